This design comes from an exercise in tuning for small area on the open sky130 flow, not from production work.
Where RTL was checked, it was by simulation tests only, not by an equivalence proof against the original.
Runs are listed by start time; runs that overlapped did not see each other's results, and the first one shown may already differ from the original design.
The series may have gaps, and a smaller design here may also do less where the tests do not look.
For runs 1, 2 and 7, only the layout was checked, not whether the RTL still works.
Power figures rest on the tool's default switching activity, not on a simulated workload.

===== flow/config.mk =====
export PLATFORM = sky130hd
export DESIGN_NAME = proc
export DESIGN_NICKNAME = proc
export VERILOG_FILES = /design/flow/design.v
export SDC_FILE = /design/flow/constraint.sdc
export NUM_CORES = 4
export LEC_CHECK = 0
export CAP_MARGIN = 20
export CORE_MARGIN = 2
export CORE_UTILIZATION = 40
export SLEW_MARGIN = 20

===== flow/constraint.sdc =====
create_clock -name core_clock -period 10.0 [get_ports {clk}]
set_input_delay 2.0000 -clock core_clock [delete_from_list [all_inputs] [get_ports {clk}]]
set_output_delay 2.0000 -clock core_clock [all_outputs]
set_load 0.01 [all_outputs]

===== flow/design.v =====
module flip_flop(clk, d, enable, reset, q);
input clk, d, enable, reset;
output reg q;
always @(posedge clk)
begin
    if (reset == 0) begin
      q <= 0;  
    end
  else if (enable == 1) begin
      q <= d;
  end 
end
endmodule
module register#(parameter WIDTH = 16)
(
  input clk,
  input [WIDTH-1:0] d,
  input enable,
  input reset,
  output [WIDTH-1:0] q
  );
  genvar i;
  generate
    for (i=0; i< WIDTH; i=i+1)
      begin: gen_register
        flip_flop my_flip_flop(.clk(clk), .d(d[i]), .enable(enable), 
          .reset(reset), .q(q[i]));
      end
  endgenerate
endmodule
module mux2 #(parameter WIDTH=16)(
  input [WIDTH-1:0] a,
  input [WIDTH-1:0] b,
  input sel,
  output reg   [WIDTH-1:0] out);
  always @(*)
  begin
    case(sel)
      1'b0 : out=a;
      1'b1 : out=b;
      default : out= {WIDTH{1'b0}};
    endcase
  end
endmodule
module mux4(
  input [15:0] a,
  input [15:0] b,
  input [15:0] c,
  input [15:0] d,
  input [1:0] sel, 
  output reg   [15:0] out);
  always @(*)
  begin
    case(sel)
      2'b00 : out=a;
      2'b01 : out=b;
      2'b10 : out=c;
      2'b11 : out=d;
      default : out= 16'h0;
    endcase
  end
endmodule
module mux4_#(parameter WIDTH=16)(
  input [WIDTH-1:0] a,
  input [WIDTH-1:0] b,
  input [WIDTH-1:0] c,
  input [WIDTH-1:0] d,
  input [1:0] sel, 
  output reg   [WIDTH-1:0] out);
  always @(*)
  begin
    case(sel)
      2'b00 : out<=a;
      2'b01 : out<=b;
      2'b10 : out<=c;
      2'b11 : out<=d;
      default : out<= {WIDTH{1'b0}};
    endcase
  end
endmodule
module mux8(
  input [15:0] a,
  input [15:0] b,
  input [15:0] c,
  input [15:0] d,
  input [15:0] e,
  input [15:0] f,
  input [15:0] g,
  input [15:0] h,
  input [2:0] sel, 
  output reg   [15:0] out);
  always @(*)
  begin
    case(sel)
      3'b000 : out=a;
      3'b001 : out=b;
      3'b010 : out=c;
      3'b011 : out=d;
      3'b100 : out=e;
      3'b101 : out=f;
      3'b110 : out=g;
      3'b111 : out=h;
      default : out= 16'h0;
    endcase
  end
endmodule
module decode3
( 
input writeEnable,
input [2:0] d,
output reg [7:0] q
);
always @(*)
begin
  if (writeEnable == 0)
    begin
      q = 8'h00;
    end
  else
    begin
      case(d)
        3'b000: q <= 8'b00000001;
        3'b001: q <= 8'b00000010;
        3'b010: q <= 8'b00000100;
        3'b011: q <= 8'b00001000;
        3'b100: q <= 8'b00010000;
        3'b101: q <= 8'b00100000;
        3'b110: q <= 8'b01000000;
        3'b111: q <= 8'b10000000;
        default: q <= 8'b00000000;
      endcase
    end
end
endmodule
module port_selector #(parameter ADDR_WIDTH=3, parameter LOG_PORT_NUM=2)(
	input[ADDR_WIDTH-1:0] addr_a,
	input[ADDR_WIDTH-1:0] addr_b,
	input[ADDR_WIDTH-1:0] addr_c,
	input we_a,
	input we_b,
	input we_c,
	input[ADDR_WIDTH-1:0] fixed_addr,  
	output reg we_output,
	output reg[LOG_PORT_NUM-1:0]sel  
);
	always @(*)begin
		if(we_a==1 & addr_a==fixed_addr) begin
			we_output<=1'b1;
			sel<=2'b00;  
		end
		else if(we_b==1 & addr_b==fixed_addr) begin
			we_output<=1'b1;
			sel<=2'b01; 
		     end
		else if(we_c==1 & addr_c==fixed_addr) begin
			we_output<=1'b1;
			sel<=2'b10;
		     end
		else begin
			we_output<=1'b0;
			sel<=2'b00;	
		end
	end
endmodule
module register_file#(parameter NUM_REGISTERS = 8, parameter LOG_NUM_REGISTERS=3, parameter WIDTH = 16)
( 
  input clk,
  input [LOG_NUM_REGISTERS-1:0]rb,  
  input [LOG_NUM_REGISTERS-1:0]ra,
  output reg [WIDTH-1:0] a,
  output reg [WIDTH-1:0] b,
  input [WIDTH-1:0] d,
  input [LOG_NUM_REGISTERS-1:0] writeAddr,
  input writeEnable,  
  input reset
  );
  wire [7:0] writeEnableInternal1;
  wire [WIDTH*NUM_REGISTERS - 1:0]concatenated_outputs;  
  always @(*)
    begin
      case(ra)
        3'b000: a <= concatenated_outputs[15:0];
        3'b001: a <= concatenated_outputs[31:16];
        3'b010: a <= concatenated_outputs[47:32];
        3'b011: a <= concatenated_outputs[63:48];
        3'b100: a <= concatenated_outputs[79:64];
        3'b101: a <= concatenated_outputs[95:80];
        3'b110: a <= concatenated_outputs[111:96];
        default: a <= concatenated_outputs[127:112];
      endcase
    end
  always @(*)
    begin
      case(rb)
        3'b000: b <= concatenated_outputs[15:0];
        3'b001: b <= concatenated_outputs[31:16];
        3'b010: b <= concatenated_outputs[47:32];
        3'b011: b <= concatenated_outputs[63:48];
        3'b100: b <= concatenated_outputs[79:64];
        3'b101: b <= concatenated_outputs[95:80];
        3'b110: b <= concatenated_outputs[111:96];
        default: b <= concatenated_outputs[127:112];
      endcase
    end
  decode3 we_dec
  ( 
    .writeEnable(writeEnable),
    .d(writeAddr),
    .q(writeEnableInternal1)
  );
  genvar i;
  generate
    for (i=0; i<NUM_REGISTERS; i=i+1)
      begin: gen_regfile
        register my_register(.clk(clk), .d(d), .enable(writeEnableInternal1[i]), 
          .reset(reset), 
          .q(concatenated_outputs[(i + 1)*WIDTH - 1:i*WIDTH]));
      end  
  endgenerate
endmodule
module rob_bypasses_reg_file#(parameter NUM_REGISTERS = 8, parameter LOG_NUM_REGISTERS=3, parameter WIDTH = 3)
( 
  input clk,
  input [LOG_NUM_REGISTERS-1:0]rb,  
  input [LOG_NUM_REGISTERS-1:0]ra,
  output reg [WIDTH-1:0] a,
  output reg [WIDTH-1:0] b,
  input [WIDTH-1:0] d,
  input [LOG_NUM_REGISTERS-1:0] writeAddr,
  input writeEnable,  
  input reset
  );
  wire [7:0] writeEnableInternal1;
  wire [WIDTH*NUM_REGISTERS - 1:0]concatenated_outputs;  
  always @(*)
    begin
      case(ra)
        3'b000: a <= concatenated_outputs[WIDTH-1:0];
        3'b001: a <= concatenated_outputs[2*WIDTH-1:WIDTH];
        3'b010: a <= concatenated_outputs[3*WIDTH-1:2*WIDTH];
        3'b011: a <= concatenated_outputs[4*WIDTH-1:3*WIDTH];
        3'b100: a <= concatenated_outputs[5*WIDTH-1:4*WIDTH];
        3'b101: a <= concatenated_outputs[6*WIDTH-1:5*WIDTH];
        3'b110: a <= concatenated_outputs[7*WIDTH-1:6*WIDTH];
        3'b111: a <= concatenated_outputs[8*WIDTH-1:7*WIDTH];
      endcase
      case(rb)
        3'b000: b <= concatenated_outputs[WIDTH-1:0];
        3'b001: b <= concatenated_outputs[2*WIDTH-1:WIDTH];
        3'b010: b <= concatenated_outputs[3*WIDTH-1:2*WIDTH];
        3'b011: b <= concatenated_outputs[4*WIDTH-1:3*WIDTH];
        3'b100: b <= concatenated_outputs[5*WIDTH-1:4*WIDTH];
        3'b101: b <= concatenated_outputs[6*WIDTH-1:5*WIDTH];
        3'b110: b <= concatenated_outputs[7*WIDTH-1:6*WIDTH];
        3'b111: b <= concatenated_outputs[8*WIDTH-1:7*WIDTH];
      endcase
    end
  decode3 we_dec
  ( 
    .writeEnable(writeEnable),
    .d(writeAddr),
    .q(writeEnableInternal1)
  );
  genvar i;
  generate
    for (i=0; i<NUM_REGISTERS; i=i+1)
      begin: gen_regfile
        register#(WIDTH) my_register(.clk(clk), .d(d), .enable(writeEnableInternal1[i]), 
          .reset(reset), 
          .q(concatenated_outputs[(i + 1)*WIDTH - 1:i*WIDTH]));
      end  
  endgenerate
endmodule
module rob_register_file#(parameter NUM_REGISTERS = 8, parameter LOG_NUM_REGISTERS=3, parameter WIDTH = 41)
( 
  input clk,
  input [LOG_NUM_REGISTERS-1:0]ra,
  output reg [WIDTH-1:0] a,
  input [LOG_NUM_REGISTERS-1:0]rb,
  output reg [WIDTH-1:0] b,
  input [LOG_NUM_REGISTERS-1:0]rc,
  output reg [WIDTH-1:0] c,
  input [WIDTH-1:0] d_a,
  input [LOG_NUM_REGISTERS-1:0] writeAddr_a,
  input writeEnable_a, 
  input [WIDTH-1:0] d_b,
  input [LOG_NUM_REGISTERS-1:0] writeAddr_b,
  input writeEnable_b, 
  input [WIDTH-1:0] d_c,
  input [LOG_NUM_REGISTERS-1:0] writeAddr_c,
  input writeEnable_c, 
  input reset
  );
  wire [NUM_REGISTERS-1:0]write_enable_reg;
  wire [2*NUM_REGISTERS-1:0] port_sel__mux;
  wire [WIDTH*NUM_REGISTERS - 1:0] mux_out__reg_in;
  wire [WIDTH*NUM_REGISTERS - 1:0]concatenated_outputs;  
  always @(*)
    begin
      case(ra)
        3'b000: a <= concatenated_outputs[WIDTH-1:0];
        3'b001: a <= concatenated_outputs[2*WIDTH-1:WIDTH];
        3'b010: a <= concatenated_outputs[3*WIDTH-1:2*WIDTH];
        3'b011: a <= concatenated_outputs[4*WIDTH-1:3*WIDTH];
        3'b100: a <= concatenated_outputs[5*WIDTH-1:4*WIDTH];
        3'b101: a <= concatenated_outputs[6*WIDTH-1:5*WIDTH];
        3'b110: a <= concatenated_outputs[7*WIDTH-1:6*WIDTH];
        3'b111: a <= concatenated_outputs[8*WIDTH-1:7*WIDTH];
        default: a <= {WIDTH{1'b0}};
      endcase
      case(rb)
        3'b000: b <= concatenated_outputs[WIDTH-1:0];
        3'b001: b <= concatenated_outputs[2*WIDTH-1:WIDTH];
        3'b010: b <= concatenated_outputs[3*WIDTH-1:2*WIDTH];
        3'b011: b <= concatenated_outputs[4*WIDTH-1:3*WIDTH];
        3'b100: b <= concatenated_outputs[5*WIDTH-1:4*WIDTH];
        3'b101: b <= concatenated_outputs[6*WIDTH-1:5*WIDTH];
        3'b110: b <= concatenated_outputs[7*WIDTH-1:6*WIDTH];
        3'b111: b <= concatenated_outputs[8*WIDTH-1:7*WIDTH];
        default: b <= {WIDTH{1'b0}};
      endcase
      case(rc)
        3'b000: c <= concatenated_outputs[WIDTH-1:0];
        3'b001: c <= concatenated_outputs[2*WIDTH-1:WIDTH];
        3'b010: c <= concatenated_outputs[3*WIDTH-1:2*WIDTH];
        3'b011: c <= concatenated_outputs[4*WIDTH-1:3*WIDTH];
        3'b100: c <= concatenated_outputs[5*WIDTH-1:4*WIDTH];
        3'b101: c <= concatenated_outputs[6*WIDTH-1:5*WIDTH];
        3'b110: c <= concatenated_outputs[7*WIDTH-1:6*WIDTH];
        3'b111: c <= concatenated_outputs[8*WIDTH-1:7*WIDTH];
        default: c <= {WIDTH{1'b0}};
      endcase
    end
  genvar i;
  generate
    for (i=0; i<NUM_REGISTERS; i=i+1)
      begin: gen_regfile
        register #(WIDTH) my_register(.clk(clk), .d(mux_out__reg_in[(i + 1)*WIDTH - 1:i*WIDTH]),
          .enable(write_enable_reg[i]), 
          .reset(reset), 
          .q(concatenated_outputs[(i + 1)*WIDTH - 1:i*WIDTH]));
      end  
  endgenerate
  generate
    for (i=0; i<NUM_REGISTERS; i=i+1)
      begin: control_multi_writting
      port_selector #(3, 2) my_port_selector(.addr_a(writeAddr_a), .addr_b(writeAddr_b), 
       .addr_c(writeAddr_c), .we_a(writeEnable_a), .we_b(writeEnable_b), .we_c(writeEnable_c),
       .fixed_addr(i[2:0]), .we_output(write_enable_reg[i]), 
       .sel(port_sel__mux[i*2+1:i*2]));
      mux4_ #(WIDTH) my_mux(.a(d_a), .b(d_b), .c(d_c), .d({WIDTH{1'b0}}), 
            .sel(port_sel__mux[i*2+1:i*2]),
            .out(mux_out__reg_in[(i + 1)*WIDTH - 1:i*WIDTH]));
      end 
  endgenerate
endmodule
module rob#(parameter ROB_REGISTER_SIZE=41, 
           parameter ROB_NUM_REGS=8,
           parameter LOG_ROB_NUM_REGS=3)(
  input clk,
  input reset,
  input [2:0]   slot_id_input_sp,
  input [1:0]   valid_exception_input_sp,
  input [2:0]   addr_result_input_sp,
  input [15:0]  result_input_sp,
  input [15:0]  pc_input_sp,
  input         write_enable_input_sp, 
  input [1:0]   ex_vector_input_sp,
  input         ticketWE_input_sp, 
  input         ldBYTE,
  input [2:0]   slot_id_input_lp,
  input [1:0]   valid_exception_input_lp,
  input [2:0]   addr_result_input_lp,
  input [15:0]  result_input_lp,
  input [15:0]  pc_input_lp,
  input         write_enable_input_lp,
  input [1:0]   ex_vector_input_lp, 
  input ticketWE_input_lp, 
  input tail_increment_enable,
  input [2:0]rb,  
  input [2:0]rc,  
  output [15:0] result_head,
  output [2:0] addr_result_head,
  output        write_enable_RB,
  output [15:0] pc_output,
  output [1:0]  ex_vector_head,
  output ldBYTE_output,
  output reg[2:0]tail,
  output[ROB_REGISTER_SIZE-1:0] b,
  output[ROB_REGISTER_SIZE-1:0] c,
  output reg  empty
  );
  wire [2:0]increment_tail;
  wire [2:0]increment_head;
  reg [2:0]     head;
  wire[1:0]     valid_exception_head;
  reg enable_increment_head;
   rob_register_file #(ROB_NUM_REGS, LOG_ROB_NUM_REGS, ROB_REGISTER_SIZE) reorder_buffer(
  .clk(clk), 
  .reset(reset),
  .ra(head), 
  .a({addr_result_head, result_head,
      valid_exception_head, pc_output, ex_vector_head, ldBYTE_output, write_enable_RB}),
  .rb(rb),
  .b(b),
  .rc(rc),
  .c(c),
  .writeAddr_b(slot_id_input_sp),
  .d_b({addr_result_input_sp, result_input_sp, valid_exception_input_sp,
    pc_input_sp, ex_vector_input_sp, ldBYTE, write_enable_input_sp}),
  .writeEnable_b(ticketWE_input_sp),
  .d_a(41'h0000000000),
  .writeAddr_a(tail),
  .writeEnable_a(1'b1),
  .writeAddr_c(slot_id_input_lp),
  .d_c({addr_result_input_lp, result_input_lp, valid_exception_input_lp,
    pc_input_lp, ex_vector_input_lp, 1'b0, write_enable_input_lp}),
  .writeEnable_c(ticketWE_input_lp)
  );
  register #(LOG_ROB_NUM_REGS) tail_aux(
  .clk(clk),
  .reset(reset),
  .enable(tail_increment_enable),
  .d((increment_tail +1'b1)),
  .q(increment_tail)
  );
  register #(LOG_ROB_NUM_REGS) head_aux(
  .clk(clk),
  .reset(reset),
  .enable(enable_increment_head),
  .d((increment_head +1'b1)),
  .q(increment_head)
  );
  always @ (*)
  begin
      if(valid_exception_head==2'b10) begin 
        enable_increment_head<=1'b1;
      end
      else begin
        enable_increment_head<=1'b0;
      end
  end
  always @ (*)
  begin
    if((tail-head)==0 | (tail-head==1))begin
      empty<=1'b1;
    end
    else begin
      empty<=1'b0;
    end
    tail <=increment_tail;
    head <=increment_head;
  end
endmodule
module fetch(
  input [15:0]initial_inst_addr,   
  input [1:0]sel_pc,               
  input [15:0]branch_pc,           
  input clk,
  input enable_pc,
  input reset,
  output[15:0]imem_addr,
  input [15:0]imem_data,
  output[15:0]inst_code,
  output[15:0]pc_output,
  output [1:0] ex_vector_output
);
  wire [15:0]mux_out__pc_in;
  wire [15:0]pc_out__mem_in;
  assign pc_output=pc_out__mem_in;
assign ex_vector_output=2'b00;
mux4 my_mux(
  .a(initial_inst_addr), 
  .b(pc_out__mem_in+2'b01),
  .c(branch_pc),
  .d(16'h000),
  .sel(sel_pc),
  .out(mux_out__pc_in)
);
register my_pc(
  .clk(clk),
  .enable(enable_pc),
  .reset(1'b1),
  .d(mux_out__pc_in),
  .q(pc_out__mem_in)
);
assign imem_addr=pc_out__mem_in;
assign inst_code=imem_data;
endmodule
module decode #(parameter ROB_REG_SIZE=41)(
  input clk,    
  input reset,  
  output reg [1:0]  sel_pc,    
  output [15:0]     branch_pc, 
  output        enable_pc,
  output [15:0] pc_output,
  output ticketWE_output,
  output [15:0]     regA,
  output [15:0]     regB,
  output [15:0]     dataReg,
  output reg [1:0] ldSt_enable,
  output reg [3:0]      cop,
  output [2:0]      destReg_addr,
  output reg        writeEnableALU,
  output reg[2:0]   bypass_rob_addr,
  output reg[2:0]   bypass_rob_data,
  output reg        bypass_rob_we,
  output reg[2:0]   bypass_rob_read_porta,
  output reg[2:0]   bypass_rob_read_portb,
  output reg[2:0]   opa_addr_fstages,
  output reg[2:0]   opb_addr_fstages,
  output reg        enableALU,
  output reg        enableFSTAGES,
  output reg[8:0]      inmed,
  output reg [1:0]  bp_output,
  output        clean_alu,  
  output tail_rob_increment_enable,
  input[15:0]pc_input,
  input[2:0]destReg_addrALU,
  input[15:0]alu_result,
  input[1:0] bp_ALU,
  input[2:0] ticketALU, 
  input[2:0]destReg_addrTLB,
  input[15:0]tlblookup_result,
  input[1:0] bp_TLB,
  input[2:0] ticketTLB, 
  input[2:0]destReg_addrCACHE,
  input[15:0]cache_result,
  input[1:0] bp_CACHE,
  input[2:0] ticketCACHE, 
  input[2:0]destReg_addrWB,
  input[15:0]wb_result,
  input[1:0] bp_WB,
  input[2:0] ticketWB, 
  input [2:0] tail_rob_input,
  input       rob_empty,
  input [15:0] dROB,
  input [2:0] writeAddrROB,
  input writeEnableROB,
  input [ROB_REG_SIZE-1:0] bypass_rob_opa,
  input [ROB_REG_SIZE-1:0] bypass_rob_opb,
  input [15:0] ex_pc,
  input [15:0] ex_dTLB,
  input [1:0]  ex_vectorROB,
  input [2:0] updated_ticket_opa,
  input [2:0] updated_ticket_opb,
  input [1:0] bypass_here_ready_a,
  input [1:0] bypass_here_ready_b,
  input [15:0] bypass_data_fstages,
  input[15:0]instruction_code_a,
  input[1:0]  ex_vector_input_a,
  output[1:0] ex_vector_output
);
  reg [1:0] sel_pc_aux;
  wire [15:0] instruction_code;
  wire [1:0]  ex_vector_input;
  reg Ex_sel;
  mux2 #(16) my_Exmux(
  .a(instruction_code_a),
  .b(16'h0000),
  .sel(Ex_sel),
  .out(instruction_code)
  );
  mux2 #(2) my_Exmux_2(
  .a(ex_vector_input_a),
  .b(2'b10),
  .sel(Ex_sel),
  .out(ex_vector_input)
  );
  always @(*)
  begin
    if(instruction_code_a[15:12]==4'b1111)begin
        Ex_sel<=1'b1;
    end
    else begin
        Ex_sel<=1'b0;
    end
  end
  reg        inst_needs_ticket;
  reg        inst_needs_ticket_2;
  reg        enable_pc_a;
  reg        enable_pc_b;
  reg        enable_pc_reset;
  reg        clean_alu_a;
  reg        clean_alu_b;  
  reg        clean_alu_reset;  
  reg[2:0]    operating_a;
  reg[2:0]    operating_b;
  wire [15:0]   q_instruction_code;
  wire [15:0]   regAWire;
  wire [15:0]   regBWire;
  reg[2:0]      sel_bypass_a;
  reg[2:0]      sel_bypass_b;
  reg           enable_decode_a;
  reg           enable_decode_b;
  reg           enable_decode_reset;
  reg           clean_instruction_code;
  assign destReg_addr = q_instruction_code[11:9];
  assign branch_pc =regB; 
  assign dataReg =regB; 
  assign enable_pc= (enable_pc_a & enable_pc_b & enable_pc_reset);
  assign clean_alu= clean_alu_a | clean_alu_b | clean_alu_reset;
  assign tail_rob_increment_enable= enable_decode_a & enable_decode_b &inst_needs_ticket_2;
  assign ticketWE_output=inst_needs_ticket_2;
  register #(34) decode_register(
    .clk(clk),
    .enable(enable_decode_a & enable_decode_b),  
    .reset(reset & ~clean_instruction_code),
    .d({instruction_code, pc_input, ex_vector_input}),
    .q({q_instruction_code, pc_output, ex_vector_output})
  );
 register_file my_register_file(
  .clk(clk),  
  .reset(reset),
  .ra(operating_a),
  .rb(operating_b),
  .a(regAWire),
  .b(regBWire),
  .d(dROB),
  .writeAddr(writeAddrROB),
  .writeEnable(writeEnableROB)
);
  mux8 mux_bypass_a(
  .a(regAWire),            
  .b(alu_result),
  .c(tlblookup_result),
  .d(cache_result),
  .e(wb_result),
  .f(bypass_data_fstages),  
  .g(bypass_rob_opa[ROB_REG_SIZE-4:ROB_REG_SIZE-19]),       
  .h(16'h0000),
  .sel(sel_bypass_a),
  .out(regA)
  );
  mux8 mux_bypass_b(
  .a(regBWire),
  .b(alu_result),
  .c(tlblookup_result),
  .d(cache_result),
  .e(wb_result),
  .f(bypass_data_fstages),  
  .g(bypass_rob_opb[ROB_REG_SIZE-4:ROB_REG_SIZE-19]),
  .h(16'h0000),
  .sel(sel_bypass_b),
  .out(regB)
  );  
  always @(*)
  begin
    clean_alu_reset<=0;
    enable_decode_reset<=1;
    enable_pc_reset<= 1;
    if (reset == 0)begin
      sel_pc <= 2'b00;  
    end
    else begin
      sel_pc <= sel_pc_aux;
    end
  end
  always @(*)
  begin
      sel_bypass_a<= 3'b000;
      clean_alu_a<=0;
      enable_decode_a<=1;
      enable_pc_a<= 1;
      case(cop)
        4'b0001, 4'b0010, 4'b0100, 4'b0101, 4'b0110:
          if(operating_a==destReg_addrALU & ticketALU==updated_ticket_opa & bp_ALU!=2'b00)begin
            if(bp_ALU==2'b01)begin  
              sel_bypass_a<= 3'b001;
              clean_alu_a<=0;
              enable_decode_a<=1;
              enable_pc_a<= 1;
            end
            else if(bp_ALU==2'b10)begin  
              clean_alu_a<=1;
              enable_decode_a<=0;
              enable_pc_a<=0;
            end
          end
        else 
          if(operating_a == destReg_addrTLB & ticketTLB==updated_ticket_opa & bp_TLB!=2'b00)begin
            if(bp_TLB==2'b01)begin  
              sel_bypass_a<= 3'b010;
              clean_alu_a<=0;
              enable_decode_a<=1;
              enable_pc_a<= 1;
            end
            else if(bp_TLB==2'b10)begin  
              clean_alu_a<=1;
              enable_decode_a<=0;
              enable_pc_a<=0;
            end
          end
        else 
          if(operating_a == destReg_addrCACHE & ticketCACHE==updated_ticket_opa & bp_CACHE!=2'b00)begin
              sel_bypass_a<= 3'b011;
              clean_alu_a<=0;
              enable_decode_a<=1;
              enable_pc_a<= 1;
          end
        else
          if(operating_a == destReg_addrWB & ticketWB==updated_ticket_opa & bp_WB!=2'b00)begin
              sel_bypass_a<= 3'b100;
              clean_alu_a<=0;
              enable_decode_a<=1;
              enable_pc_a<= 1;
          end
        else
          if(bypass_here_ready_a==2'b11)begin
              sel_bypass_a<= 3'b101;
              clean_alu_a<=0;
              enable_decode_a<=1;
              enable_pc_a<= 1;
            end
            else if(bypass_here_ready_a==2'b10)begin  
              clean_alu_a<=1;
              enable_decode_a<=0;
              enable_pc_a<=0;
            end
        else 
          if(operating_a==bypass_rob_opa[ROB_REG_SIZE-1:ROB_REG_SIZE-3] & bypass_rob_opa[ROB_REG_SIZE-20]==1'b1)begin
              sel_bypass_a<= 3'b110;
              clean_alu_a<=0;
              enable_decode_a<=1;
              enable_pc_a<= 1;
          end
        else begin
          sel_bypass_a<= 3'b000;
          clean_alu_a<=0;
          enable_decode_a<=1;
          enable_pc_a<= 1;
        end
        default : begin
                  sel_bypass_a<= 3'b000;
                  clean_alu_a<=0;
                  enable_decode_a<=1;
                  enable_pc_a<= 1;
                  end
      endcase
  end
  always @(*)
  begin
      sel_bypass_b<= 3'b000;
      clean_alu_b<=0;
      enable_decode_b<=1;
      enable_pc_b<= 1;
      case(cop)
        4'b0001, 4'b0010, 4'b0100, 4'b0101:
          if(operating_b==destReg_addrALU & ticketALU==updated_ticket_opb & bp_ALU!=2'b00)begin
            if(bp_ALU==2'b01)begin  
              sel_bypass_b<= 3'b001;
              clean_alu_b<=0;
              enable_decode_b<=1;
              enable_pc_b<= 1;
            end
            else if(bp_ALU==2'b10)begin  
              clean_alu_b<=1;
              enable_decode_b<=0;
              enable_pc_b<=0;
            end
          end
        else 
          if(operating_b == destReg_addrTLB & ticketTLB==updated_ticket_opb & bp_TLB!=2'b00)begin
            if(bp_TLB==2'b01)begin  
              sel_bypass_b<= 3'b010;
              clean_alu_b<=0;
              enable_decode_b<=1;
              enable_pc_b<= 1;
            end
            else if(bp_TLB==2'b10)begin  
              clean_alu_b<=1;
              enable_decode_b<=0;
              enable_pc_b<=0;
            end
          end
        else 
          if(operating_b == destReg_addrCACHE & ticketCACHE==updated_ticket_opb & bp_CACHE!=2'b00)begin
              sel_bypass_b<= 3'b011;
              clean_alu_b<=0;
              enable_decode_b<=1;
              enable_pc_b<= 1;
          end
        else
          if(operating_b == destReg_addrWB & ticketWB==updated_ticket_opb & bp_WB!=2'b00)begin
              sel_bypass_b<= 3'b100;
              clean_alu_b<=0;
              enable_decode_b<=1;
              enable_pc_b<= 1;
          end
        else
          if(bypass_here_ready_b==2'b11)begin
              sel_bypass_b<= 3'b101;
              clean_alu_b<=0;
              enable_decode_b<=1;
              enable_pc_b<= 1;
            end
            else if(bypass_here_ready_b==2'b10)begin  
              clean_alu_b<=1;
              enable_decode_b<=0;
              enable_pc_b<=0;
            end
        else 
          if(operating_b==bypass_rob_opb[ROB_REG_SIZE-1:ROB_REG_SIZE-3]& bypass_rob_opb[ROB_REG_SIZE-20]==1'b1)begin
              sel_bypass_b<= 3'b110;
              clean_alu_b<=0;
              enable_decode_b<=1;
              enable_pc_b<= 1;
          end
        else begin
          sel_bypass_b<= 3'b000;
          clean_alu_b<=0;
          enable_decode_b<=1;
          enable_pc_b<= 1;
        end
        4'b0111:  
          if(rob_empty==1)begin
            sel_bypass_b<= 3'b000;
            clean_alu_b<=0;
            enable_decode_b<=1;
            enable_pc_b<= 1;
          end
          else begin
              clean_alu_b<=1;
              enable_decode_b<=0;
              enable_pc_b<=0;
          end
        default : begin
                  sel_bypass_b<= 3'b000;
                  clean_alu_b<=0;
                  enable_decode_b<=1;
                  enable_pc_b<= 1;
                  end
      endcase
  end
  always @(*)
  begin
    bypass_rob_read_porta<=operating_a;
    bypass_rob_read_portb<=operating_b;
    opa_addr_fstages<=operating_a;
    opb_addr_fstages<=operating_b;
  end
  always @(*)begin
    if(writeEnableALU==1 & enable_decode_a & enable_decode_b)begin
      bypass_rob_addr<=destReg_addr;
      bypass_rob_data<=tail_rob_input;
      bypass_rob_we<=1'b1;
    end
    else begin
      bypass_rob_addr<=3'b000;
      bypass_rob_data<=3'b000;
      bypass_rob_we<=1'b0;
    end
  end
  always @(*)
  begin
    cop<=q_instruction_code[15:12];
    if(cop==4'b0110 | cop == 4'b0111)
      inmed <= {3'b000, q_instruction_code[5:0]};
    else
      inmed <= q_instruction_code[8:0];
    operating_a<=q_instruction_code[8:6];
    case(cop) 
      4'b0101 : begin  
                  operating_b<=q_instruction_code[2:0];
                  ldSt_enable<=2'b00;
                  if(regA==16'b0000000000000000)begin
                    sel_pc_aux<=2'b01;
                    clean_instruction_code<=0;      
                  end
                  else begin
                    sel_pc_aux<=2'b10;
                    clean_instruction_code<=1;
                  end
                end
      4'b0111 : begin  
                  operating_b<=q_instruction_code[11:9];
                  ldSt_enable<=2'b01;
                  clean_instruction_code<=0;
                  sel_pc_aux<=1;
                end
      4'b0110 : begin  
                  operating_b<=q_instruction_code[2:0];
                  ldSt_enable<=2'b10;
                  clean_instruction_code<=0;
                  sel_pc_aux<=1;
                end
      default : begin 
                  operating_b<=q_instruction_code[2:0];
                  ldSt_enable<=2'b00;
                  clean_instruction_code<=0;
                  sel_pc_aux<=1;
                end
    endcase
  end
  always @(*)
  begin
    case(q_instruction_code[15:12]) 
      4'b0000 : bp_output <= 0;
      4'b0101 : bp_output <= 0;
      4'b0111 : bp_output <= 0;
      4'b0110 : bp_output <= 2;
      default : bp_output <= 1;
    endcase
  end
  always @(*)
  begin
    case(q_instruction_code[15:12])
      4'b0000 : writeEnableALU <= 0;
      4'b0001 : writeEnableALU <= 1;
      4'b0010 : writeEnableALU <= 1;
      4'b0011 : writeEnableALU <= 1;
      4'b0100 : writeEnableALU <= 1; 
      4'b0101 : writeEnableALU <= 0; 
      4'b0110 : writeEnableALU <= 1;       
      4'b0111 : writeEnableALU <= 0;
      4'b1000 : writeEnableALU <= 1;
      default : writeEnableALU <= 0; 
    endcase
  end
  always @(*)
  begin
    case(q_instruction_code[15:12])
      4'b0000 : if(ex_vector_output!=2'b00)begin
                  inst_needs_ticket_2 <= 1;
                end
                else begin
                  inst_needs_ticket_2 <= 0;
                end
      4'b0001 : inst_needs_ticket_2 <= 1;
      4'b0010 : inst_needs_ticket_2 <= 1;
      4'b0011 : inst_needs_ticket_2 <= 1;
      4'b0100 : inst_needs_ticket_2 <= 1; 
      4'b0101 : inst_needs_ticket_2 <= 0; 
      4'b0110 : inst_needs_ticket_2 <= 1;       
      4'b0111 : inst_needs_ticket_2 <= 1;
      4'b1000 : inst_needs_ticket_2 <= 1;
      default : inst_needs_ticket_2 <= 0; 
    endcase
  end
  always @(*)
  begin
    if(q_instruction_code[15:12]== 4'b1000)begin
      enableFSTAGES<=1;
      enableALU<=0;
    end
  else begin
      enableFSTAGES<=0;
      enableALU<=1;
    end
  end
endmodule
module alu #(parameter INPUT_WIDTH=16)(
  input unsigned [INPUT_WIDTH-1:0]reg_A,
  input unsigned [INPUT_WIDTH-1:0]reg_B,
  input [3:0] cop,
  output [INPUT_WIDTH-1:0]result,
  output OVF
);
wire unsigned [INPUT_WIDTH:0] aux_reg_A=reg_A;
wire unsigned [INPUT_WIDTH:0] aux_reg_B=reg_B;
reg unsigned [INPUT_WIDTH:0] result_aux;
assign result= result_aux[INPUT_WIDTH-1:0];
assign OVF= result_aux[INPUT_WIDTH];
always @(*)
  begin
    case(cop)
      4'b0000 : result_aux=0;
      4'b0001 : result_aux=aux_reg_A + aux_reg_B;
      4'b0010 : result_aux=aux_reg_A - aux_reg_B;
      4'b0011 : result_aux=aux_reg_B;
      4'b0100 : if(aux_reg_A == aux_reg_B)begin
                  result_aux=1;
                end else begin
                  result_aux=0;
                end
      4'b0101 : result_aux=0;
      4'b0110 : result_aux= aux_reg_A + aux_reg_B; 
      4'b0111 : result_aux= aux_reg_A + aux_reg_B; 
      default : result_aux= 0;
    endcase
  end
endmodule
module alu_stage(
  input       clk,
  input       enable_alu,
  input       reset,
  input [15:0]regA,
  input [15:0]regB,
  input [3:0] cop,
  input [8:0] inmediate,
  input [15:0]dataReg,
  input [1:0] ldSt_enable,
  input [2:0] destReg_addr,
  input [1:0] ex_vector_input,
  input ticketWE_input,
  input       we,
  input [1:0] bp_input,
  input [2:0] tail_rob_input,
  input [15:0]pc_input,
  output[15:0]  alu_result,
  output        OVF,
  output[2:0]   destReg_addr_output,
  output        we_output,
  output [1:0]  bp_output,
  output [15:0] dataReg_output,
  output [1:0]  ldSt_enable_output,
  output [2:0]  tail_rob_output,
  output [15:0] pc_output,
  output [1:0] ex_vector_output,
  output ticketWE_output
  );
  wire [15:0]q_regA__alu_in;
  wire [15:0]q_regB__mux_a;
  wire [15:0]mux_out__alu_in;
  wire [3:0] q_cop__alu_in;
  wire [8:0] q_inmediate__mux_b; 
  reg regB_sel;
  register #(91) alu_register(
    .clk(clk),
    .enable(enable_alu),
    .reset(reset & enable_alu),
    .d({regA, regB, cop, destReg_addr, we, inmediate, bp_input, dataReg,
       ldSt_enable, tail_rob_input, pc_input, 
       ex_vector_input, ticketWE_input}),
    .q({q_regA__alu_in, q_regB__mux_a, q_cop__alu_in, destReg_addr_output,
       we_output, q_inmediate__mux_b, bp_output, dataReg_output, 
       ldSt_enable_output, tail_rob_output, pc_output, 
       ex_vector_output, ticketWE_output})
  );
  mux2 my_mux(
    .a(q_regB__mux_a),
    .b({ 7'b0000000, q_inmediate__mux_b}),
    .out(mux_out__alu_in),
    .sel(regB_sel)
  );
  alu my_alu(
    .reg_A(q_regA__alu_in),
    .reg_B(mux_out__alu_in),
    .cop(q_cop__alu_in),
    .result(alu_result),
    .OVF(OVF)
  );
  always @(*)
  begin
    case (q_cop__alu_in)
      4'b0011, 4'b0110, 4'b0111: regB_sel<=1;
      default:                   regB_sel<=0;
    endcase
  end
endmodule
module tlblookup_stage(
  input       clk,
  input       enable_tlblookup,
  input       reset,
  input[15:0] alu_result,
  input[15:0] dataReg,
  input[1:0]  ldSt_enable,
  input[2:0]  destReg_addr_input,
  input       we_input,
  input [1:0] bp_input,
  input [2:0] tail_rob_input,
  input [15:0]pc_input,
  input [1:0] ex_vector_input,
  input ticketWE_input,
  output[15:0]  tlblookup_result,
  output[2:0]   destReg_addr_output,
  output        we_output,
  output [1:0]  bp_output,
  output[15:0]  dataReg_output,
  output[1:0]   ldSt_enable_output,
  output [2:0]  tail_rob_output,
  output [15:0] pc_output,  
  output [1:0]  ex_vector_output,
  output ticketWE_output
  );
  register #(62) tlblookup_register(
    .clk(clk),
    .enable(enable_tlblookup),
    .reset(reset),
    .d({alu_result, destReg_addr_input, we_input, bp_input,
     dataReg, ldSt_enable, tail_rob_input, pc_input,
     ex_vector_input, ticketWE_input}),
    .q({tlblookup_result, destReg_addr_output, we_output, bp_output,
     dataReg_output, ldSt_enable_output, tail_rob_output, pc_output,
     ex_vector_output, ticketWE_output})
  );
endmodule
module cache_stage(
  input       clk,
  input       enable_cache,
  input       reset,
  input[15:0] dataReg,
  input[1:0]  ldSt_enable,
  input[15:0]tlb_result,
  input[2:0] destReg_addr_input,
  input      we_input,
  input [1:0] bp_input,
  input [2:0] tail_rob_input,
  input [15:0]pc_input,
  input [1:0] ex_vector_input,
  input ticketWE_input,
  output[15:0]cache_result,
  output[2:0] destReg_addr_output,
  output     we_output,
  output [1:0] bp_output,
  output [2:0] tail_rob_output,
  output [15:0]pc_output,
  output [1:0] ex_vector_output,
  output ticketWE_output
  );
  wire[15:0] dataReg_output;
  wire[1:0]  ldSt_enable_output;
  register #(62) cache_register(
    .clk(clk),
    .enable(enable_cache),
    .reset(reset),
    .d({tlb_result, destReg_addr_input, we_input, bp_input, dataReg,
      ldSt_enable, tail_rob_input, pc_input, 
      ex_vector_input, ticketWE_input}),
    .q({cache_result, destReg_addr_output, we_output, bp_output,
      dataReg_output, ldSt_enable_output, tail_rob_output, pc_output,
      ex_vector_output, ticketWE_output})
  );
endmodule
module wb_stage(
  input       clk,
  input       enable_wb,
  input       reset,
  input[15:0] cache_result,
  input[2:0]  destReg_addr_input,
  input       we_input,
  input [1:0] bp_input,
  input [2:0]  tail_rob_input,
  input [15:0]  pc_input,
  input [1:0] ex_vector_input,
  input ticketWE_input,
  output[15:0]wb_result,
  output[2:0] destReg_addr_output,
  output      we_output,
  output [1:0]bp_output,
  output [2:0]  tail_rob_output,
  output [15:0]  pc_output,
  output [1:0] ex_vector_output,
  output ticketWE_output
  );
  register #(44) tlblookup_register(
    .clk(clk),
    .enable(enable_wb),
    .reset(reset),
    .d({cache_result, destReg_addr_input, we_input, bp_input,
      tail_rob_input, pc_input, ex_vector_input, ticketWE_input}),
    .q({wb_result, destReg_addr_output, we_output, bp_output,
      tail_rob_output, pc_output, ex_vector_output, ticketWE_output})
  );
endmodule
module f_stages#(parameter NUM_STAGES=6, parameter REG_SIZE=39)(
  input         clk,
  input         enable,
  input         reset,
  input [2:0]   opa_addr,
  input [2:0]   opb_addr,
  input [8:0]   inmediate,
  input [2:0]   opa_ticket,
  input [2:0]   opb_ticket,
  input [2:0]   destReg_addr,
  input         we,
  input [2:0]   tail_rob_input,
  input [15:0]  pc_input,
  output[2:0]   destReg_addr_output,
  output        we_output,
  output [2:0]  tail_rob_output,
  output [15:0] pc_output,
  output[15:0]  result_output,
  output reg[1:0] bypass_here_ready_a,
  output reg[1:0] bypass_here_ready_b,
  output reg[15:0] bypass_data
);
wire [(REG_SIZE*(NUM_STAGES-1))-1:0]dq;
wire [15:0] result_input;
assign result_input= {7'b0000000, inmediate};
genvar i;
generate
    for (i=0; i<NUM_STAGES; i=i+1)
      begin: generate_f_stages
       if(i==0)
        register #(REG_SIZE) my_register(.clk(clk), .enable(enable), .reset(reset&enable), 
          .d({destReg_addr, we, tail_rob_input, pc_input, result_input}), 
          .q(dq[REG_SIZE-1:0]) );
       else if(i==NUM_STAGES-1)
        register #(REG_SIZE) my_register(.clk(clk), .enable(1'b1), .reset(reset), 
          .d(dq[(i*REG_SIZE)-1 :(i-1)*REG_SIZE]), 
          .q({destReg_addr_output, we_output, tail_rob_output, pc_output, result_output}));
       else
         register #(REG_SIZE) my_register(.clk(clk), .enable(1'b1), .reset(reset), 
          .d(dq[(i*REG_SIZE)-1 :(i-1)*REG_SIZE]), 
          .q(dq[(i*REG_SIZE)+REG_SIZE-1 : i*REG_SIZE]) );
      end 
  endgenerate
  always @(*)
  begin
    bypass_data<=result_output;
     if(opa_addr==dq[REG_SIZE-1:REG_SIZE-3]          
      & dq[REG_SIZE-4]==1'b1                         
      & opa_ticket==dq[REG_SIZE-5:REG_SIZE-7])begin  
      bypass_here_ready_a<=2'b10;
    end
    else if(opa_addr==dq[REG_SIZE-3+(1*REG_SIZE)+2:REG_SIZE-3+(1*REG_SIZE)]
            & dq[36+(1*REG_SIZE)-1]==1'b1
            & opa_ticket==dq[REG_SIZE-3+(1*REG_SIZE)-2:REG_SIZE-3+(1*REG_SIZE)-4])begin
      bypass_here_ready_a<=2'b10;
    end
    else if(opa_addr==dq[REG_SIZE-3+(2*REG_SIZE)+2:REG_SIZE-3+(2*REG_SIZE)]
            & dq[36+(2*REG_SIZE)-1]==1'b1
            & opa_ticket==dq[REG_SIZE-3+(2*REG_SIZE)-2:REG_SIZE-3+(2*REG_SIZE)-4])begin
      bypass_here_ready_a<=2'b10;
    end
    else if(opa_addr==dq[REG_SIZE-3+(3*REG_SIZE)+2:REG_SIZE-3+(3*REG_SIZE)]
            & dq[36+(3*REG_SIZE)-1]==1'b1
            & opa_ticket==dq[REG_SIZE-3+(3*REG_SIZE)-2:REG_SIZE-3+(3*REG_SIZE)-4])begin
      bypass_here_ready_a<=2'b10;
    end
    else if(opa_addr==dq[REG_SIZE-3+(4*REG_SIZE)+2:REG_SIZE-3+(4*REG_SIZE)]
            & dq[36+(4*REG_SIZE)-1]==1'b1
            & opa_ticket==dq[REG_SIZE-3+(4*REG_SIZE)-2:REG_SIZE-3+(4*REG_SIZE)-4])begin
      bypass_here_ready_a<=2'b10;
    end
    else if(opa_addr==destReg_addr_output 
            & we_output==1'b1
            & opa_ticket==tail_rob_output)begin
      bypass_here_ready_a<=2'b11;
    end
    else begin
      bypass_here_ready_a<=2'b00;
    end
  end
  always @(*)
  begin
    if(opb_addr==dq[REG_SIZE-1:REG_SIZE-3] 
      & dq[REG_SIZE-4]==1'b1
      & opb_ticket==dq[REG_SIZE-5:REG_SIZE-7])begin
      bypass_here_ready_b<=2'b10;
    end
    else if(opb_addr==dq[REG_SIZE-3+(1*REG_SIZE)+2:REG_SIZE-3+(1*REG_SIZE)]
            & dq[36+(1*REG_SIZE)-1]==1'b1
            & opb_ticket==dq[REG_SIZE-3+(1*REG_SIZE)-2:REG_SIZE-3+(1*REG_SIZE)-4])begin
            bypass_here_ready_b<=2'b10;
    end
    else if(opb_addr==dq[REG_SIZE-3+(2*REG_SIZE)+2:REG_SIZE-3+(2*REG_SIZE)]
            & dq[36+(2*REG_SIZE)-1]==1'b1
            & opb_ticket==dq[REG_SIZE-3+(2*REG_SIZE)-2:REG_SIZE-3+(2*REG_SIZE)-4])begin
            bypass_here_ready_b<=2'b10;
    end
    else if(opb_addr==dq[REG_SIZE-3+(3*REG_SIZE)+2:REG_SIZE-3+(3*REG_SIZE)]
            & dq[36+(3*REG_SIZE)-1]==1'b1
            & opb_ticket==dq[REG_SIZE-3+(3*REG_SIZE)-2:REG_SIZE-3+(3*REG_SIZE)-4])begin
            bypass_here_ready_b<=2'b10;
    end
    else if(opb_addr==dq[REG_SIZE-3+(4*REG_SIZE)+2:REG_SIZE-3+(4*REG_SIZE)]
            & dq[36+(4*REG_SIZE)-1]==1'b1
            & opb_ticket==dq[REG_SIZE-3+(4*REG_SIZE)-2:REG_SIZE-3+(4*REG_SIZE)-4])begin
            bypass_here_ready_b<=2'b10;
    end
    else if(opb_addr==destReg_addr_output 
            & we_output==1'b1
            & opb_ticket==tail_rob_output)begin
            bypass_here_ready_b<=2'b11;
    end
    else begin
      bypass_here_ready_b<=2'b00;
    end
  end
endmodule
module proc #(parameter ROB_REGISTER_SIZE=41, 
              parameter ROB_NUM_REGS=8,
              parameter LOG_ROB_NUM_REGS=3)(
  input clk,
  input reset,
  input enable_pc_external,
  output [15:0] imem_addr,
  input  [15:0] imem_data,
  output        rf_we,
  output [2:0]  rf_waddr,
  output [15:0] rf_wdata,
  output        st_valid,
  output [15:0] st_addr,
  output [15:0] st_data
);
assign rf_we    = writeEnable_ROB;
assign rf_waddr = destReg_addr_ROB;
assign rf_wdata = result_ROB;
assign st_valid = (ldSt_enableCACHE == 2'b01);
assign st_addr  = tlb_resultCACHE;
assign st_data  = dataRegCACHE;
wire [15:0] inst_code;
wire [15:0] fetch_pcDECODE;
wire [1:0]  fetch_ex_vector_DECODE;
wire [1:0]  sel_pc;     
wire [15:0] branch_pc_addr;
wire block_pc;
wire tail_rob_increment_enable;
wire [2:0]bypass_rob_addr;
wire [2:0]bypass_rob_data;
wire bypass_rob_we;
wire [2:0]bypass_rob_read_porta;
wire [2:0]bypass_rob_read_portb;
wire [2:0]bypass_rob_read_roba;
wire [2:0]bypass_rob_read_robb;
wire [15:0] regA;
wire [15:0] regB;
wire [3:0]  cop;
wire [15:0] dataRegALU;
wire [1:0]  ldSt_enableALU;
wire [2:0]  destReg_addrALU;
wire        writeEnableALU;
wire [8:0]  inmediate;
wire [1:0]  bp_ALU;
wire        clean_alu;
wire        decode_enableALU;
wire [15:0] pcALU;
wire [1:0]  ex_vectorALU;
wire        ticketWE_ALU;
wire        decode_enableFSTAGES;
wire [2:0]  opa_addr_fstages;
wire [2:0]  opb_addr_fstages;
wire [2:0] tail_robDECODE;
wire [ROB_REGISTER_SIZE-1:0]bypass_rob_opa;
wire [ROB_REGISTER_SIZE-1:0]bypass_rob_opb;
wire rob_empty;
wire [15:0] dataRegTLB;
wire [1:0]  ldSt_enableTLB;
wire[15:0]  alu_resultTLB;
wire [2:0]  destReg_addrTLB;
wire        writeEnableTLB;
wire [1:0]  bp_TLB;
wire [2:0]  tail_robTLB;
wire [15:0] pcTLB;
wire [1:0]  ex_vectorTLB;
wire        ticketWE_TLB;
wire [15:0] dataRegCACHE;
wire [1:0]  ldSt_enableCACHE;
wire[15:0]  tlb_resultCACHE;
wire [2:0]  destReg_addrCACHE;
wire        writeEnableCACHE;
wire [1:0]  bp_CACHE;
wire [2:0]  tail_robCACHE;
wire [15:0] pcCACHE;
wire [1:0]  ex_vectorCACHE;
wire        ticketWE_CACHE;
wire[15:0]  cache_resultWB;
wire [2:0]  destReg_addrWB;
wire        writeEnableWB;
wire [1:0]  bp_WB;
wire [2:0]  tail_robWB;
wire [15:0] pcWB;
wire [1:0]  ex_vectorWB;
wire        ticketWE_WB;
wire[15:0]  wb_resultDECODE;
wire [2:0]  destReg_addrDECODE;
wire [1:0]  bp_DECODE;
wire [2:0]  tail_robROB;
wire[15:0]  wb_resultROB;
wire [2:0]  destReg_addrROB;
wire        writeEnableROB;
wire [15:0] short_ppl_pcROB;
wire [1:0]  ex_vectorROB;
wire        wb_ticketWE_ROB;
wire [15:0] result_ROB;
wire [2:0]  destReg_addr_ROB;
wire        writeEnable_ROB;
wire [15:0] ex_pc_DECODE;
wire [15:0] ex_dTLB_DECODE = 16'h0000;
wire [1:0]  ex_vectorROB_DECODE;
wire [2:0]    long_ppl_destReg_addrROB;
wire          long_ppl_writeEnableROB;
wire [2:0]    long_ppl_tail_robROB;
wire [15:0]   long_ppl_pcROB;
wire [15:0]   long_ppl_wb_resultROB;
wire [1:0]  bypass_here_ready_a;
wire [1:0]  bypass_here_ready_b;
wire [15:0] bypass_data_fstages;
rob_bypasses_reg_file my_rob_bypasses_reg_file(
.clk(clk),
.reset(reset),
.a(bypass_rob_read_roba),
.b(bypass_rob_read_robb),
.ra(bypass_rob_read_porta),
.rb(bypass_rob_read_portb),
.d(bypass_rob_data),
.writeAddr(bypass_rob_addr),
.writeEnable(bypass_rob_we)
);
f_stages my_f_stages(
.clk(clk),
.reset(reset),
.enable(decode_enableFSTAGES),
.destReg_addr(destReg_addrALU),
.we(writeEnableALU),  
.tail_rob_input(tail_robDECODE),
.pc_input(pcALU),
.inmediate(inmediate),
.opa_addr(opa_addr_fstages),
.opb_addr(opb_addr_fstages),
.opa_ticket(bypass_rob_read_roba),
.opb_ticket(bypass_rob_read_robb),
.destReg_addr_output(long_ppl_destReg_addrROB),
.we_output(long_ppl_writeEnableROB),
.tail_rob_output(long_ppl_tail_robROB),
.pc_output(long_ppl_pcROB),
.result_output(long_ppl_wb_resultROB),
.bypass_here_ready_a(bypass_here_ready_a),
.bypass_here_ready_b(bypass_here_ready_b),
.bypass_data(bypass_data_fstages)
);
rob my_rob(
.clk(clk),
.reset(reset),
.tail_increment_enable(tail_rob_increment_enable),
.rb(bypass_rob_read_roba),
.rc(bypass_rob_read_robb),
.slot_id_input_sp(tail_robROB),
.valid_exception_input_sp(2'b10),
.addr_result_input_sp(destReg_addrROB),
.result_input_sp(wb_resultROB),
.pc_input_sp(short_ppl_pcROB),
.ex_vector_input_sp(ex_vectorROB),
.write_enable_input_sp(writeEnableROB),
.ticketWE_input_sp(wb_ticketWE_ROB),
.ldBYTE(1'b1),
.slot_id_input_lp(long_ppl_tail_robROB),
.valid_exception_input_lp(2'b10),
.addr_result_input_lp(long_ppl_destReg_addrROB),
.result_input_lp(long_ppl_wb_resultROB),
.pc_input_lp(long_ppl_pcROB),
.ex_vector_input_lp(2'b00), 
.write_enable_input_lp(long_ppl_writeEnableROB),
.ticketWE_input_lp(long_ppl_writeEnableROB),
.result_head(result_ROB),
.addr_result_head(destReg_addr_ROB),
.write_enable_RB(writeEnable_ROB),
.b(bypass_rob_opa),
.c(bypass_rob_opb),
.tail(tail_robDECODE),
.empty(rob_empty),
.ex_vector_head(ex_vectorROB_DECODE),
.pc_output(ex_pc_DECODE)
);
fetch my_fetch(
.clk(clk),                      
.enable_pc(block_pc & enable_pc_external),
.reset(reset),                 
.imem_addr(imem_addr),
.imem_data(imem_data),
.initial_inst_addr(16'h000c),   
.sel_pc(sel_pc),                
.branch_pc(branch_pc_addr),     
.inst_code(inst_code),
.pc_output(fetch_pcDECODE),
.ex_vector_output(fetch_ex_vector_DECODE)
);
decode my_decode(
.clk(clk),    
.reset(reset),  
.instruction_code_a(inst_code),
.pc_input(fetch_pcDECODE),
.ex_vector_input_a(fetch_ex_vector_DECODE),
.tail_rob_input(tail_robDECODE),
.bypass_rob_opa(bypass_rob_opa),
.bypass_rob_opb(bypass_rob_opb),
.dROB(result_ROB),
.writeAddrROB(destReg_addr_ROB),
.writeEnableROB(writeEnable_ROB),
.rob_empty(rob_empty),
.ex_pc(ex_pc_DECODE),
.ex_dTLB(ex_dTLB_DECODE),
.ex_vectorROB(ex_vectorROB_DECODE),
.bypass_here_ready_a(bypass_here_ready_a),
.bypass_here_ready_b(bypass_here_ready_b),
.bypass_data_fstages(bypass_data_fstages),
.sel_pc(sel_pc),               
.branch_pc(branch_pc_addr),         
.enable_pc(block_pc),
.tail_rob_increment_enable(tail_rob_increment_enable),
.bypass_rob_addr(bypass_rob_addr),
.bypass_rob_data(bypass_rob_data),
.bypass_rob_we(bypass_rob_we),
.bypass_rob_read_porta(bypass_rob_read_porta),
.bypass_rob_read_portb(bypass_rob_read_portb),
.regA(regA),
.regB(regB),
.cop(cop),
.destReg_addr(destReg_addrALU),
.writeEnableALU(writeEnableALU),
.inmed(inmediate),
.bp_output(bp_ALU),
.clean_alu(clean_alu),
.dataReg(dataRegALU),
.ldSt_enable(ldSt_enableALU),
.enableALU(decode_enableALU),
.pc_output(pcALU),
.ex_vector_output(ex_vectorALU),
.ticketWE_output(ticketWE_ALU),
.enableFSTAGES(decode_enableFSTAGES),
.opa_addr_fstages(opa_addr_fstages),
.opb_addr_fstages(opb_addr_fstages),
.alu_result(alu_resultTLB),
.destReg_addrALU(destReg_addrTLB),
.bp_ALU(bp_TLB),
.ticketALU(tail_robTLB),
.tlblookup_result(tlb_resultCACHE),
.destReg_addrTLB(destReg_addrCACHE),
.bp_TLB(bp_CACHE),
.ticketTLB(tail_robCACHE),
.cache_result(cache_resultWB),
.destReg_addrCACHE(destReg_addrWB),
.bp_CACHE(bp_WB),
.ticketCACHE(tail_robWB),
.wb_result(wb_resultROB),
.destReg_addrWB(destReg_addrROB),
.bp_WB(bp_DECODE),
.ticketWB(tail_robROB),
.updated_ticket_opa(bypass_rob_read_roba),
.updated_ticket_opb(bypass_rob_read_robb)
);
alu_stage my_alu(
.clk(clk),
.reset(reset & ~clean_alu),
.enable_alu(decode_enableALU),
.regA(regA),
.regB(regB),
.cop(cop),
.destReg_addr(destReg_addrALU),
.we(writeEnableALU),
.inmediate(inmediate),
.bp_input(bp_ALU),
.dataReg(dataRegALU),
.ldSt_enable(ldSt_enableALU),
.tail_rob_input(tail_robDECODE),
.pc_input(pcALU),
.ex_vector_input(ex_vectorALU),
.ticketWE_input(ticketWE_ALU),
.OVF(),                        
.alu_result(alu_resultTLB),
.destReg_addr_output(destReg_addrTLB),
.we_output(writeEnableTLB),
.bp_output(bp_TLB),
.dataReg_output(dataRegTLB),
.ldSt_enable_output(ldSt_enableTLB),
.tail_rob_output(tail_robTLB),
.pc_output(pcTLB),
.ex_vector_output(ex_vectorTLB),
.ticketWE_output(ticketWE_TLB)
);
tlblookup_stage my_tlb(
.clk(clk),
.enable_tlblookup(1'b1),
.reset(reset),
.alu_result(alu_resultTLB),
.destReg_addr_input(destReg_addrTLB),
.we_input(writeEnableTLB),
.bp_input(bp_TLB),
.dataReg(dataRegTLB),
.ldSt_enable(ldSt_enableTLB),
.tail_rob_input(tail_robTLB),
.pc_input(pcTLB),
.ex_vector_input(ex_vectorTLB),
.ticketWE_input(ticketWE_TLB),
.tlblookup_result(tlb_resultCACHE),
.destReg_addr_output(destReg_addrCACHE),
.we_output(writeEnableCACHE),
.bp_output(bp_CACHE),
.dataReg_output(dataRegCACHE),
.ldSt_enable_output(ldSt_enableCACHE),
.tail_rob_output(tail_robCACHE),
.pc_output(pcCACHE),
.ex_vector_output(ex_vectorCACHE),
.ticketWE_output(ticketWE_CACHE)
);
cache_stage my_cache(
.clk(clk),
.enable_cache(1'b1),
.reset(reset),
.tlb_result(tlb_resultCACHE),
.destReg_addr_input(destReg_addrCACHE),
.we_input(writeEnableCACHE),
.bp_input(bp_CACHE),
.dataReg(dataRegCACHE),
.ldSt_enable(ldSt_enableCACHE),
.tail_rob_input(tail_robCACHE),
.pc_input(pcCACHE),
.ex_vector_input(ex_vectorCACHE),
.ticketWE_input(ticketWE_CACHE),
.cache_result(cache_resultWB),
.destReg_addr_output(destReg_addrWB),
.we_output(writeEnableWB),
.bp_output(bp_WB),
.tail_rob_output(tail_robWB),
.pc_output(pcWB),
.ex_vector_output(ex_vectorWB),
.ticketWE_output(ticketWE_WB)
);
wb_stage my_wb(
.clk(clk),
.enable_wb(1'b1),
.reset(reset),
.cache_result(cache_resultWB),
.destReg_addr_input(destReg_addrWB),
.we_input(writeEnableWB),
.bp_input(bp_WB),
.tail_rob_input(tail_robWB),
.pc_input(pcWB),
.ex_vector_input(ex_vectorWB),
.ticketWE_input(ticketWE_WB),
.wb_result(wb_resultROB),
.destReg_addr_output(destReg_addrROB),
.we_output(writeEnableROB),
.tail_rob_output(tail_robROB),
.pc_output(short_ppl_pcROB),
.ex_vector_output(ex_vectorROB),
.ticketWE_output(wb_ticketWE_ROB),
.bp_output(bp_DECODE)
);
endmodule

===== flow/run.sh =====
#!/bin/bash
# synth_recipe.tcl (not shown) runs the flow's synth.tcl, then flattens the netlist and writes it again
# the make line also repeats each setting of config.mk as NAME=value (left out here)
make -C /OpenROAD-flow-scripts/flow DESIGN_CONFIG=/design/flow/config.mk WORK_HOME=/design/flow/orfs CLKGATE_MAP_FILE= SYNTH_SCRIPT=/design/flow/synth_recipe.tcl finish

==> reports/results.txt, run 1 <==
Outcome - timing/DRC/antenna clean
Post-synthesis adder-cell area fraction - 0.0192
GRT met3 Usage - 0.0863
Worst-Margin Slew - 1.29 ns
Most common cell after layout, fill and taps aside - nor2_1
Top FF cell, synth - dfxtp_1
Setup bufs post-CTS - 0
R2r setup slk - 2.01 ns
Most frequent cells in the layout - 696 x nor2_1, 590 x dfxtp_1, 379 x nand2_1
Top post-synthesis cells by area - dfxtp_1 34%, nor2_1 7.6%, mux2i_1 7.0%
Post-Syn Area - 34,400 sq um
GPL Wtd Cong - 1.04
P per Cell Area - 186 nW/um^2
Complex-gate fraction of the synthesized area - 0.206
IO Count - 88
GRT busiest layer - met2
Clk latency of the worst-skew pair - 0.65 ns
FF-to-FF path depth - 16
Combinational family with the most area after synthesis - simple AND/OR/NAND/NOR gates
Pint - 4560 uW
Die H - 297 um
Fin crit period - 7.99 ns
Gr ovfl total - 0
Port Buffers - 87
DR vias/cell - 6.42
Share of cells above drive strength 1 - 0.0862
Hold_buf cts - 0
Synthesis warning total - 17
Final nets - 4,155
GR Util met1 - 0.469
CTS sink cnt - 609
Clock share of power - 0.378
CP endpoint kind - flop
Global-route wire length before repair - 227,000 um
CTS buffer count - 70
Die area - 88,400 sq um
Max Cap Viol - 0
Die Width - 297 um
Peak Freq - 0.125 GHz
Net Sw Power - 2530 uW
Nature of the critical path startpoint - flop
DR iter-0 viols - 5,406
Worst Path Arrival - 8.40 ns
Drt drc - 0
Vias in the first global route - 31,100
Hold Path Cell Cnt - 1
Synth area leader - dfxtp_1
Hold/Removal Path Class - reg -> reg
Period utilisation layout - 0.799
Leakage - 0.0149 uW
Final hold violation count - 0
Clock-pin slew on the worst setup and hold paths - 0.06 ns
Max Buffers Root-to-Sink - 3
Post-Route WL - 159,000 um
WL/cell - 29.9 um
CP max FO - 58
CTS root buffer - clkbuf_16
Register area share after synthesis - 0.359
Sw frac - 0.357
Area grow syn2layout - 10.6%
Setup TNS - 0 ns
Largest net degree at the start of global routing - 124
Post-Syn Area per Cell - 8.13 sq um
Mapped Cells - 4,235
Xor and xnor area share after synthesis - 0.0293
Slew Viols, Final - 0
Post-synth cell types - 116
Post_cts resized - 0
Worst Skew - 0.0409 ns
Required time worst endpoint - 10.41 ns
Initial core utilization - 0.404
DP HPWL - 112,000 um
Post-synthesis mux area share - 0.0962
IR Drop Worst-Case VDD - 0.154 mV
Post-synth EDFFs - 16
Sequential Power Share - 0.375
Final antenna-violating net count - 0
Logic gate share of total power - 0.247
Design Power - 7090 uW
Yosys reg bits - 609
Synth Area in Simple Gates - 0.225
Met2 Use GR - 0.501
# rows - 107
First-pass DRT Iterations - 10
Vias - 34,000
Initial antenna violation count - 13
Final setup vio count - 0
Syn nets - 4,305
Ys async rst share - 0
All-Layer GR Usage - 0.347
Top-area cell type share of the netlist area - 0.345
RSZ-0062 raised after global routing - no
Core ar. - 85,300 sq um
CTS H-tree lvls - 3
Slew headroom - 0.142
Crit path kind - reg -> reg
CTS tree - built
==> per-layer routing <==
layer	share of wire	up-vias
met4	0.063	4
met2	0.41	2435
li1	-	14700
met1	0.40	16300
met5	0.00049	-
met3	0.12	536
==> power groups by stage <==
| stage | sequential, uW | combinational, uW | clock [uW] |
|---|---|---|---|
| 6_report | 2660 | 1750 | 2680 |
| 4_1_cts | 2650 | 1660 | 2700 |
| 3_3_place_gp | 2700 | 1660 | 0 |
| 5_1_grt | 2660 | 1810 | 2800 |
| 3_5_place_dp | 2700 | 1660 | 0 |
| 2_1_floorplan | 2620 | 993 | 0 |
==> worst max-delay path, cell delays in order (launching register included) <==
cell	delay, ns
dfxtp_4	0.92
nor2_1	0.26
a31oi_1	0.33
nand3_1	0.82
nor2_1	1.00
a221oi_1	0.20
a21oi_1	0.20
and4b_1	0.33
a31oi_4	0.79
mux2i_1	0.43
o22a_1	0.25
o311ai_1	0.15
nor4_2	0.39
and4_1	0.39
a21oi_2	0.08
buf_4	0.26
nor3_1	0.86
==> cell type report <==
cell class / count / area [sq um]
Inverter: 83 / 319
Clock inverter: 42 / 454
Timing Repair Buffer: 178 / 1560
Fill cell: 8512 / 47200
Multi-Input combinational cell: 3143 / 20000
Tap cell: 1144 / 1430
Antenna cell: 14 / 35.0
Sequential cell: 609 / 12400
Clock buffer: 85 / 1890
==> cells by family after synthesis <==
group / count (synthesis)
compound gates: 1017
xor+xnor: 115
fa+ha+maj: 51
buf+inv: 483
flops: 609
mux: 297
simple gates: 1663
==> cell usage after synthesis, types with 12 or more instances <==
library cell / n
a41oi_1: 16
mux4_2: 21
mux2_2: 27
nor2b_1: 34
inv_1: 79
xnor2_1: 94
a31oi_1: 50
o211a_1: 13
dfxtp_1: 593
nand2b_1: 14
a221oi_1: 35
o211ai_1: 29
and3_1: 35
o22ai_1: 47
buf_6: 17
mux2i_1: 242
clkbuf_1: 258
a222oi_1: 42
edfxtp_1: 16
o221ai_1: 24
or2_2: 16
buf_1: 15
o21ai_0: 155
nor2_1: 699
nor3b_1: 15
nor3_1: 55
a21o_1: 14
or3_1: 12
a22oi_1: 128
nand3_1: 90
nand2_1: 380
o22a_1: 15
nand4_1: 27
a211oi_1: 67
and2_1: 206
ha_1: 48
nand3b_1: 12
buf_4: 72
o31ai_1: 14
a21oi_1: 226
buf_2: 38
xor2_1: 21
==> stage by stage <==
stage / util / setup slack [ns] / area [sq um] / hold WS [ns] / instances
finish: 0.447 / 2.01 / 38100 / 0.418 / 5298
global route: 0.446 / 1.84 / 38000 / 0.439 / 5284
CTS: 0.446 / 2.46 / 38000 / 0.424 / 5284
detailed placement: 0.418 / 2.50 / 35700 / 0.412 / 5157
global placement: 0.418 / 2.52 / 35700 / 0.409 / 5157
floorplan: - / 5.22 / 34400 / 0.406 / 4235
==> how the worst max path moves through the flow <==
| stage | from | endpoint | cells after the start |
|---|---|---|---|
| after global placement | flop | flop | 16 |
| after global routing | flop | flop | 16 |
| after floorplan | flop | my_fetch.my_pc.gen_register[2].my_flip_flop.q | 23 |
| after detailed placement | flop | flop | 17 |
| after CTS | flop | flop | 17 |
| final | flop | flop | 16 |
==> run 2, diff against run 1 <==
==> flow/design.v (replaced) <==
module proc(
  input         clk,
  input         reset,
  input         enable_pc_external,
  output [15:0] imem_addr,
  input  [15:0] imem_data,
  output        rf_we,
  output [2:0]  rf_waddr,
  output [15:0] rf_wdata,
  output        st_valid,
  output [15:0] st_addr,
  output [15:0] st_data
);
  integer k;
  reg [15:0]  pc;
  reg [15:0]  di;               
  reg [127:0] rf;               
  reg [23:0]  tkt;              
  reg [7:0]   rob_v;            
  reg [7:0]   rob_we;           
  reg [23:0]  rob_addr;
  reg [127:0] rob_res;
  reg [2:0]   tail, head;
  reg [15:0] e_res, e_data;     
  reg [2:0]  e_dest, e_tick;
  reg        e_twe, e_st;
  reg [1:0]  e_bp;
  reg [15:0] t_res, t_data;
  reg [2:0]  t_dest, t_tick;
  reg        t_twe, t_st;
  reg [1:0]  t_bp;
  reg [2:0]  c_dest, c_tick;
  reg        c_twe, c_bp;
  reg [2:0]  w_dest, w_tick;
  reg        w_twe, w_bp;
  reg [5:0]  l_v;
  reg [17:0] l_tick;
  wire [3:0] op = di[15:12];
  wire is_nop  = op == 4'b0000;
  wire is_add  = op == 4'b0001;
  wire is_sub  = op == 4'b0010;
  wire is_mov  = op == 4'b0011;
  wire is_cmp  = op == 4'b0100;
  wire is_bnz  = op == 4'b0101;
  wire is_ld   = op == 4'b0110;
  wire is_st   = op == 4'b0111;
  wire is_long = op == 4'b1000;
  wire is_exc  = op == 4'b1111;
  wire use_a = is_add | is_sub | is_cmp | is_bnz | is_ld;
  wire use_b = is_add | is_sub | is_cmp | is_bnz;
  wire we_op = is_add | is_sub | is_mov | is_cmp | is_ld | is_long;
  wire tk_op = we_op | is_st | is_exc;
  wire [1:0] bp_op = is_ld ? 2'b10 :
                     (is_nop | is_bnz | is_st | is_exc) ? 2'b00 : 2'b01;
  wire [2:0] opa = di[8:6];
  wire [2:0] opb = is_st ? di[11:9] : di[2:0];
  reg [2:0]  tka, tkb;
  reg [15:0] rfa, rfb;
  reg        ra_v, rb_v;
  reg [2:0]  ra_addr, rb_addr;
  reg [15:0] ra_res, rb_res;
  always @(*) begin
    tka = tkt[opa*3 +: 3];
    tkb = tkt[opb*3 +: 3];
    rfa = rf[opa*16 +: 16];
    rfb = rf[opb*16 +: 16];
    ra_v = rob_v[tka];
    rb_v = rob_v[tkb];
    ra_addr = rob_addr[tka*3 +: 3];
    rb_addr = rob_addr[tkb*3 +: 3];
    ra_res = rob_res[tka*16 +: 16];
    rb_res = rob_res[tkb*16 +: 16];
  end
  wire am = ra_addr == opa;
  wire bm = rb_addr == opb;
  reg [5:0] lm_a, lm_b;
  always @(*) begin
    for (k = 0; k < 6; k = k + 1) begin
      lm_a[k] = l_v[k] & (l_tick[k*3 +: 3] == tka);
      lm_b[k] = l_v[k] & (l_tick[k*3 +: 3] == tkb);
    end
  end
  wire e_hit_a = (e_dest == opa) & (e_tick == tka) & (e_bp != 2'b00);
  wire t_hit_a = (t_dest == opa) & (t_tick == tka) & (t_bp != 2'b00);
  wire c_hit_a = (c_dest == opa) & (c_tick == tka) & c_bp;
  wire w_hit_a = (w_dest == opa) & (w_tick == tka) & w_bp;
  wire e_hit_b = (e_dest == opb) & (e_tick == tkb) & (e_bp != 2'b00);
  wire t_hit_b = (t_dest == opb) & (t_tick == tkb) & (t_bp != 2'b00);
  wire c_hit_b = (c_dest == opb) & (c_tick == tkb) & c_bp;
  wire w_hit_b = (w_dest == opb) & (w_tick == tkb) & w_bp;
  reg fw_a, zr_a, stall_a, fw_b, zr_b, stall_b;
  always @(*) begin
    fw_a = 1'b0; zr_a = 1'b0; stall_a = 1'b0;
    if (use_a) begin
      if (e_hit_a) begin
        if (e_bp == 2'b01) begin fw_a = 1'b1; zr_a = !e_twe; end
        else if (e_bp == 2'b10) stall_a = 1'b1;
      end
      else if (t_hit_a) begin
        if (t_bp == 2'b01) begin fw_a = 1'b1; zr_a = !t_twe; end
        else if (t_bp == 2'b10) stall_a = 1'b1;
      end
      else if (c_hit_a) begin fw_a = 1'b1; zr_a = !c_twe; end
      else if (w_hit_a) begin fw_a = 1'b1; zr_a = !w_twe; end
      else if (|lm_a[4:0] & am) stall_a = 1'b1;
      else if ((lm_a[5] | ra_v) & am) fw_a = 1'b1;
    end
  end
  always @(*) begin
    fw_b = 1'b0; zr_b = 1'b0; stall_b = 1'b0;
    if (use_b) begin
      if (e_hit_b) begin
        if (e_bp == 2'b01) begin fw_b = 1'b1; zr_b = !e_twe; end
        else if (e_bp == 2'b10) stall_b = 1'b1;
      end
      else if (t_hit_b) begin
        if (t_bp == 2'b01) begin fw_b = 1'b1; zr_b = !t_twe; end
        else if (t_bp == 2'b10) stall_b = 1'b1;
      end
      else if (c_hit_b) begin fw_b = 1'b1; zr_b = !c_twe; end
      else if (w_hit_b) begin fw_b = 1'b1; zr_b = !w_twe; end
      else if (|lm_b[4:0] & bm) stall_b = 1'b1;
      else if ((lm_b[5] | rb_v) & bm) fw_b = 1'b1;
    end
    else if (is_st) begin
      stall_b = (tail != head) & ({1'b0, tail} != {1'b0, head} + 4'd1);
    end
  end
  wire [15:0] regA = fw_a ? (zr_a ? 16'h0000 : ra_res) : rfa;
  wire [15:0] regB = fw_b ? (zr_b ? 16'h0000 : rb_res) : rfb;
  wire stall = stall_a | stall_b;
  wire clean = is_bnz & (regA != 16'h0000);
  wire alloc = !stall & tk_op;
  wire [15:0] imm = (is_ld | is_st) ? {10'b0, di[5:0]} : {7'b0, di[8:0]};
  wire        subm = is_sub | is_cmp;
  wire [15:0] bop = (is_ld | is_st) ? imm : regB;
  wire [15:0] sum = regA + (subm ? ~bop : bop) + {15'b0, subm};
  reg  [15:0] alu_out;
  always @(*) begin
    if (is_add | is_sub | is_ld | is_st) alu_out = sum;
    else if (is_mov | is_long) alu_out = imm;
    else if (is_cmp) alu_out = {15'b0, sum == 16'h0000};
    else alu_out = 16'h0000;
  end
  assign imem_addr = pc;
  always @(posedge clk) begin
    if (!stall & enable_pc_external)
      pc <= !reset ? 16'h000c : clean ? regB : pc + 16'd1;
  end
  always @(posedge clk) begin
    if (!reset | clean) di <= 16'h0000;
    else if (!stall) di <= imem_data;
  end
  always @(posedge clk) begin
    if (!reset) begin
      tkt <= 24'h0;
      tail <= 3'd0;
    end
    else if (!stall) begin
      if (we_op) tkt[di[11:9]*3 +: 3] <= tail;
      if (tk_op) tail <= tail + 3'd1;
    end
  end
  wire e_clr = !reset | stall | is_long;
  always @(posedge clk) begin
    e_res  <= sum;
    e_data <= rfb;
    e_dest <= di[11:9];
    e_tick <= tail;
    if (e_clr) begin
      e_bp <= 2'b00; e_st <= 1'b0; e_twe <= 1'b0;
    end else begin
      e_bp <= bp_op; e_st <= is_st; e_twe <= tk_op;
    end
    t_res <= e_res; t_data <= e_data; t_dest <= e_dest; t_tick <= e_tick;
    c_dest <= t_dest; c_tick <= t_tick;
    w_dest <= c_dest; w_tick <= c_tick;
    if (!reset) begin
      t_bp <= 2'b00; t_st <= 1'b0; t_twe <= 1'b0;
      c_bp <= 1'b0;  c_twe <= 1'b0;
      w_bp <= 1'b0;  w_twe <= 1'b0;
    end else begin
      t_bp <= e_bp;  t_st <= e_st; t_twe <= e_twe;
      c_bp <= |t_bp; c_twe <= t_twe;
      w_bp <= c_bp;  w_twe <= c_twe;
    end
    l_tick <= {l_tick[14:0], tail};
    l_v    <= reset ? {l_v[4:0], is_long} : 6'b0;
  end
  assign st_valid = t_st;
  assign st_addr  = t_res;
  assign st_data  = t_data;
  always @(posedge clk) begin
    for (k = 0; k < 8; k = k + 1) begin
      if (!reset | (tail == k))
        rob_v[k] <= 1'b0;
      else if ((w_twe & (w_tick == k)) | (l_v[5] & (l_tick[17:15] == k)))
        rob_v[k] <= 1'b1;
      if (alloc & (tail == k)) begin
        rob_we[k] <= we_op;
        rob_addr[k*3 +: 3] <= is_exc ? 3'b000 : di[11:9];
        rob_res[k*16 +: 16] <= alu_out;
      end
    end
    if (!reset) head <= 3'd0;
    else if (rob_v[head]) head <= head + 3'd1;
  end
  assign rf_we    = rob_v[head] & rob_we[head];
  assign rf_waddr = rob_addr[head*3 +: 3];
  assign rf_wdata = rob_res[head*16 +: 16];
  always @(posedge clk) begin
    if (!reset) rf <= 128'h0;
    else if (rf_we) rf[rf_waddr*16 +: 16] <= rf_wdata;
  end
endmodule
--- a/flow/config.mk
+++ b/flow/config.mk
@@ -7,5 +7,6 @@
 export LEC_CHECK = 0
 export CAP_MARGIN = 20
 export CORE_MARGIN = 2
-export CORE_UTILIZATION = 40
+export CORE_UTILIZATION = 60
+export PLACE_DENSITY = 0.72
 export SLEW_MARGIN = 20
==> reports/results.txt, run 2 <==
Outcome - timing/DRC/antenna clean
Antenna cells - 0 (-14)
Clock-pin slew on the worst setup and hold paths - 0.06 ns (about the same)
CP max FO - 25 (-57%)
Critical Path Max Stage Delay - 0.81 ns (-0.19 ns)
Most used cell, CP - a21oi_1
Largest net degree at the start of global routing - 117 (-5.6%)
Port Buffers - 87 (unchanged)
Slew headroom - 0.237 (+0.0956)
Required time worst endpoint - 10.32 ns (-0.09 ns)
Worst r2r src - di[15]
DP HPWL - 55,800 um (-50%)
Initial core utilization - 0.607 (+0.203)
DR vias/cell - 6.94 (+8.0%)
Hold/Removal Path Class - reg -> reg
Most frequent cells in the layout - 289 x dfxtp_1, 280 x nor2_1, 248 x nand2_1
Fin cells - 2,983 (-44%)
CP endpoint kind - flop
Post-Route WL - 81,700 um (-49%)
CTS tree - built
Most common cell after layout, fill and taps aside - dfxtp_1
Placed Instances - 2,892 (-44%)
Fin crit period - 9.21 ns (+1.22 ns)
Largest regs - rf: 128 flops, rob_res: 128 flops
Post_cts resized - 0 (unchanged)
Final antenna-violating net count - 0 (unchanged)
Max Cap Viol - 0 (unchanged)
Worst Path Arrival - 9.53 ns (+1.13 ns)
Setup bufs post-CTS - 0 (unchanged)
Final nets - 2,461 (-41%)
Post-synth EDFFs - 176 (+160)
Setup TNS - 0 ns (unchanged)
Worst Skew - 0.0212 ns (-0.0197 ns)
All-Layer GR Usage - 0.382 (+0.0356)
Gr ovfl total - 0 (unchanged)
Fillers - 3,083 (-64%)
Die H - 207 um (-30%)
CTS H-tree lvls - 2 (-1)
Global-route wire length before repair - 122,000 um (-47%)
P per Cell Area - 181 nW/um^2 (-2.6%)
Top post-synthesis cells by area - dfxtp_1 24%, edfxtp_1 21%, mux4_2 11%
WL/cell - 27.4 um (-8.6%)
Nature of the critical path startpoint - flop
Drt drc - 0 (unchanged)
Synthesis warning total - 1 (-16)
Post-synth cell types - 88 (-24%)
IR Drop Worst-Case VDD - 0.188 mV (+22%)
Worst-Margin Slew - 1.12 ns (-0.167 ns)
Ys async rst share - 0 (unchanged)
Register area share after synthesis - 0.452 (+0.0933)
Most frequent cell after synthesis - dfxtp_1
Final hold violation count - 0 (unchanged)
GPL Wtd Cong - 0.963 (-7.3%)
Post-Syn Area per Cell - 10.3 sq um (+27%)
Yosys reg bits - 470 (-23%)
Hold_buf cts - 0 (unchanged)
Setup crit start - di[15]
Share of cells above drive strength 1 - 0.145 (+0.0586)
Initial antenna violation count - 4 (-9)
Vias in the first global route - 19,400 (-37%)
First-pass DRT Iterations - 6 (-4)
Core ar. - 40,700 sq um (-52%)
CTS buffer count - 49 (-30%)
Synth area leader - dfxtp_1
Reg-to-Reg End - rob_res[32]
CTS root buffer - clkbuf_16
Die Width - 207 um (-30%)
Post-Syn Area - 24,700 sq um (-28%)
Hold WS - 0.317 ns (-0.101 ns)
FF-to-FF path depth - 31 (+15)
CTS sink cnt - 470 (-23%)
Crit path kind - reg -> reg
Top FF cell, synth - dfxtp_1
R2r setup slk - 0.79 ns (-1.22 ns)
Slew Viols, Final - 0 (unchanged)
Vias - 20,700 (-39%)
DR iter-0 viols - 3,180 (-41%)
Max Buffers Root-to-Sink - 3 (unchanged)
Clk latency of the worst-skew pair - 0.60 ns (-0.05 ns)
Leakage - 0.0101 uW (-32%)
Area grow syn2layout - 12.3%
Die area - 42,800 sq um (-52%)
Slowest library cell on the worst path - dfxtp_1
RSZ-0062 raised after global routing - no
Top-area cell type share of the netlist area - 0.238 (-0.107)
Mapped Cells - 2,390 (-44%)
# rows - 74 (-31%)
Critical Path Sink - rob_res[32]
Final setup vio count - 0 (unchanged)
IO Count - 88 (unchanged)
Commonest cells post-synth - 294 x dfxtp_1, 280 x nor2_1, 248 x nand2_1
Period utilisation layout - 0.921 (+0.122)
Peak Freq - 0.109 GHz (-13%)
Syn nets - 2,440 (-43%)
run 2: cell types whose count changed in the layout (fill, tap and decap cells not counted), moves of 132 or more:
cell	change
nor2_1	-416
and2_1	-146
mux2i_1	-193
a21oi_1	-141
edfxtp_1	+160
o21ai_0	-132
dfxtp_1	-301
run 2: power by group:
group          leakage [uW]  switching [uW]  internal [uW]
Combinational       0.00524             565            325
Sequential          0.00401             101           2100
Clock              0.000865             768           1180
run 2: kinds of logic (layout without fill, tap and decap cells):
family,Yosys count,in the layout,synth area share
simple gates,868,868,0.163
flops,470,470,0.452
compound gates,467,467,0.137
fa+ha+maj,31,31,0.0160
xor+xnor,102,102,0.0361
buf+inv,213,274,0.0349
mux,239,239,0.160
run 2: stage by stage:
| step | util | power [uW] | cell area (sq um) | worst slack (ns) |
|---|---|---|---|---|
| 6_report | 0.681 | 5040 | 27800 | 0.790 |
| 4_1_cts | 0.681 | 5020 | 27800 | 0.935 |
| 2_1_floorplan | - | 2750 | 24700 | 2.87 |
| 3_3_place_gp | 0.639 | 3090 | 26000 | 1.34 |
| 3_5_place_dp | 0.639 | 3100 | 26000 | 1.07 |
| 5_1_grt | 0.681 | 5190 | 27800 | 0.110 |
run 2: how the worst min path moves through the flow:
| stage | startpoint | end | slack, ns | depth (start not counted) |
|---|---|---|---|---|
| floorplan | e_data[0] | t_data[0] | 0.31 | 0 |
| global placement | e_res[15] | t_res[15] | 0.31 | 0 |
| detailed placement | e_data[8] | t_data[8] | 0.31 | 0 |
| CTS | e_res[4] | t_res[4] | 0.32 | 0 |
| global route | e_data[4] | t_data[4] | 0.33 | 0 |
| finish | e_res[4] | t_res[4] | 0.32 | 0 |
run 2: layout make-up:
| class | count | area, sq um | area share |
|---|---|---|---|
| multi-input combinational | 1707 | 12700 | 0.459 |
| sequential | 470 | 11200 | 0.403 |
| clock buffer | 71 | 1510 | 0.0543 |
| timing repair buffer | 142 | 1290 | 0.0464 |
| tap | 532 | 666 | 0.0240 |
| clock inverter | 20 | 230 | 0.00829 |
| inverter | 41 | 156 | 0.00563 |
run 2: per-layer routing:
| metal | vias up | track usage | wire, um |
|---|---|---|---|
| met5 | - | 0 | 26 |
| met4 | 4 | 0.149 | 3310 |
| met3 | 256 | 0.0852 | 10100 |
| met2 | 1448 | 0.565 | 35800 |
| met1 | 10000 | 0.549 | 32500 |
| li1 | 8955 | - | - |
run 2: critical path, delay by kind of cell, from the launching register on:
| kind | cells | cell delay (ns) |
|---|---|---|
| AOI/OAI and AO/OA | 21 | 4.83 |
| xor gates and xnor gates | 2 | 0.26 |
| adders and majority gates | 1 | 0.30 |
| buffers and inverters | 2 | 0.53 |
| DFF | 1 | 0.81 |
| and+or+nand+nor | 5 | 2.20 |
==> run 3, diff against run 2 <==
--- a/flow/design.v
+++ b/flow/design.v
@@ -53,23 +53,36 @@
   wire [1:0] bp_op = is_ld ? 2'b10 :
                      (is_nop | is_bnz | is_st | is_exc) ? 2'b00 : 2'b01;
   wire [2:0] opa = di[8:6];
-  wire [2:0] opb = is_st ? di[11:9] : di[2:0];
+  wire [2:0] opb = di[2:0];                   
+  wire [2:0] opr = is_st ? di[11:9] : di[2:0];  
+  function [7:0] dec8(input [2:0] a);
+    dec8 = 8'b1 << a;
+  endfunction
   reg [2:0]  tka, tkb;
   reg [15:0] rfa, rfb;
   reg        ra_v, rb_v;
   reg [2:0]  ra_addr, rb_addr;
   reg [15:0] ra_res, rb_res;
-  always @(*) begin
-    tka = tkt[opa*3 +: 3];
-    tkb = tkt[opb*3 +: 3];
-    rfa = rf[opa*16 +: 16];
-    rfb = rf[opb*16 +: 16];
-    ra_v = rob_v[tka];
-    rb_v = rob_v[tkb];
-    ra_addr = rob_addr[tka*3 +: 3];
-    rb_addr = rob_addr[tkb*3 +: 3];
-    ra_res = rob_res[tka*16 +: 16];
-    rb_res = rob_res[tkb*16 +: 16];
+  wire [7:0] opa_h = dec8(opa), opb_h = dec8(opb), opr_h = dec8(opr);
+  reg  [7:0] tka_h, tkb_h;
+  always @(*) begin
+    tka = 3'd0; tkb = 3'd0; rfa = 16'd0; rfb = 16'd0;
+    for (k = 0; k < 8; k = k + 1) begin
+      tka = tka | (tkt[k*3 +: 3] & {3{opa_h[k]}});
+      tkb = tkb | (tkt[k*3 +: 3] & {3{opb_h[k]}});
+      rfa = rfa | (rf[k*16 +: 16] & {16{opa_h[k]}});
+      rfb = rfb | (rf[k*16 +: 16] & {16{opr_h[k]}});
+    end
+    tka_h = dec8(tka); tkb_h = dec8(tkb);
+    ra_v = |(rob_v & tka_h);
+    rb_v = |(rob_v & tkb_h);
+    ra_addr = 3'd0; rb_addr = 3'd0; ra_res = 16'd0; rb_res = 16'd0;
+    for (k = 0; k < 8; k = k + 1) begin
+      ra_addr = ra_addr | (rob_addr[k*3 +: 3] & {3{tka_h[k]}});
+      rb_addr = rb_addr | (rob_addr[k*3 +: 3] & {3{tkb_h[k]}});
+      ra_res = ra_res | (rob_res[k*16 +: 16] & {16{tka_h[k]}});
+      rb_res = rb_res | (rob_res[k*16 +: 16] & {16{tkb_h[k]}});
+    end
   end
   wire am = ra_addr == opa;
   wire bm = rb_addr == opb;
@@ -205,9 +218,19 @@
     if (!reset) head <= 3'd0;
     else if (rob_v[head]) head <= head + 3'd1;
   end
-  assign rf_we    = rob_v[head] & rob_we[head];
-  assign rf_waddr = rob_addr[head*3 +: 3];
-  assign rf_wdata = rob_res[head*16 +: 16];
+  wire [7:0] head_h = dec8(head);
+  reg [2:0]  hd_addr;
+  reg [15:0] hd_res;
+  always @(*) begin
+    hd_addr = 3'd0; hd_res = 16'd0;
+    for (k = 0; k < 8; k = k + 1) begin
+      hd_addr = hd_addr | (rob_addr[k*3 +: 3] & {3{head_h[k]}});
+      hd_res = hd_res | (rob_res[k*16 +: 16] & {16{head_h[k]}});
+    end
+  end
+  assign rf_we    = |(rob_v & rob_we & head_h);
+  assign rf_waddr = hd_addr;
+  assign rf_wdata = hd_res;
   always @(posedge clk) begin
     if (!reset) rf <= 128'h0;
     else if (rf_we) rf[rf_waddr*16 +: 16] <= rf_wdata;
--- a/flow/config.mk
+++ b/flow/config.mk
@@ -8,5 +8,6 @@
 export CAP_MARGIN = 20
 export CORE_MARGIN = 2
 export CORE_UTILIZATION = 60
+export CTS_BUF_LIST = sky130_fd_sc_hd__clkbuf_4
 export PLACE_DENSITY = 0.72
 export SLEW_MARGIN = 20
==> reports/results.txt, run 3 <==
All-Layer GR Usage - 0.404 (+0.0214)
Outcome - timing/DRC/antenna clean
Register Area - 11,200 sq um (about the same)
Post-synth cell types - 103 (+17%)
Worst Path Arrival - 9.39 ns (-0.14 ns)
Top-area cell type share of the netlist area - 0.237 (-0.00103)
DR iter-0 viols - 3,658 (+15%)
Period utilisation layout - 0.863 (-0.0578)
DP HPWL - 60,100 um (+7.8%)
Largest regs - rf: 128 flops, rob_res: 128 flops
Yosys reg bits - 470 (unchanged)
Most used cell, CP - a21oi_1
Core ar. - 40,800 sq um (+0.23%)
Final setup vio count - 0 (unchanged)
CTS H-tree lvls - 3 (+1)
IO Count - 88 (unchanged)
WL/cell - 27.4 um (+0.20%)
Final nets - 2,670 (+8.5%)
Area grow syn2layout - 10.5%
Final antenna-violating net count - 0 (unchanged)
Logic gate share of total power - 0.190 (+0.013)
Synth Area in Simple Gates - 0.159 (-0.00464)
Sw frac - 0.315 (+0.0305)
Leakage - 0.0104 uW (+3.2%)
CP endpoint kind - flop
Clk latency of the worst-skew pair - 0.97 ns (+0.37 ns)
Port Buffers - 87 (unchanged)
Clock-pin slew on the worst setup and hold paths - 0.07 ns (about the same)
Post-Syn Area - 24,800 sq um (+0.44%)
CTS tree - built
Largest net degree at the start of global routing - 95 (-19%)
Global-route wire length before repair - 132,000 um (+9.0%)
Share of cells above drive strength 1 - 0.134 (-0.0112)
IR Drop Worst-Case VDD - 0.150 mV (-20%)
Syn nets - 2,616 (+7.2%)
Synthesis warning total - 1 (unchanged)
P per Cell Area - 172 nW/um^2 (-5.0%)
Synth area leader - dfxtp_1
Initial antenna violation count - 7 (+3)
Setup bufs post-CTS - 0 (unchanged)
Worst-Margin Slew - 1.17 ns (+0.0492 ns)
GPL Wtd Cong - 0.995 (+3.3%)
Die H - 207 um (+0.22%)
Peak Freq - 0.116 GHz (+6.7%)
Post-synthesis adder-cell area fraction - 0.0195 (+0.00346)
Placed Instances - 3,027 (+4.7%)
Fin crit period - 8.63 ns (-0.578 ns)
Slew Viols, Final - 0 (unchanged)
Gr ovfl total - 0 (unchanged)
Vias in the first global route - 21,300 (+9.7%)
Die area - 43,000 sq um (+0.43%)
Crit path kind - reg -> reg
Top FF cell, synth - dfxtp_1
Setup TNS - 0 ns (unchanged)
Post-synth EDFFs - 176 (unchanged)
Critical Path Max Stage Delay - 0.74 ns (-0.07 ns)
CP max FO - 22 (-12%)
DR vias/cell - 6.93 (-0.14%)
Drt drc - 0 (unchanged)
Register area share after synthesis - 0.450 (-0.00196)
Xor and xnor area share after synthesis - 0.0380 (+0.00181)
CTS sink cnt - 470 (unchanged)
Fin cells - 3,240 (+8.6%)
Max Buffers Root-to-Sink - 3 (unchanged)
Vias - 22,400 (+8.5%)
CTS root buffer - clkbuf_4
Nature of the critical path startpoint - flop
Clock share of power - 0.338 (-0.048)
Most frequent cell after synthesis - dfxtp_1
Max Cap Viol - 0 (unchanged)
Worst Skew - 0.107 ns (+0.0855 ns)
Post-Syn Area per Cell - 9.70 sq um (-6.2%)
Sequential Power Share - 0.472 (+0.035)
Hold/Removal Path Class - reg -> reg
Mapped Cells - 2,559 (+7.1%)
Post-Route WL - 88,900 um (+8.8%)
Slowest library cell on the worst path - dfxtp_1
Initial core utilization - 0.608 (+0.00126)
Area of the multi-input gates - 12,700 sq um (-0.54%)
Hold_buf cts - 0 (unchanged)
Ys async rst share - 0 (unchanged)
Post-synthesis mux area share - 0.0929 (-0.0672)
Post_cts resized - 0 (unchanged)
Final hold violation count - 0 (unchanged)
Commonest cells post-synth - 294 x dfxtp_1, 285 x nand2_1, 271 x nor2_1
Die Width - 207 um (+0.22%)
Required time worst endpoint - 10.76 ns (+0.44 ns)
# rows - 74 (unchanged)
First-pass DRT Iterations - 8 (+2)
Pint - 3240 uW (-10%)
Complex-gate fraction of the synthesized area - 0.198 (+0.0609)
CTS buffer count - 116 (+140%)
Top post-synthesis cells by area - dfxtp_1 24%, edfxtp_1 21%, a22oi_1 4.7%
Most frequent cells in the layout - 291 x dfxtp_1, 285 x nand2_1, 268 x nor2_1
Post-DP Area - 26,000 sq um (-0.26%)
Slew headroom - 0.219 (-0.0177)
Fillers - 3,293 (+6.8%)
Net Sw Power - 1490 uW (+3.9%)
Final instance area - 27,400 sq um (-1.2%)
RSZ-0062 raised after global routing - no
Most common cell after layout, fill and taps aside - dfxtp_1
Combinational family with the most area after synthesis - compound AO/OA/AOI/OAI gates
==> run 3: logic make-up (layout without fill, tap and decap cells) <==
family	Yosys count	in the layout
multiplexers	185	185
AO/OA/AOI/OAI	658	658
buffers and inverters	248	391
other	0	6
XOR/XNOR	106	106
adder cells (fa/ha/maj)	38	38
flip-flops	470	470
AND/OR/NAND/NOR	854	854
==> run 3: cell type report <==
| type | count | share of cell area |
|---|---|---|
| multi-input cells | 1841 | 0.462 |
| flip-flops and latches | 470 | 0.407 |
| repair buffers | 144 | 0.0473 |
| clock buffers | 160 | 0.0438 |
| well taps | 532 | 0.0243 |
| clock inverters | 47 | 0.00926 |
| inverters | 40 | 0.00556 |
| diodes | 6 | 0.000547 |
==> run 3: metal layers <==
metal	wire, um	part of all wire	GRT usage
met4	4130	0.046	0.186
met2	38600	0.43	0.607
met5	0	0	0
met1	34200	0.38	0.535
met3	11900	0.13	0.124
==> run 3: critical path: cells and delay by family, from the launching register on <==
kind	cells	cell delay, ns
XOR/XNOR	2	0.36
flip-flops	1	0.74
multiplexers	4	1.22
AND/OR/NAND/NOR	6	1.94
buffers and inverters	3	0.96
AO/OA/AOI/OAI	15	2.72
adder cells (fa/ha/maj)	1	0.49
==> run 3: path summary, 6_finish.rpt <==
kind	start	endpoint	slack (ns)	depth (start not counted)
max reg2reg	di[1]	rob_res[80]	1.37	31
min	e_data[15]	t_data[15]	0.32	0
max	di[1]	rob_res[80]	1.37	31
min reg2reg	e_data[15]	t_data[15]	0.32	0
==> run 3: power by group through the flow <==
stage,Sequential [uW],Clock [uW],Combinational [uW]
after global placement,2260,0,855
after detailed placement,2270,0,862
after floorplan,2220,0,546
final,2230,1600,898
after CTS,2230,1610,867
after global routing,2240,1720,941
==> run 3: per-stage QoR <==
stage	worst slack [ns]	hold slack [ns]	util	power, uW
5_1_grt	0.911	0.331	0.672	4900
4_1_cts	1.49	0.320	0.671	4710
3_3_place_gp	1.63	0.310	0.636	3120
6_report	1.37	0.322	0.672	4730
2_1_floorplan	2.94	0.310	-	2770
3_5_place_dp	1.53	0.312	0.636	3130
==> run 4, diff against run 3 <==
==> flow/flow/run.sh (new file) <==
#!/bin/bash
# Own layout flow. It runs the standard flow (standard.sh) with these
# changes:
#  1. after the standard synthesis, the combinational logic is re-mapped by
#     ABC with an area-oriented script (flow/resyn.ys, flow/area.abc); the
#     flip-flops are untouched black boxes, so register names and cell types
#     stay those of the standard synthesis;
#  2. ports are buffered with buf_1;
#  3. clock tree synthesis inserts no dummy loads and uses clkbuf_4 buffers.
# Each tool's output goes to a log file of its own in this folder.
set -euo pipefail
W=$(pwd)
R=$W/orfs/results/sky130hd/proc/base
LIB=$FLOW_HOME/platforms/sky130hd/lib/sky130_fd_sc_hd__tt_025C_1v80.lib
YOSYS=$FLOW_HOME/../tools/install/yosys/bin/yosys
export BUFFER_PORTS_ARGS="-buffer_cell sky130_fd_sc_hd__buf_1"
export CTS_ARGS="-sink_clustering_enable -repair_clock_nets -dont_use_dummy_load -buf_list sky130_fd_sc_hd__clkbuf_4"

bash standard.sh synth > log_1_synth.txt 2>&1
cp $R/1_2_yosys.v $R/1_2_yosys_std.v
python3 flow/genmodels.py $LIB comb_models.v > log_genmodels.txt 2>&1
sed -e "s#LIBFILE#$LIB#g" -e "s#RESULTS#$R#g" flow/resyn.ys > resyn.ys
$YOSYS -s resyn.ys > log_resyn_yosys.txt 2>&1
rm -f $R/1_synth.odb $R/1_synth.sdc
bash standard.sh synth > log_1b_synth_odb.txt 2>&1
bash standard.sh > log_2_layout.txt 2>&1
==> flow/flow/area.abc (new file) <==
strash
balance
rewrite
refactor
balance
rewrite
rewrite -z
balance
refactor -z
rewrite -z
balance
dch
&get -n
&st
&dch
&nf -R 1000 -p -F 10 -C 32
&put
==> flow/flow/genmodels.py (new file) <==
# Generate Verilog models of the combinational sky130hd cells from the liberty file.
import re, sys
lib = open(sys.argv[1]).read()
out = []
for m in re.finditer(r'\n\s*cell\s*\(\s*"?(\w+)"?\s*\)\s*\{', lib):
    name = m.group(1)
    # find the cell body by brace matching
    i = m.end(); depth = 1
    while depth:
        c = lib[i]
        if c == '{': depth += 1
        elif c == '}': depth -= 1
        i += 1
    body = lib[m.end():i]
    if re.search(r'\b(ff|latch|statetable)\s*\(', body): continue
    pins = []
    for pm in re.finditer(r'\n\s*pin\s*\(\s*"?(\w+)"?\s*\)\s*\{', body):
        j = pm.end(); d = 1
        while d:
            c = body[j]
            if c == '{': d += 1
            elif c == '}': d -= 1
            j += 1
        pb = body[pm.end():j]
        dirm = re.search(r'direction\s*:\s*"?(\w+)"?', pb)
        fm = re.search(r'function\s*:\s*"([^"]*)"', pb)
        pins.append((pm.group(1), dirm.group(1) if dirm else None, fm.group(1) if fm else None))
    outs = [p for p in pins if p[1] == 'output']
    ins = [p for p in pins if p[1] == 'input']
    if not outs or any(p[2] is None for p in outs): continue
    def conv(f):
        f = f.replace('!', '~').replace('+', '|').replace('*', '&')
        f = re.sub(r'(\w)\s+(?=[\w(~])', r'\1 & ', f)   # implicit AND by space
        f = re.sub(r'\)\s+(?=[\w(~])', ') & ', f)
        return f
    ports = [p[0] for p in ins] + [p[0] for p in outs]
    s = 'module %s(%s);\n' % (name, ', '.join(ports))
    for p in ins: s += '  input %s;\n' % p[0]
    for p in outs: s += '  output %s;\n  assign %s = %s;\n' % (p[0], p[0], conv(p[2]))
    s += 'endmodule\n'
    out.append(s)
open(sys.argv[2], 'w').write('\n'.join(out))
print(len(out), 'models')
==> flow/flow/resyn.ys (new file) <==
# Re-map the standard synthesis's combinational logic for area. The
# flip-flops are read as black boxes, so every register keeps its instance
# name and cell type; only the logic between them is re-mapped by ABC.
read_verilog comb_models.v
read_liberty -lib -ignore_redef LIBFILE
read_verilog RESULTS/1_2_yosys_std.v
hierarchy -top proc
flatten
delete t:$scopeinfo
simplemap
opt_clean
abc -script flow/area.abc -liberty LIBFILE -dont_use sky130_fd_sc_hd__lpflow_bleeder_1 -dont_use sky130_fd_sc_hd__lpflow_clkbufkapwr_1 -dont_use sky130_fd_sc_hd__lpflow_clkbufkapwr_16 -dont_use sky130_fd_sc_hd__lpflow_clkbufkapwr_2 -dont_use sky130_fd_sc_hd__lpflow_clkbufkapwr_4 -dont_use sky130_fd_sc_hd__lpflow_clkbufkapwr_8 -dont_use sky130_fd_sc_hd__lpflow_clkinvkapwr_1 -dont_use sky130_fd_sc_hd__lpflow_clkinvkapwr_16 -dont_use sky130_fd_sc_hd__lpflow_clkinvkapwr_2 -dont_use sky130_fd_sc_hd__lpflow_clkinvkapwr_4 -dont_use sky130_fd_sc_hd__lpflow_clkinvkapwr_8 -dont_use sky130_fd_sc_hd__lpflow_decapkapwr_12 -dont_use sky130_fd_sc_hd__lpflow_decapkapwr_3 -dont_use sky130_fd_sc_hd__lpflow_decapkapwr_4 -dont_use sky130_fd_sc_hd__lpflow_decapkapwr_6 -dont_use sky130_fd_sc_hd__lpflow_decapkapwr_8 -dont_use sky130_fd_sc_hd__lpflow_inputiso0n_1 -dont_use sky130_fd_sc_hd__lpflow_inputiso0p_1 -dont_use sky130_fd_sc_hd__lpflow_inputiso1n_1 -dont_use sky130_fd_sc_hd__lpflow_inputiso1p_1 -dont_use sky130_fd_sc_hd__lpflow_inputisolatch_1 -dont_use sky130_fd_sc_hd__lpflow_isobufsrc_1 -dont_use sky130_fd_sc_hd__lpflow_isobufsrc_16 -dont_use sky130_fd_sc_hd__lpflow_isobufsrc_2 -dont_use sky130_fd_sc_hd__lpflow_isobufsrc_4 -dont_use sky130_fd_sc_hd__lpflow_isobufsrc_8 -dont_use sky130_fd_sc_hd__lpflow_isobufsrckapwr_16 -dont_use sky130_fd_sc_hd__lpflow_lsbuf_lh_hl_isowell_tap_1 -dont_use sky130_fd_sc_hd__lpflow_lsbuf_lh_hl_isowell_tap_2 -dont_use sky130_fd_sc_hd__lpflow_lsbuf_lh_hl_isowell_tap_4 -dont_use sky130_fd_sc_hd__lpflow_lsbuf_lh_isowell_4 -dont_use sky130_fd_sc_hd__lpflow_lsbuf_lh_isowell_tap_1 -dont_use sky130_fd_sc_hd__lpflow_lsbuf_lh_isowell_tap_2 -dont_use sky130_fd_sc_hd__lpflow_lsbuf_lh_isowell_tap_4 -dont_use sky130_fd_sc_hd__probe_p_8 -dont_use sky130_fd_sc_hd__probec_p_8 
opt_clean -purge
setundef -zero
hilomap -singleton -hicell sky130_fd_sc_hd__conb_1 HI -locell sky130_fd_sc_hd__conb_1 LO
insbuf -buf sky130_fd_sc_hd__buf_4 A X
opt_clean -purge
rename -hide w:*.*
opt_clean -purge
tee -o resyn_stat.txt stat -liberty LIBFILE
write_verilog -noattr -nohex -nodec RESULTS/1_2_yosys.v
==> flow/standard.sh (new file) <==
#!/bin/bash
# synth_recipe.tcl (not shown) runs the flow's synth.tcl, then flattens the netlist and writes it again
# the make line also repeats each setting of config.mk as NAME=value (left out here)
make -C /OpenROAD-flow-scripts/flow DESIGN_CONFIG=/design/flow/config.mk WORK_HOME=/design/flow/orfs CLKGATE_MAP_FILE= SYNTH_SCRIPT=/design/flow/synth_recipe.tcl "${@:-finish}"
--- a/flow/config.mk
+++ b/flow/config.mk
@@ -7,7 +7,6 @@
 export LEC_CHECK = 0
 export CAP_MARGIN = 20
 export CORE_MARGIN = 2
-export CORE_UTILIZATION = 60
-export CTS_BUF_LIST = sky130_fd_sc_hd__clkbuf_4
-export PLACE_DENSITY = 0.72
+export CORE_UTILIZATION = 55
+export PLACE_DENSITY = 0.65
 export SLEW_MARGIN = 20
removed: flow/run.sh
==> reports/results.txt, run 4 <==
All-Layer GR Usage - 0.395 (-0.00893)
CP Buf/Inv Count - 1 (-2)
Peak Freq - 0.106 GHz (-8.3%)
Die Width - 201 um (-3.0%)
RSZ-0062 raised after global routing - no
Vias in the first global route - 19,600 (-8.1%)
Worst Skew - 0.0825 ns (-0.0241 ns)
Syn nets - 2,199 (-16%)
Slowest library cell on the worst path - or4_2
Initial antenna violation count - 3 (-4)
Largest net degree at the start of global routing - 79 (-17%)
Core ar. - 38,600 sq um (-5.6%)
Final nets - 2,465 (-7.7%)
Hold_buf cts - 0 (unchanged)
IR Drop Worst-Case VDD - 0.127 mV (-15%)
DR vias/cell - 7.01 (+1.3%)
WL/cell - 27.4 um (about the same)
Final hold violation count - 0 (unchanged)
Most common cell after layout, fill and taps aside - a21oi_1
Max Buffers Root-to-Sink - 3 (unchanged)
DR iter-0 viols - 3,900 (+6.6%)
Worst-Margin Slew - 1.17 ns (+0.00511 ns)
Share of cells above drive strength 1 - 0.0917 (-0.0420)
GPL Wtd Cong - 0.999 (+0.40%)
Gr ovfl total - 0 (unchanged)
P per Cell Area - 180 nW/um^2 (+4.2%)
Area grow syn2layout - 11.7%
Hold path start - e_data[6]
Slew headroom - 0.209 (-0.0108)
DP HPWL - 55,000 um (-8.5%)
Die area - 40,500 sq um (-5.9%)
Post-Route WL - 81,400 um (-8.4%)
Nature of the critical path startpoint - flop
Setup TNS - 0 ns (unchanged)
Post-Syn Area per Cell - 9.81 sq um (+1.2%)
Final antenna-violating net count - 0 (unchanged)
Hold WS - 0.293 ns (-0.0293 ns)
Mapped Cells - 2,180 (-15%)
Fillers - 3,412 (+3.6%)
CTS buffer count - 118 (+1.7%)
Global-route wire length before repair - 121,000 um (-8.8%)
Final setup vio count - 0 (unchanged)
Period utilisation layout - 0.941 (+0.0779)
Largest regs - rf: 128 flops, rob_res: 128 flops
Setup bufs post-CTS - 0 (unchanged)
Setup crit start - di[2]
Max Cap Viol - 0 (unchanged)
Post-Syn Area - 21,400 sq um (-14%)
Family with the most delay on the worst path - compound AO/OA/AOI/OAI gates
Slew Viols, Final - 0 (unchanged)
IO Count - 88 (unchanged)
Synthesis warning total - 1 (unchanged)
Critical Path Max Stage Delay - 1.03 ns (+0.29 ns)
Outcome - timing/DRC/antenna clean
Hold/Removal Path Class - reg -> reg
First-pass DRT Iterations - 12 (+4)
Most frequent cells in the layout - 305 x a21oi_1, 294 x dfxtp_1, 234 x o21ai_0
Initial core utilization - 0.555 (-0.0530)
Worst Path Arrival - 9.96 ns (+0.57 ns)
Post_cts resized - 0 (unchanged)
Vias - 20,800 (-7.2%)
CTS sink cnt - 470 (unchanged)
CTS root buffer - clkbuf_4
Worst r2r src - di[2]
# rows - 72 (-2.7%)
Required time worst endpoint - 10.55 ns (-0.21 ns)
Drt drc - 0 (unchanged)
Clk latency of the worst-skew pair - 0.92 ns (-0.05 ns)
Fin crit period - 9.41 ns (+0.779 ns)
Leakage - 0.00840 uW (-20%)
Port Buffers - 87 (unchanged)
CP max FO - 24 (+9.1%)
CTS tree - built
Clock-pin slew on the worst setup and hold paths - 0.06 ns (about the same)
Die H - 201 um (-3.0%)
Crit path kind - reg -> reg
CTS H-tree lvls - 3 (unchanged)
CP endpoint kind - flop
-- run 4: power breakdown --
group          switching (uW)  leakage (uW)  internal [uW]  total [uW]
combinational             605       0.00383            257         862
clock                     688      0.000543            530        1220
sequential               92.6       0.00403           2120        2210
-- run 4: metal layers --
metal,up-vias,part of all wire,GRT usage
met3,323,0.12,0.102
li1,9093,-,-
met2,1553,0.45,0.614
met1,9846,0.39,0.517
met5,-,0,0
met4,0,0.051,0.186
-- run 4: worst register-to-register path: cells and delay by family, from the launching register on --
kind                      cells  cell delay [ns]
AOI/OAI and AO/OA            17             4.63
and+or+nand+nor               9             2.90
buffers and inverters         1             0.29
xor gates and xnor gates      2             0.44
DFF                           1             0.85
-- run 4: worst paths after layout --
check,endpoint,slack (ns),depth (start not counted)
worst min register to register,t_data[6],0.29,0
worst max-delay path,rob_res[80],0.59,29
worst min-delay path,t_data[6],0.29,0
worst max register to register,rob_res[80],0.59,29
-- run 4: final cells by class --
cell class                 instances  area, sq um  share of cell area
clock buffer                     118          886              0.0371
timing repair buffer             162          906              0.0379
inverter                          74          278              0.0116
tap                              518          648              0.0271
multi-input combinational       1620         9990               0.418
antenna                            6         15.0            0.000628
sequential                       470        11200               0.468
-- run 4: through the flow --
| stage | setup WS [ns] | instance area (sq um) | utilization | cells | total power (uW) |
|---|---|---|---|---|---|
| 3_3_place_gp | 0.996 | 23000 | 0.596 | 2844 | 3060 |
| 2_1_floorplan | 0.474 | 21400 | - | 2180 | 2700 |
| 3_5_place_dp | 0.691 | 23000 | 0.596 | 2844 | 3070 |
| 6_report | 0.589 | 23900 | 0.620 | 2968 | 4290 |
| 4_1_cts | 0.622 | 23900 | 0.619 | 2962 | 4260 |
| 5_1_grt | 0.289 | 23900 | 0.620 | 2966 | 4450 |
==> run 5, diff against run 4 <==
--- a/flow/flow/run.sh
+++ b/flow/flow/run.sh
@@ -6,7 +6,7 @@
 #     flip-flops are untouched black boxes, so register names and cell types
 #     stay those of the standard synthesis;
 #  2. ports are buffered with buf_1;
-#  3. clock tree synthesis inserts no dummy loads and uses clkbuf_4 buffers.
+#  3. clock tree synthesis inserts no dummy loads.
 # Each tool's output goes to a log file of its own in this folder.
 set -euo pipefail
 W=$(pwd)
@@ -14,7 +14,7 @@
 LIB=$FLOW_HOME/platforms/sky130hd/lib/sky130_fd_sc_hd__tt_025C_1v80.lib
 YOSYS=$FLOW_HOME/../tools/install/yosys/bin/yosys
 export BUFFER_PORTS_ARGS="-buffer_cell sky130_fd_sc_hd__buf_1"
-export CTS_ARGS="-sink_clustering_enable -repair_clock_nets -dont_use_dummy_load -buf_list sky130_fd_sc_hd__clkbuf_4"
+export CTS_ARGS="-sink_clustering_enable -repair_clock_nets -dont_use_dummy_load"
 
 bash standard.sh synth > log_1_synth.txt 2>&1
 cp $R/1_2_yosys.v $R/1_2_yosys_std.v
--- a/flow/config.mk
+++ b/flow/config.mk
@@ -7,6 +7,5 @@
 export LEC_CHECK = 0
 export CAP_MARGIN = 20
 export CORE_MARGIN = 2
-export CORE_UTILIZATION = 55
-export PLACE_DENSITY = 0.65
+export CORE_UTILIZATION = 40
 export SLEW_MARGIN = 20
==> reports/results.txt, run 5 <==
Die H - 235 um (+17%)
Critical Path Max Stage Delay - 0.97 ns (-0.06 ns)
# rows - 84 (+17%)
Post-Syn Area - 21,400 sq um (unchanged)
Worst Path Arrival - 9.60 ns (-0.36 ns)
Initial antenna violation count - 4 (+1)
Post_cts resized - 0 (unchanged)
Initial core utilization - 0.405 (-0.149)
Nature of the critical path startpoint - flop
Slew headroom - 0.182 (-0.0268)
Worst-Margin Slew - 1.23 ns (+0.0526 ns)
Setup bufs post-CTS - 0 (unchanged)
Post-Route WL - 83,800 um (+3.0%)
CTS root buffer - clkbuf_16
Fin crit period - 9.27 ns (-0.139 ns)
Die area - 55,400 sq um (+37%)
Slowest library cell on the worst path - dfxtp_1
Core Util, Final - 0.464 (-0.156)
Clock-pin slew on the worst setup and hold paths - 0.05 ns (about the same)
IO Count - 88 (unchanged)
Final instance area - 24,500 sq um (+2.4%)
P per Cell Area - 191 nW/um^2 (+6.5%)
Area grow syn2layout - 14.3%
Synthesis warning total - 1 (unchanged)
Final hold violation count - 0 (unchanged)
CP endpoint kind - flop
Most common cell after layout, fill and taps aside - a21oi_1
Most frequent cells in the layout - 305 x a21oi_1, 293 x dfxtp_1, 232 x o21ai_0
Leakage - 0.00848 uW (+0.94%)
Gr ovfl total - 0 (unchanged)
Slew Viols, Final - 0 (unchanged)
Die Width - 235 um (+17%)
First-pass DRT Iterations - 11 (-1)
Final antenna-violating net count - 0 (unchanged)
Final nets - 2,399 (-2.7%)
Period utilisation layout - 0.927 (-0.0139)
Antenna cells - 0 (-6)
Post-DP Area - 23,200 sq um (+0.94%)
Drt drc - 0 (unchanged)
Post-Syn Area per Cell - 9.81 sq um (unchanged)
Share of cells above drive strength 1 - 0.0673 (-0.0244)
Hold_buf cts - 0 (unchanged)
Port Buffers - 87 (unchanged)
Core ar. - 52,800 sq um (+37%)
Final setup vio count - 0 (unchanged)
Worst Skew - 0.0465 ns (-0.0360 ns)
Clk latency of the worst-skew pair - 0.61 ns (-0.31 ns)
Max Cap Viol - 0 (unchanged)
Outcome - timing/DRC/antenna clean
Fin cells - 3,066 (+3.3%)
CP max FO - 20 (-17%)
Required time worst endpoint - 10.33 ns (-0.22 ns)
DR vias/cell - 6.62 (-5.6%)
CTS buffer count - 50 (-58%)
Hold/Removal Path Class - reg -> reg
CTS tree - built
CTS sink cnt - 470 (unchanged)
GPL Wtd Cong - 0.982 (-1.7%)
Crit path kind - reg -> reg
Placed Instances - 3,015 (+6.0%)
All-Layer GR Usage - 0.291 (-0.104)
Largest net degree at the start of global routing - 99 (+25%)
RSZ-0062 raised after global routing - no
Setup TNS - 0 ns (unchanged)
CTS H-tree lvls - 2 (-1)
WL/cell - 27.3 um (-0.31%)
Vias - 20,300 (-2.5%)
IR Drop Worst-Case VDD - 0.135 mV (+5.9%)
Largest regs - rf: 128 flops, rob_res: 128 flops
Vias in the first global route - 18,700 (-4.6%)
Global-route wire length before repair - 123,000 um (+1.5%)
Syn nets - 2,199 (unchanged)
Mapped Cells - 2,180 (unchanged)
DR iter-0 viols - 3,631 (-6.9%)
DP HPWL - 58,000 um (+5.5%)
Max Buffers Root-to-Sink - 3 (unchanged)
Peak Freq - 0.108 GHz (+1.5%)
run 5: power by group:
group	internal, uW	switching (uW)	leakage [uW]
clock network	871	722	0.000616
logic	255	617	0.00384
registers	2120	92.3	0.00403
total	3240	1430	0.00848
run 5: metrics by stage:
stage	total power, uW	setup slack (ns)	hold WS, ns
after floorplan	2700	0.474	0.310
after global placement	3070	1.25	0.311
after detailed placement	3080	0.881	0.312
after CTS	4650	0.900	0.324
after global routing	4800	0.438	0.329
final	4670	0.728	0.324
run 5: final cells by class:
cell class | instances | area [sq um]
fill | 4988 | 28300
tap | 688 | 861
multi-input combinational | 1620 | 9980
clock buffer | 50 | 1250
timing repair buffer | 164 | 918
inverter | 74 | 278
sequential | 470 | 11200
run 5: critical path, delay by kind of cell (launching register included):
family | cells | cell delay (ns)
xor gates and xnor gates | 3 | 0.67
buffers and inverters | 1 | 0.27
and+or+nand+nor | 13 | 3.86
DFF | 1 | 0.97
AOI/OAI and AO/OA | 14 | 3.21
run 5: metal layers:
| metal | GRT usage | routed length [um] |
|---|---|---|
| met5 | 0 | 13 |
| met4 | 0.0926 | 2850 |
| met3 | 0.0815 | 10800 |
| met2 | 0.448 | 36600 |
| met1 | 0.396 | 33600 |
run 5: worst paths after layout:
check / from / to / slack, ns / depth (start not counted)
setup / recovery: di[2] / rob_res[78] / 0.73 / 31
hold / removal: e_data[6] / t_data[6] / 0.32 / 0
setup reg to reg: di[2] / rob_res[78] / 0.73 / 31
hold reg to reg: e_data[6] / t_data[6] / 0.32 / 0
==> run 6, diff against run 5 <==
--- a/flow/design.v
+++ b/flow/design.v
@@ -21,11 +21,11 @@
   reg [23:0]  rob_addr;
   reg [127:0] rob_res;
   reg [2:0]   tail, head;
-  reg [15:0] e_res, e_data;     
+  reg [15:0] e_data;            
   reg [2:0]  e_dest, e_tick;
   reg        e_twe, e_st;
   reg [1:0]  e_bp;
-  reg [15:0] t_res, t_data;
+  reg [15:0] t_data;
   reg [2:0]  t_dest, t_tick;
   reg        t_twe, t_st;
   reg [1:0]  t_bp;
@@ -59,6 +59,7 @@
     dec8 = 8'b1 << a;
   endfunction
   reg [2:0]  tka, tkb;
+  reg [2:0]  tka_r, tkb_r;    
   reg [15:0] rfa, rfb;
   reg        ra_v, rb_v;
   reg [2:0]  ra_addr, rb_addr;
@@ -67,9 +68,8 @@
   reg  [7:0] tka_h, tkb_h;
   always @(*) begin
     tka = 3'd0; tkb = 3'd0; rfa = 16'd0; rfb = 16'd0;
-    for (k = 0; k < 8; k = k + 1) begin
-      tka = tka | (tkt[k*3 +: 3] & {3{opa_h[k]}});
-      tkb = tkb | (tkt[k*3 +: 3] & {3{opb_h[k]}});
+    tka = tka_r; tkb = tkb_r;
+    for (k = 0; k < 8; k = k + 1) begin
       rfa = rfa | (rf[k*16 +: 16] & {16{opa_h[k]}});
       rfb = rfb | (rf[k*16 +: 16] & {16{opr_h[k]}});
     end
@@ -82,6 +82,22 @@
       rb_addr = rb_addr | (rob_addr[k*3 +: 3] & {3{tkb_h[k]}});
       ra_res = ra_res | (rob_res[k*16 +: 16] & {16{tka_h[k]}});
       rb_res = rb_res | (rob_res[k*16 +: 16] & {16{tkb_h[k]}});
+    end
+  end
+  wire [7:0] nra_h = dec8(imem_data[8:6]), nrb_h = dec8(imem_data[2:0]);
+  reg  [2:0] tka_n, tkb_n;
+  always @(*) begin
+    tka_n = 3'd0; tkb_n = 3'd0;
+    for (k = 0; k < 8; k = k + 1) begin
+      tka_n = tka_n | (tkt[k*3 +: 3] & {3{nra_h[k]}});
+      tkb_n = tkb_n | (tkt[k*3 +: 3] & {3{nrb_h[k]}});
+    end
+  end
+  wire tw = we_op & reset;    
+  always @(posedge clk) begin
+    if (!stall) begin
+      tka_r <= (tw & (di[11:9] == imem_data[8:6])) ? tail : tka_n;
+      tkb_r <= (tw & (di[11:9] == imem_data[2:0])) ? tail : tkb_n;
     end
   end
   wire am = ra_addr == opa;
@@ -161,8 +177,9 @@
       pc <= !reset ? 16'h000c : clean ? regB : pc + 16'd1;
   end
   always @(posedge clk) begin
-    if (!reset | clean) di <= 16'h0000;
-    else if (!stall) di <= imem_data;
+    if (!stall) di[11:0] <= imem_data[11:0];
+    if (!reset | clean) di[15:12] <= 4'h0;
+    else if (!stall) di[15:12] <= imem_data[15:12];
   end
   always @(posedge clk) begin
     if (!reset) begin
@@ -176,7 +193,6 @@
   end
   wire e_clr = !reset | stall | is_long;
   always @(posedge clk) begin
-    e_res  <= sum;
     e_data <= rfb;
     e_dest <= di[11:9];
     e_tick <= tail;
@@ -185,7 +201,7 @@
     end else begin
       e_bp <= bp_op; e_st <= is_st; e_twe <= tk_op;
     end
-    t_res <= e_res; t_data <= e_data; t_dest <= e_dest; t_tick <= e_tick;
+    t_data <= e_data; t_dest <= e_dest; t_tick <= e_tick;
     c_dest <= t_dest; c_tick <= t_tick;
     w_dest <= c_dest; w_tick <= c_tick;
     if (!reset) begin
@@ -201,7 +217,14 @@
     l_v    <= reset ? {l_v[4:0], is_long} : 6'b0;
   end
   assign st_valid = t_st;
-  assign st_addr  = t_res;
+  wire [7:0] tt_h = dec8(t_tick);
+  reg [15:0] st_res;
+  always @(*) begin
+    st_res = 16'd0;
+    for (k = 0; k < 8; k = k + 1)
+      st_res = st_res | (rob_res[k*16 +: 16] & {16{tt_h[k]}});
+  end
+  assign st_addr  = st_res;
   assign st_data  = t_data;
   always @(posedge clk) begin
     for (k = 0; k < 8; k = k + 1) begin
--- a/flow/flow/run.sh
+++ b/flow/flow/run.sh
@@ -6,7 +6,7 @@
 #     flip-flops are untouched black boxes, so register names and cell types
 #     stay those of the standard synthesis;
 #  2. ports are buffered with buf_1;
-#  3. clock tree synthesis inserts no dummy loads.
+#  3. clock tree synthesis inserts no dummy loads and uses clkbuf_4 buffers.
 # Each tool's output goes to a log file of its own in this folder.
 set -euo pipefail
 W=$(pwd)
@@ -14,7 +14,7 @@
 LIB=$FLOW_HOME/platforms/sky130hd/lib/sky130_fd_sc_hd__tt_025C_1v80.lib
 YOSYS=$FLOW_HOME/../tools/install/yosys/bin/yosys
 export BUFFER_PORTS_ARGS="-buffer_cell sky130_fd_sc_hd__buf_1"
-export CTS_ARGS="-sink_clustering_enable -repair_clock_nets -dont_use_dummy_load"
+export CTS_ARGS="-sink_clustering_enable -repair_clock_nets -dont_use_dummy_load -buf_list sky130_fd_sc_hd__clkbuf_4"
 
 bash standard.sh synth > log_1_synth.txt 2>&1
 cp $R/1_2_yosys.v $R/1_2_yosys_std.v
==> flow/flow/area.abc (replaced) <==
strash
&get -n
&syn4
&deepsyn -T 60
&syn4
&deepsyn -T 60
&put
dch
&get -n
&st
&dch
&nf -R 1000 -p -F 10 -C 32
&put
--- a/flow/config.mk
+++ b/flow/config.mk
@@ -7,5 +7,6 @@
 export LEC_CHECK = 0
 export CAP_MARGIN = 20
 export CORE_MARGIN = 2
-export CORE_UTILIZATION = 40
+export CORE_UTILIZATION = 55
+export PLACE_DENSITY = 0.65
 export SLEW_MARGIN = 20
==> reports/results.txt, run 6 <==
Crit path kind - reg -> reg
IO Count - 88 (unchanged)
Required time worst endpoint - 10.54 ns (+0.21 ns)
CTS H-tree lvls - 3 (+1)
Design Power - 4160 uW (-11%)
CP endpoint kind - flop
Vias in the first global route - 19,500 (+4.5%)
Hold path start - e_data[14]
Logic gate share of total power - 0.215 (+0.028)
Fin crit period - 9.04 ns (-0.231 ns)
Reg-to-Reg End - rob_res[112]
Slew Viols, Final - 0 (unchanged)
Leakage - 0.00758 uW (-11%)
Pint - 2770 uW (-15%)
Die area - 38,900 sq um (-30%)
Setup TNS - 0 ns (unchanged)
Synthesis warning total - 1 (unchanged)
Top sig layer - met5
CTS root buffer - clkbuf_4
Most used cell, CP - maj3_1
Worst r2r src - tka_r[0]
Most common cell after layout, fill and taps aside - nand2_1
DP HPWL - 56,300 um (-3.0%)
Core Util, Final - 0.621 (+0.158)
R2r setup slk - 0.96 ns (+0.23 ns)
Final antenna-violating net count - 0 (unchanged)
Final setup vio count - 0 (unchanged)
Mapped Cells - 2,026 (-7.1%)
Most frequent cells in the layout - 261 x nand2_1, 250 x dfxtp_1, 194 x edfxtp_1
Sw frac - 0.334 (+0.0275)
CTS buffer count - 109 (+120%)
Net Sw Power - 1390 uW (-3.0%)
Die Width - 197 um (-16%)
Final hold violation count - 0 (unchanged)
Drt drc - 0 (unchanged)
Gr ovfl total - 0 (unchanged)
Setup WS pre-CTS - 1.33 ns (+0.444 ns)
DR iter-0 viols - 3,733 (+2.8%)
Core ar. - 36,700 sq um (-30%)
Die H - 197 um (-16%)
Register Area - 10,800 sq um (-3.1%)
Largest regs - rf: 128 flops, rob_res: 128 flops
Sequential Power Share - 0.512 (+0.040)
M1 WL - 29,900 um (-11%)
GPL Wtd Cong - 1.04 (+5.4%)
DR vias/cell - 7.49 (+13%)
CP max FO - 18 (-10%)
All-Layer GR Usage - 0.426 (+0.135)
Final nets - 2,293 (-4.4%)
Fillers - 3,125 (-37%)
Area of the multi-input gates - 9470 sq um (-5.1%)
Met3 WL post-DR - 12,100 um (+12%)
Post-Syn Area per Cell - 10.1 sq um (+3.4%)
Worst-Margin Slew - 1.34 ns (+0.108 ns)
Max Buffers Root-to-Sink - 3 (unchanged)
Syn nets - 2,045 (-7.0%)
Peak Freq - 0.111 GHz (+2.6%)
Hold_buf cts - 0 (unchanged)
WL/cell - 30.5 um (+12%)
Post-Syn Area - 20,600 sq um (-3.9%)
Critical Path Max Stage Delay - 0.84 ns (-0.13 ns)
Worst Skew - 0.112 ns (+0.0656 ns)
Port Buffers - 87 (unchanged)
CTS sink cnt - 444 (-5.5%)
Setup crit start - tka_r[0]
Largest net degree at the start of global routing - 44 (-56%)
Share of cells above drive strength 1 - 0.0845 (+0.0172)
# rows - 70 (-17%)
CTS tree - built
Clock-pin slew on the worst setup and hold paths - 0.06 ns (about the same)
Hold/Removal Path Class - reg -> reg
Outcome - timing/DRC/antenna clean
Vias - 20,500 (+1.2%)
Clk latency of the worst-skew pair - 0.87 ns (+0.26 ns)
Hold path endpoint - t_data[14]
FF-to-FF path depth - 35 (+13%)
Max Cap Viol - 0 (unchanged)
Initial core utilization - 0.560 (+0.155)
Fin worst setup slack - 0.959 ns (+0.231 ns)
Hold Path Cell Cnt - 0 (unchanged)
Clock share of power - 0.273 (-0.068)
Area grow syn2layout - 10.9%
Period utilisation layout - 0.904 (-0.0231)
Setup bufs post-CTS - 0 (unchanged)
IR Drop Worst-Case VDD - 0.133 mV (-1.1%)
First-pass DRT Iterations - 14 (+3)
Post-Route WL - 83,800 um (about the same)
Post_cts resized - 0 (unchanged)
Worst Path Arrival - 9.59 ns (about the same)
Slew headroom - 0.107 (-0.0748)
Detailed route wirelength on metal2 - 35,500 um (-3.2%)
Initial antenna violation count - 4 (unchanged)
Slowest library cell on the worst path - edfxtp_1
RSZ-0062 raised after global routing - no
Nature of the critical path startpoint - flop
P per Cell Area - 182 nW/um^2 (-4.5%)
Global-route wire length before repair - 122,000 um (-0.20%)
-- run 6: cell types whose count changed in the layout (fill, tap and decap cells not counted), sizes merged, moves of 44 or more --
cell / before / now
dfxtp: 294 / 250
clkbuf: 51 / 110
o22ai: 48 / 159
a21oi: 305 / 50
o21ai: 235 / 173
nor2: 144 / 83
nand2: 182 / 261
-- run 6: final cells by class --
cell class | instances | area share
Clock buffer | 109 | 0.0359
Inverter | 70 | 0.0115
Tap cell | 468 | 0.0257
Timing Repair Buffer | 153 | 0.0362
Multi-Input combinational cell | 1496 | 0.415
Antenna cell | 4 | 0.000439
Sequential cell | 444 | 0.475
-- run 6: worst max-delay path: cells and delay by family (launching register included) --
family          cells  cell delay, ns
simple gates       10            2.62
xor+xnor            4            0.62
fa+ha+maj           5            1.63
buf+inv             1            0.21
compound gates     15            2.86
flops               1            0.84
-- run 6: worst max path at each step --
stage          slack, ns           end  cells after the start
6_report            0.96  rob_res[112]                     35
5_1_grt             0.61  rob_res[112]                     35
4_1_cts             1.33  rob_res[112]                     35
3_5_place_dp        1.33   rob_res[63]                     35
3_3_place_gp        1.52   rob_res[95]                     35
2_1_floorplan       1.62  rob_res[111]                     33
-- run 6: power by group through the flow --
stage / registers, uW / logic [uW] / clock network [uW]
2_1_floorplan: 2110 / 498 / 0
3_3_place_gp: 2160 / 842 / 0
3_5_place_dp: 2160 / 850 / 0
4_1_cts: 2120 / 853 / 1150
5_1_grt: 2130 / 925 / 1230
6_report: 2130 / 894 / 1140
-- run 6: metal layers --
metal / up-vias / track usage
li1: 8562 / -
met1: 9651 / 0.536
met2: 1822 / 0.625
met3: 509 / 0.139
met4: 4 / 0.286
met5: - / 0
-- run 6: through the flow --
stage               hold slack (ns)  instance area (sq um)  instances
floorplan                     0.310                  20600       2026
global placement              0.310                  22000       2629
detailed placement            0.314                  22000       2629
CTS                           0.324                  22800       2738
global route                  0.332                  22800       2742
finish                        0.322                  22800       2744
==> run 7, diff against run 6 <==
--- a/flow/design.v
+++ b/flow/design.v
@@ -59,7 +59,6 @@
     dec8 = 8'b1 << a;
   endfunction
   reg [2:0]  tka, tkb;
-  reg [2:0]  tka_r, tkb_r;    
   reg [15:0] rfa, rfb;
   reg        ra_v, rb_v;
   reg [2:0]  ra_addr, rb_addr;
@@ -68,8 +67,9 @@
   reg  [7:0] tka_h, tkb_h;
   always @(*) begin
     tka = 3'd0; tkb = 3'd0; rfa = 16'd0; rfb = 16'd0;
-    tka = tka_r; tkb = tkb_r;
-    for (k = 0; k < 8; k = k + 1) begin
+    for (k = 0; k < 8; k = k + 1) begin
+      tka = tka | (tkt[k*3 +: 3] & {3{opa_h[k]}});
+      tkb = tkb | (tkt[k*3 +: 3] & {3{opb_h[k]}});
       rfa = rfa | (rf[k*16 +: 16] & {16{opa_h[k]}});
       rfb = rfb | (rf[k*16 +: 16] & {16{opr_h[k]}});
     end
@@ -82,22 +82,6 @@
       rb_addr = rb_addr | (rob_addr[k*3 +: 3] & {3{tkb_h[k]}});
       ra_res = ra_res | (rob_res[k*16 +: 16] & {16{tka_h[k]}});
       rb_res = rb_res | (rob_res[k*16 +: 16] & {16{tkb_h[k]}});
-    end
-  end
-  wire [7:0] nra_h = dec8(imem_data[8:6]), nrb_h = dec8(imem_data[2:0]);
-  reg  [2:0] tka_n, tkb_n;
-  always @(*) begin
-    tka_n = 3'd0; tkb_n = 3'd0;
-    for (k = 0; k < 8; k = k + 1) begin
-      tka_n = tka_n | (tkt[k*3 +: 3] & {3{nra_h[k]}});
-      tkb_n = tkb_n | (tkt[k*3 +: 3] & {3{nrb_h[k]}});
-    end
-  end
-  wire tw = we_op & reset;    
-  always @(posedge clk) begin
-    if (!stall) begin
-      tka_r <= (tw & (di[11:9] == imem_data[8:6])) ? tail : tka_n;
-      tkb_r <= (tw & (di[11:9] == imem_data[2:0])) ? tail : tkb_n;
     end
   end
   wire am = ra_addr == opa;
==> reports/results.txt, run 7 <==
Outcome - timing/DRC/antenna clean
Net Sw Power - 1270 uW (-8.7%)
Slew Viols, Final - 0 (unchanged)
DR iter-0 viols - 3,331 (-11%)
Hold/Removal Path Class - reg -> reg
Post-Syn Area per Cell - 9.92 sq um (-2.2%)
Drt drc - 0 (unchanged)
Post-Syn Area - 20,200 sq um (-1.8%)
Final antenna-violating net count - 0 (unchanged)
Hold Path Cell Cnt - 0 (unchanged)
Final nets - 2,348 (+2.4%)
Post-Route WL - 83,900 um (+0.10%)
Clock share of power - 0.287 (+0.014)
RSZ-0062 raised after global routing - no
Port Buffers - 87 (unchanged)
Peak Freq - 0.106 GHz (-4.0%)
Logic gate share of total power - 0.197 (-0.018)
Fin worst setup slack - 0.584 ns (-0.375 ns)
Clock-pin slew on the worst setup and hold paths - 0.06 ns (about the same)
DR vias/cell - 7.38 (-1.4%)
IO Count - 88 (unchanged)
Area grow syn2layout - 13.2%
Final hold violation count - 0 (unchanged)
CTS H-tree lvls - 3 (unchanged)
Leakage - 0.00753 uW (-0.65%)
Hold_buf cts - 0 (unchanged)
Setup crit start - di[8]
Period utilisation layout - 0.942 (+0.0375)
Critical Path Max Stage Delay - 0.50 ns (-0.34 ns)
Max Cap Viol - 0 (unchanged)
Crit path kind - reg -> reg
Final setup vio count - 0 (unchanged)
DP HPWL - 56,500 um (+0.39%)
Slowest library cell on the worst path - edfxtp_1
Initial core utilization - 0.555 (-0.00482)
Pint - 2700 uW (-2.6%)
Most common cell after layout, fill and taps aside - nand2_1
All-Layer GR Usage - 0.432 (+0.00649)
Setup WS pre-CTS - -0.00124 ns (-1.33 ns)
Reg-to-Reg End - rob_res[0]
WL/cell - 30.0 um (-1.9%)
IR Drop Worst-Case VDD - 0.126 mV (-5.7%)
CTS tree - built
Worst-Margin Slew - 1.20 ns (-0.132 ns)
Gr ovfl total - 0 (unchanged)
CTS buffer count - 110 (+0.92%)
FF-to-FF path depth - 42 (+20%)
Most frequent cells in the layout - 272 x nand2_1, 250 x dfxtp_1, 198 x o21ai_0
P per Cell Area - 174 nW/um^2 (-4.9%)
Slew headroom - 0.195 (+0.0884)
Die H - 196 um (-0.89%)
Nature of the critical path startpoint - flop
Synthesis warning total - 1 (unchanged)
# rows - 70 (unchanged)
Mapped Cells - 2,035 (+0.44%)
CTS sink cnt - 438 (-1.4%)
Share of cells above drive strength 1 - 0.114 (+0.0294)
Core Util, Final - 0.629 (+0.00764)
Worst r2r src - di[8]
Fin crit period - 9.42 ns (+0.375 ns)
Most used cell, CP - maj3_1
Vias in the first global route - 19,600 (+0.19%)
Largest net degree at the start of global routing - 59 (+34%)
CP endpoint kind - flop
Syn nets - 2,054 (+0.44%)
Largest regs - rf: 128 flops, rob_res: 128 flops
GPL Wtd Cong - 1.01 (-2.4%)
Initial antenna violation count - 2 (-2)
Final instance area - 22,900 sq um (+0.26%)
Worst Path Arrival - 10.00 ns (+0.41 ns)
Critical path depth - 42 (+20%)
CTS root buffer - clkbuf_4
R2r setup slk - 0.58 ns (-0.38 ns)
Required time worst endpoint - 10.58 ns (+0.04 ns)
Post-DP Area - 21,900 sq um (-0.29%)
Hold path start - e_data[12]
Sw frac - 0.320 (-0.0142)
Die Width - 196 um (-0.89%)
Max Buffers Root-to-Sink - 3 (unchanged)
Worst Skew - 0.122 ns (+0.00993 ns)
Hold path endpoint - t_data[12]
Die area - 38,300 sq um (-1.8%)
Vias - 20,700 (+0.54%)
Clk latency of the worst-skew pair - 0.86 ns (about the same)
Global-route wire length before repair - 123,000 um (+0.19%)
Family with the most delay on the worst path - simple AND/OR/NAND/NOR gates
Sequential Power Share - 0.517 (+0.005)
CP Buf/Inv Count - 4 (+3)
CP max FO - 9 (-9)
First-pass DRT Iterations - 11 (-3)
Core ar. - 36,300 sq um (-0.95%)
[run 7: power by group through the flow]
stage	clock [uW]	combinational, uW	sequential [uW]
after detailed placement	0	728	2080
after floorplan	0	425	2050
final	1140	781	2050
after CTS	1140	732	2040
after global placement	0	721	2080
after global routing	1220	812	2050
[run 7: layer usage]
metal  part of all wire  wire length [um]  vias to the layer above  GRT usage
li1                   -                 -                     8648          -
met1               0.36             30300                     9720      0.555
met2               0.43             36000                     1841      0.650
met3               0.15             12200                      447      0.132
met4              0.064              5360                        2      0.247
met5            0.00011                 9                        -          0
[run 7: layout make-up]
cell class / instances / area (sq um)
Timing Repair Buffer: 198 / 1160
Antenna cell: 4 / 10.0
Tap cell: 468 / 586
Inverter: 78 / 297
Clock buffer: 110 / 826
Sequential cell: 438 / 10700
Multi-Input combinational cell: 1503 / 9330
Fill cell: 3136 / 13500
[run 7: worst max-delay path by stage]
stage	endpoint	slack, ns
after global placement	rob_res[96]	0.34
after global routing	rob_res[64]	0.03
after floorplan	rob_res[0]	0.01
after detailed placement	rob_res[0]	-0.001
final	rob_res[0]	0.58
after CTS	rob_res[64]	0.13
[run 7: through the flow]
step                      total power [uW]  std cells  hold WS [ns]  setup TNS [ns]
after floorplan                       2480       2035         0.310               0
after global placement                2800       2680         0.310               0
after detailed placement              2810       2680         0.313        -0.00831
after CTS                             3920       2790         0.321               0
after global routing                  4090       2797         0.326               0
final                                 3970       2799         0.323               0
[run 7: timing repair]
action,in CTS,in global routing
buffers inserted,0,5
endpoints found under the setup margin,8,40
gates resized for setup,1,28
pin swaps,0,2

-- afterwards: timing with drivers on the ports --
In the flow no input, the clock included, has a driving cell. The finished layouts below were timed again as built, in two steps. Step 1 assumes that a clkbuf_16 drives the clock port and a buf_2 every other input. Step 2 times the ports against the registers' clock, not the clock port: input delays grow and output delays shrink by t, the midpoint of the rising clock arrivals with the driver on. Three values: ideal ports, drivers, drivers and shift; two values: the first two.
run | t (ns) | slack for setup (ns) | pins driven straight from the clock port
run 1 | 0.705 | 2.009 / 2.009 / 2.009 | 1
run 2 | 0.647 | 0.790 / 0.790 / 0.790 | 1
run 3 | 0.975 | 1.368 / 1.368 / 1.368 | 1
run 4 | 0.930 | 0.589 / 0.589 / 0.589 | 1
run 5 | 0.649 | 0.728 / 0.728 / 0.728 | 1
run 6 | 0.873 | 0.959 / 0.959 / 0.959 | 1
run 7 | 0.854 | 0.584 / 0.584 / 0.584 | 1
After both steps every run listed still meets setup and hold.
